This design comes from an exercise in tuning for small area on the open sky130 flow, not from production work. RTL that was checked went through simulation tests only; none was proved equivalent to the original. Order is by start time. A run may have started before the one above it ended, and the first run may already hold edits. The series may have gaps, and a smaller design here may also do less where the tests do not look. The RTL of runs 1 to 4 and 10 was laid out without a check of its function. No activity file was given, so power comes from the tool's default toggle rates.

===== flow/run.sh =====
#!/bin/bash
# synth_recipe.tcl (not shown) runs the flow's synth.tcl, then flattens the netlist and writes it again
# the make line also repeats each setting of config.mk as NAME=value (left out here)
make -C /OpenROAD-flow-scripts/flow DESIGN_CONFIG=/design/flow/config.mk WORK_HOME=/design/flow/orfs CLKGATE_MAP_FILE= SYNTH_SCRIPT=/design/flow/synth_recipe.tcl finish

===== flow/config.mk =====
export PLATFORM = sky130hd
export DESIGN_NAME = spi_trx
export DESIGN_NICKNAME = spi_trx
export VERILOG_FILES = /design/flow/design.v
export SDC_FILE = /design/flow/constraint.sdc
export NUM_CORES = 4
export LEC_CHECK = 0
export CAP_MARGIN = 20
export CORE_MARGIN = 2
export CORE_UTILIZATION = 40
export SLEW_MARGIN = 20

===== flow/constraint.sdc =====
create_clock -name core_clock -period 5.0 [get_ports {clk}]
set_input_delay 1.0000 -clock core_clock [delete_from_list [all_inputs] [get_ports {clk}]]
set_output_delay 1.0000 -clock core_clock [all_outputs]
set_load 0.01 [all_outputs]

===== flow/design.v =====
module serial_crc_new (
    input wire clk,
    input wire rst_n,
    input wire data_in,     
    input wire data_valid,  
    input wire init,        
    input wire [1:0] crc_mode,  
    input wire [31:0] polynomial,  
    output reg [31:0] crc_out     
);
wire    crc_max;
assign crc_max = (crc_mode == 2'b00) ?  crc_out[7]  :
                 (crc_mode == 2'b01) ?  crc_out[15] :
                                        crc_out[31] ;
wire    [31:0] crc_mask;
assign  crc_mask = (crc_mode == 2'b00) ? 32'h0000_00ff :
                   (crc_mode == 2'b01) ? 32'h0000_ffff :
                                         32'hffff_ffff ;
wire    roll_back ;
assign  roll_back = crc_max ^ data_in;
wire    [31:0] crc_out_next;
assign crc_out_next[0] = polynomial[0] ? roll_back : data_in;
genvar i;
generate
    for (i = 1; i < 32; i = i + 1) begin : crc_out_next_gen
        assign crc_out_next[i] = polynomial[i] ? crc_out[i-1] ^ roll_back : crc_out[i-1];
    end
endgenerate
always @(posedge clk or negedge rst_n) begin
    if (!rst_n) begin
        crc_out <= 32'hffff_ffff;
    end
    else if (init) begin
        crc_out <= 32'hffff_ffff;
    end
    else if (data_valid) begin
        crc_out <= crc_out_next & crc_mask;
    end
end
endmodule
module spi_txc (
    input wire sclk_tx,
    input wire spi_tx_rstn,
    input wire [31:0] spi_tx_data,
    input wire [1:0] df,
    input wire [12:0] spi_tnum_max,
    input wire lsbf,
    input wire crc_en,
    input wire rxonly,
    input wire [31:0] crc_poly,
    output wire [31:0] tx_crc_data_out,
    output reg tx_start,
    output reg tx_num_max_en,
    output reg tx_crc_en,
    output wire shift_out
);
wire [31:0] shift_reg_pre;
reg [31:0]  shift_reg;
wire [4:0]  shift_num_cnt_pre;
reg [4:0]   shift_num_cnt;
wire [4:0]  shift_num_max;
reg [12:0]  tx_num_cnt;
assign shift_num_max = (df == 2'b00) ? 5'd7 :
                        (df == 2'b01) ? 5'd15 : 5'd31 ;
wire [31:0] tx_data;
wire [31:0] tx_data_sort;
assign tx_data = (crc_en & tx_num_max_en) ? tx_crc_data_out : spi_tx_data;
assign tx_data_sort = tx_msb_sort(tx_data, df, lsbf);
assign shift_reg_pre = rxonly                ? 32'h0 : 
                       shift_num_cnt == 5'd0 ? tx_data_sort : {1'b0, shift_reg[31:1]};
always @(posedge sclk_tx or negedge spi_tx_rstn) begin
    if (!spi_tx_rstn) begin
        shift_reg <= 32'h0;
    end
    else begin
        shift_reg <= shift_reg_pre;
    end
end
assign shift_num_cnt_pre = (shift_num_cnt >= shift_num_max) | rxonly ? 5'd0 : (shift_num_cnt + 1'b1);
always @(posedge sclk_tx or negedge spi_tx_rstn) begin
    if (!spi_tx_rstn) begin
        shift_num_cnt <= 5'd0;
    end
    else begin
        shift_num_cnt <= shift_num_cnt_pre;
    end
end
wire [12:0] tx_num_cnt_pre;
assign tx_num_cnt_pre = (rxonly | ~crc_en) ? 13'h0 : 
                        ((shift_num_cnt == 5'd0) & ~tx_num_max_en) ? (tx_num_cnt + 1'b1) : tx_num_cnt;
always @(posedge sclk_tx or negedge spi_tx_rstn) begin
    if (!spi_tx_rstn) begin
        tx_num_cnt <= 13'h0;
    end
    else begin
        tx_num_cnt <= tx_num_cnt_pre;
    end
end
wire tx_num_max_en_pre;
assign tx_num_max_en_pre = (tx_num_cnt_pre >= spi_tnum_max);
always @(posedge sclk_tx or negedge spi_tx_rstn) begin
    if (!spi_tx_rstn) begin
        tx_num_max_en <= 1'b0;
    end
    else begin
        tx_num_max_en <= tx_num_max_en_pre;
    end
end
wire tx_crc_en_pre;
assign tx_crc_en_pre =  ~crc_en ? 1'b0 : 
                        (tx_num_max_en & (shift_num_cnt == 5'd0) ? 1'b1 : tx_crc_en);
always @(posedge sclk_tx or negedge spi_tx_rstn) begin
    if (!spi_tx_rstn) begin
        tx_crc_en <= 1'b0;
    end
    else begin
        tx_crc_en <= tx_crc_en_pre;
    end
end 
always @(posedge sclk_tx or negedge spi_tx_rstn) begin
    if (!spi_tx_rstn) begin
        tx_start <= 1'b0;
    end
    else begin
        tx_start <= (shift_num_cnt == 5'd1);
    end
end
wire crc_calc_en;
assign crc_calc_en = crc_en & ~tx_crc_en_pre;
serial_crc_new u_tx_crc (
    .clk(sclk_tx),
    .rst_n(spi_tx_rstn),
    .data_in(shift_reg_pre[0]),
    .data_valid(crc_calc_en),
    .init(~crc_en),
    .crc_mode(df),
    .polynomial(crc_poly),
    .crc_out(tx_crc_data_out)
);
assign shift_out = shift_reg[0] ;
function [31:0] tx_msb_sort;
input [31:0] din    ;
input [1:0]  df     ;
input        lsbf   ;
begin
    if (lsbf) begin
        tx_msb_sort = din;
    end 
    else begin
        if (df == 2'b00) begin
            tx_msb_sort = { din[31], din[30], din[29], din[28], din[27], din[26], din[25], din[24], 
                            din[23], din[22], din[21], din[20], din[19], din[18], din[17], din[16], 
                            din[15], din[14], din[13], din[12], din[11], din[10], din[9] , din[8] , 
                            din[0] , din[1] , din[2] , din[3] , din[4] , din[5] , din[6] , din[7] }; 
        end
        else if (df == 2'b01) begin
            tx_msb_sort = { din[31], din[30], din[29], din[28], din[27], din[26], din[25], din[24], 
                            din[23], din[22], din[21], din[20], din[19], din[18], din[17], din[16], 
                            din[0] , din[1] , din[2] , din[3] , din[4] , din[5] , din[6] , din[7] , 
                            din[8] , din[9] , din[10], din[11], din[12], din[13], din[14], din[15] }; 
        end
        else begin
            tx_msb_sort = { din[0] , din[1] , din[2] , din[3] , din[4] , din[5] , din[6] , din[7] , 
                            din[8] , din[9] , din[10], din[11], din[12], din[13], din[14], din[15] ,
                            din[16], din[17], din[18], din[19], din[20], din[21], din[22], din[23] ,
                            din[24], din[25], din[26], din[27], din[28], din[29], din[30], din[31] };
        end
    end
end
endfunction
endmodule
module spi_rxc(
    input wire clk_rx,
    input wire spi_rx_rstn,
    input wire [1:0] df,
    input wire [12:0] spi_tnum_max,
    input wire lsbf,
    input wire crc_en,
    input wire rxonly,
    input wire shift_in,
    input wire [31:0] crc_poly,
    output wire [31:0] rx_crc_data_out,
    output reg [31:0] spi_rx_data,
    output reg rx_num_max_en,
    output reg rx_crc_en,
    output reg rx_busy
);
wire    [31:0]  shift_reg_pre;
reg     [31:0]  shift_reg;
wire    [4:0]   shift_num_cnt_pre;
reg     [4:0]   shift_num_cnt;
wire    [4:0]   shift_num_max;
wire    [12:0]  rx_num_cnt_pre;
reg     [12:0]  rx_num_cnt;
assign shift_num_max = (df == 2'b00) ? 5'd7 :
                        (df == 2'b01) ? 5'd15 : 5'd31 ;
assign shift_reg_pre =  {shift_in, shift_reg[31:1]};
always @(posedge clk_rx or negedge spi_rx_rstn) begin
    if (!spi_rx_rstn) begin
        shift_reg <= 32'h0;
    end
    else begin
        shift_reg <= shift_reg_pre;
    end
end
assign shift_num_cnt_pre = (shift_num_cnt >= shift_num_max) ? 5'd0 : (shift_num_cnt + 1'b1);
always @(posedge clk_rx or negedge spi_rx_rstn) begin
    if (!spi_rx_rstn) begin
        shift_num_cnt <= 5'd0;
    end
    else begin
        shift_num_cnt <= shift_num_cnt_pre;
    end
end
assign rx_num_cnt_pre = (~rxonly & ~crc_en) ? 13'h0 : 
                        ((shift_num_cnt == 5'd0) & ~rx_num_max_en) ? (rx_num_cnt + 1'b1) : rx_num_cnt;
always @(posedge clk_rx or negedge spi_rx_rstn) begin
    if (!spi_rx_rstn) begin
        rx_num_cnt <= 13'h0;
    end
    else begin
        rx_num_cnt <= rx_num_cnt_pre;
    end
end
wire rx_num_max_en_pre;
assign rx_num_max_en_pre = (rx_num_cnt_pre >= spi_tnum_max);
always @(posedge clk_rx or negedge spi_rx_rstn) begin
    if (!spi_rx_rstn) begin
        rx_num_max_en <= 1'b0;
    end
    else begin
        rx_num_max_en <= rx_num_max_en_pre;
    end
end
wire rx_crc_en_pre;
assign rx_crc_en_pre =  ~crc_en ? 1'b0 : 
                        (rx_num_max_en & (shift_num_cnt == 5'd0) ? 1'b1 : rx_crc_en);
always @(posedge clk_rx or negedge spi_rx_rstn) begin
    if (!spi_rx_rstn) begin
        rx_crc_en <= 1'b0;
    end
    else begin
        rx_crc_en <= rx_crc_en_pre;
    end
end
wire rx_busy_pre;
assign rx_busy_pre = (shift_num_cnt_pre != 5'd0);
always @(posedge clk_rx or negedge spi_rx_rstn) begin
    if (!spi_rx_rstn) begin
        rx_busy <= 1'b0;
    end
    else begin
        rx_busy <= rx_busy_pre;
    end
end
wire [31:0] rx_data;
assign rx_data = rx_msb_sort(shift_reg_pre, df, lsbf);
always @(posedge clk_rx or negedge spi_rx_rstn) begin
    if (!spi_rx_rstn) begin
        spi_rx_data <= 32'h0;
    end
    else if (shift_num_cnt_pre == 5'd0) begin
        spi_rx_data <= rx_data;
    end
end
wire crc_calc_en;
assign crc_calc_en = crc_en & ~rx_crc_en_pre;
serial_crc_new u_rx_crc (
    .clk(clk_rx),
    .rst_n(spi_rx_rstn),
    .data_in(shift_reg_pre[31]),
    .data_valid(crc_calc_en),
    .init(~crc_en),
    .crc_mode(df),
    .polynomial(crc_poly),
    .crc_out(rx_crc_data_out)
);
function [31:0] rx_msb_sort;
input [31:0] din;
input [1:0] df;
input lsbf;
begin   
    if (lsbf) begin
        if (df == 2'b00) begin
            rx_msb_sort = { 24'h0,
                            din[31], din[30], din[29], din[28], din[27], din[26], din[25], din[24]}; 
        end
        else if (df == 2'b01) begin
            rx_msb_sort = { 16'h0,
                            din[31], din[30], din[29], din[28], din[27], din[26], din[25], din[24], 
                            din[23], din[22], din[21], din[20], din[19], din[18], din[17], din[16]}; 
        end
        else begin
            rx_msb_sort = { din[31], din[30], din[29], din[28], din[27], din[26], din[25], din[24], 
                            din[23], din[22], din[21], din[20], din[19], din[18], din[17], din[16], 
                            din[15], din[14], din[13], din[12], din[11], din[10], din[9] , din[8] ,
                            din[7] , din[6] , din[5] , din[4] , din[3] , din[2] , din[1] , din[0] };
        end
    end 
    else begin
        if (df == 2'b00) begin
            rx_msb_sort = { 24'h0,
                            din[24], din[25], din[26], din[27], din[28], din[29], din[30], din[31]}; 
        end
        else if (df == 2'b01) begin
            rx_msb_sort = { 16'h0,
                            din[16], din[17], din[18], din[19], din[20], din[21], din[22], din[23], 
                            din[24], din[25], din[26], din[27], din[28], din[29], din[30], din[31]}; 
        end
        else begin
            rx_msb_sort = { din[0] , din[1] , din[2] , din[3] , din[4] , din[5] , din[6] , din[7] , 
                            din[8] , din[9] , din[10], din[11], din[12], din[13], din[14], din[15] ,
                            din[16], din[17], din[18], din[19], din[20], din[21], din[22], din[23] ,
                            din[24], din[25], din[26], din[27], din[28], din[29], din[30], din[31] };
        end
    end
end
endfunction
endmodule
module spi_trx (
    input  wire        clk,
    input  wire        rst_n,
    input  wire [1:0]  df,
    input  wire [12:0] spi_tnum_max,
    input  wire        lsbf,
    input  wire        crc_en,
    input  wire        rxonly,
    input  wire [31:0] crc_poly,
    input  wire [31:0] spi_tx_data,
    output wire [31:0] tx_crc_data_out,
    output wire        tx_start,
    output wire        tx_num_max_en,
    output wire        tx_crc_en,
    output wire        shift_out,
    input  wire        shift_in,
    output wire [31:0] rx_crc_data_out,
    output wire [31:0] spi_rx_data,
    output wire        rx_num_max_en,
    output wire        rx_crc_en,
    output wire        rx_busy
);
spi_txc u_txc (
    .sclk_tx        (clk),
    .spi_tx_rstn    (rst_n),
    .spi_tx_data    (spi_tx_data),
    .df             (df),
    .spi_tnum_max   (spi_tnum_max),
    .lsbf           (lsbf),
    .crc_en         (crc_en),
    .rxonly         (rxonly),
    .crc_poly       (crc_poly),
    .tx_crc_data_out(tx_crc_data_out),
    .tx_start       (tx_start),
    .tx_num_max_en  (tx_num_max_en),
    .tx_crc_en      (tx_crc_en),
    .shift_out      (shift_out)
);
spi_rxc u_rxc (
    .clk_rx         (clk),
    .spi_rx_rstn    (rst_n),
    .df             (df),
    .spi_tnum_max   (spi_tnum_max),
    .lsbf           (lsbf),
    .crc_en         (crc_en),
    .rxonly         (rxonly),
    .shift_in       (shift_in),
    .crc_poly       (crc_poly),
    .rx_crc_data_out(rx_crc_data_out),
    .spi_rx_data    (spi_rx_data),
    .rx_num_max_en  (rx_num_max_en),
    .rx_crc_en      (rx_crc_en),
    .rx_busy        (rx_busy)
);
endmodule

==> qor.txt, run 1 <==
Worst reg2reg startpoint -> u_rxc.shift_num_cnt[0]$_DFF_PN0_
Syn. warnings -> 3
Type of origin of the critical path -> register
Vias post-DR -> 9479
1st-pass router iterations -> 5
Total global-route track usage -> 22.19%
Buffer type at the clock tree root -> clkbuf_16
Max Freq -> 274.4 MHz
Final min period -> 3.644 ns
Commonest non-fill, non-tap cell in the layout -> clkdlybuf4s50_1
Placed Area -> 13390 sq um
LEAKAGE -> 6.004 nW
Die area -> 29460 sq um
Syn Nets -> 1314
Vias per cell -> 5.463
DRT iter0 DRCs -> 770
Hold buffer count at CTS -> 0
Finished Layout Cells -> 1735
CTS sink count -> 201
CP max FO -> 6
Register area share after synthesis -> 45.46%
RSZ-0062 raised after global routing -> no
TritonCTS Buffers -> 24
Post-Route WL -> 33260 um
Share of layout cells above drive strength 1 -> 10.70%
Worst-path clk slew -> 0.06 ns
Crit. End Element -> register
Post-route cell area -> 14190 sq um
Pre-CTS WS -> 1.170 ns
Power per Cell Area -> 392.8 nW/um^2
Placed Instances -> 1691
Antenna Violating Nets Remaining -> 0
Hold Vio Cnt, Final -> 0
Worst path cell trace -> inv_1 > ha_1 > nor4b_1 > nor2b_1 > and4_1 > nand3_1 > xor2_1 > nor2_1 > ha_1 > a21oi_1 > nor2b_1 > o21ai_0 > a21oi_1 > nor4_1 > a21oi_1
Mapped Area -> 11240 sq um
Global-route wire length before repair -> 51310 um
Hold Path Class -> reg -> reg
Vias in the first global route -> 9037
CTS tree -> done
Design Power -> 5.575 mW
Critical path type -> reg -> reg
WL/cell -> 19.17 um
Final setup fails -> 0
CP startpoint -> u_rxc.shift_num_cnt[0]$_DFF_PN0_
Fin Setup TNS -> 0 ns
Area growth syn-to-layout -> 26.26%
Status -> finished clean
DRC viols -> 0
Initial core utilization -> 40.57%
Crit path top cell by count -> a21oi_1
Row count -> 61
Slew Limit Fails -> 0
# fillers -> 2559
Synth cell types -> 55
Delay of the slowest critical-path stage -> 0.48 ns
Worst-Margin Slew -> 1.094 ns
IO Count -> 188
Register area -> 5110 sq um
Clk_skew -> 0.02090 ns
Postcts setup bufs -> 0
Synth async-reset ratio -> 100.0%
Largest net degree at the start of global routing -> 93
Max Cap Viol -> 0
Die width -> 171.6 um
Commonest cells after routing, fill and taps aside -> clkdlybuf4s50_1 (182), nand2_1 (173), dfrtp_1 (137)
Initial antenna violation count -> 1
Top_reg_cell synth -> dfrtp_1
Synthesis-stage register bit count -> 201
Placer Congestion -> 0.8724
Post-synth EDFFs -> 0
H-tree Lvls -> 1
Required @ worst endpoint -> 5.40 ns
Clock Latency Late Sink -> 0.53 ns
HPWL after DPL -> 23350 um
Clock Path Buffers -> 3
Global route overflow -> 0
Core Area -> 27710 sq um
Launch point of the worst hold path -> u_rxc.shift_reg[7]$_DFF_PN0_
Slew margin rel. -> 26.74%
Period utilisation layout -> 72.89%
Data arrival time of the worst path -> 4.04 ns
Die Y -> 171.6 um
Multi-input gate area -> 5699 sq um
Worst VDD drop -> 236.7 uV
Synth Area per Inst -> 9.430 sq um
Cts repair resizes -> 0
Synthesized instance count -> 1192
Final Worst Setup Slack -> 1.356 ns
Crit-path slowest cell -> nor2b_1
I/O Buffers -> 187
Net total in the final layout -> 1461
-- critical path: cells and delay by family (launching register included) --
kind | cells | cell delay, ns
flops | 1 | 0.46
buf+inv | 1 | 0.09
xor+xnor | 1 | 0.16
simple gates | 7 | 1.82
fa+ha+maj | 2 | 0.50
compound gates | 4 | 0.48
-- through the flow --
step / hold WS [ns] / util [%]
global route: 0.4086 / 51.22
finish: 0.3947 / 51.23
floorplan: 0.3735 / -
CTS: 0.3967 / 51.19
global placement: 0.3791 / 48.34
detailed placement: 0.3824 / 48.34
-- final timing paths --
path                                                     endpoint  slack [ns]  depth (start not counted)
setup / recovery                    u_rxc.rx_num_max_en$_DFF_PN0_        1.36                         15
hold / removal                       u_rxc.shift_reg[6]$_DFF_PN0_        0.39                          0
setup reg to reg                    u_rxc.rx_num_max_en$_DFF_PN0_        1.36                         15
hold reg to reg                      u_rxc.shift_reg[6]$_DFF_PN0_        0.39                          0
max in group asynchronous  u_txc.u_tx_crc.crc_out[31]$_DFFE_PN1P_        3.47                          2
min in group asynchronous           u_txc.shift_reg[20]$_DFF_PN0_        0.51                          1
-- where the power goes --
part	switching [mW]	total (mW)	leakage, nW	internal [mW]
registers	0.280	2.24	2.44	1.96
clock network	0.704	1.75	0.382	1.05
logic	0.823	1.58	3.18	0.760
-- synth_stat cells (11+ instances only) --
cell type	number	area [sq um]
o311ai_0	23	201.4
nand2_1	173	649.4
dfrtp_1	137	3428
and3_1	12	75.07
nor2_1	76	285.3
o211ai_1	40	300.3
nand2b_1	17	106.4
a21boi_0	17	127.6
buf_1	11	41.29
mux2i_1	57	570.6
ha_1	37	462.9
dfstp_2	64	1682
nand3_1	22	110.1
clkbuf_1	60	225.2
xnor2_1	16	140.1
o21ai_0	55	275.3
a21oi_1	113	565.5
o31ai_1	25	187.7
xor2_1	74	648.1
inv_1	27	101.4
-- metal layers --
metal | vias up | track usage (%) | wire (um)
met1 | 4611 | 32.75 | 15670
met2 | 276 | 33.23 | 14900
met4 | 0 | 6.153 | 722
li1 | 4547 | - | -
met3 | 45 | 4.050 | 1971
met5 | - | 0 | 0
-- area by class of cell --
| cell class | instances | area share (%) |
|---|---|---|
| Antenna cell | 2 | 0.03526 |
| Sequential cell | 201 | 36.00 |
| Multi-Input combinational cell | 878 | 40.16 |
| Tap cell | 378 | 3.332 |
| Clock inverter | 9 | 0.8111 |
| Inverter | 28 | 0.7405 |
| Timing Repair Buffer | 206 | 14.17 |
| Clock buffer | 33 | 4.752 |
-- cell families (layout without fill, tap and decap cells) --
| logic type | Yosys count | count (layout) | share of synthesized area, % |
|---|---|---|---|
| other cells | 0 | 2 | 0 |
| xor+xnor | 90 | 90 | 7.012 |
| buf+inv | 113 | 276 | 4.152 |
| mux | 64 | 64 | 5.877 |
| flops | 201 | 201 | 45.46 |
| simple gates | 354 | 354 | 14.27 |
| fa+ha+maj | 37 | 37 | 4.118 |
| compound gates | 333 | 333 | 19.11 |
==> inputs of run 2 (changes only) <==
==> flow/design.v (replaced) <==
module serial_crc_new (
    input  wire        clk,
    input  wire        rst_n,
    input  wire        din,
    input  wire        valid,
    input  wire        init,
    input  wire        w8,
    input  wire        w16,
    input  wire [31:0] poly,
    output reg  [31:0] crc
);
wire top = w8 ? crc[7] : w16 ? crc[15] : crc[31];
wire fb  = top ^ din;
wire [31:0] nx;
assign nx[0]    = din ^ (poly[0] & top);
assign nx[31:1] = crc[30:0] ^ (poly[31:1] & {31{fb}});
wire [31:0] mask = {{16{~w8 & ~w16}}, {8{~w8}}, 8'hff};
always @(posedge clk or negedge rst_n) begin
    if (!rst_n)
        crc <= 32'hffff_ffff;
    else if (init)
        crc <= 32'hffff_ffff;
    else if (valid)
        crc <= nx & mask;
end
endmodule
module spi_trx (
    input  wire        clk,
    input  wire        rst_n,
    input  wire [1:0]  df,
    input  wire [12:0] spi_tnum_max,
    input  wire        lsbf,
    input  wire        crc_en,
    input  wire        rxonly,
    input  wire [31:0] crc_poly,
    input  wire [31:0] spi_tx_data,
    output wire [31:0] tx_crc_data_out,
    output wire        tx_start,
    output reg         tx_num_max_en,
    output reg         tx_crc_en,
    output wire        shift_out,
    input  wire        shift_in,
    output wire [31:0] rx_crc_data_out,
    output reg  [31:0] spi_rx_data,
    output reg         rx_num_max_en,
    output reg         rx_crc_en,
    output wire        rx_busy
);
wire w8  = (df == 2'b00);
wire w16 = (df == 2'b01);
wire w32 = df[1];
reg  [4:0] cnt;
wire       cnt0 = (cnt == 5'd0);
wire       last = (&cnt[2:0]) & (w8 | (cnt[3] & (w16 | cnt[4])));
wire [4:0] cnt_inc = cnt + 1'b1;
wire [4:0] cnt_nx = {cnt_inc[4] & w32, cnt_inc[3] & ~w8, cnt_inc[2:0]};
always @(posedge clk or negedge rst_n) begin
    if (!rst_n)
        cnt <= 5'd0;
    else
        cnt <= cnt_nx;
end
assign rx_busy  = ~cnt0;
assign tx_start = ~rxonly & (cnt == 5'd2);
wire tcnt0 = cnt0 | rxonly;
reg  [12:0] ncnt;
wire        nclr = ~rxonly & ~crc_en;
wire [12:0] ncnt_pre = nclr ? 13'h0 :
                       (cnt0 & ~rx_num_max_en) ? (ncnt + 1'b1) : ncnt;
always @(posedge clk or negedge rst_n) begin
    if (!rst_n)
        ncnt <= 13'h0;
    else
        ncnt <= ncnt_pre;
end
wire max0 = (spi_tnum_max == 13'h0);
wire rx_max_pre = (ncnt_pre >= spi_tnum_max);
wire tx_max_pre = rxonly ? max0 : rx_max_pre;
wire rx_crc_pre = crc_en & ((rx_num_max_en & cnt0) | rx_crc_en);
wire tx_crc_pre = crc_en & ((tx_num_max_en & tcnt0) | tx_crc_en);
always @(posedge clk or negedge rst_n) begin
    if (!rst_n) begin
        rx_num_max_en <= 1'b0;
        tx_num_max_en <= 1'b0;
        rx_crc_en     <= 1'b0;
        tx_crc_en     <= 1'b0;
    end
    else begin
        rx_num_max_en <= rx_max_pre;
        tx_num_max_en <= tx_max_pre;
        rx_crc_en     <= rx_crc_pre;
        tx_crc_en     <= tx_crc_pre;
    end
end
wire [31:0] tsr;
wire [31:0] tsrc = (crc_en & tx_num_max_en) ? tx_crc_data_out : spi_tx_data;
wire [31:0] tsr_pre = rxonly ? 32'h0 :
                      cnt0   ? tsrc :
                      lsbf   ? {1'b0, tsr[31:1]} : {tsr[30:0], 1'b0};
reg        ts0, ts7, ts15, ts31;
reg [5:0]  ts1_6;
reg [6:0]  ts8_14;
reg [14:0] ts16_30;
assign tsr = {ts31, ts16_30, ts15, ts8_14, ts7, ts1_6, ts0};
always @(posedge clk or negedge rst_n) begin
    if (!rst_n) begin
        ts0  <= 1'b0;
        ts7  <= 1'b0;
        ts15 <= 1'b0;
        ts31 <= 1'b0;
    end
    else begin
        ts0  <= tsr_pre[0];
        ts7  <= tsr_pre[7];
        ts15 <= tsr_pre[15];
        ts31 <= tsr_pre[31];
    end
end
always @(posedge clk) begin
    ts1_6   <= tsr_pre[6:1];
    ts8_14  <= tsr_pre[14:8];
    ts16_30 <= tsr_pre[30:16];
end
assign shift_out = lsbf ? tsr[0] : w8 ? tsr[7] : w16 ? tsr[15] : tsr[31];
wire   tx_bit    = lsbf ? tsr_pre[0] : w8 ? tsr_pre[7] : w16 ? tsr_pre[15] : tsr_pre[31];
serial_crc_new u_tx_crc (
    .clk  (clk),
    .rst_n(rst_n),
    .din  (tx_bit),
    .valid(crc_en & ~tx_crc_pre),
    .init (~crc_en),
    .w8   (w8),
    .w16  (w16),
    .poly (crc_poly),
    .crc  (tx_crc_data_out)
);
reg  [31:1] rsr;
wire [31:0] din = {shift_in, rsr[31:1]};
always @(posedge clk)
    rsr <= din[31:1];
wire [31:0] rdata;
genvar g;
generate
    for (g = 0; g < 32; g = g + 1) begin : rsort
        if (g < 8)
            assign rdata[g] = lsbf ? (w8 ? din[g + 24] : w16 ? din[g + 16] : din[g]) : din[31 - g];
        else if (g < 16)
            assign rdata[g] = ~w8 & (lsbf ? (w16 ? din[g + 16] : din[g]) : din[31 - g]);
        else
            assign rdata[g] = w32 & (lsbf ? din[g] : din[31 - g]);
    end
endgenerate
always @(posedge clk or negedge rst_n) begin
    if (!rst_n)
        spi_rx_data <= 32'h0;
    else if (last)
        spi_rx_data <= rdata;
end
serial_crc_new u_rx_crc (
    .clk  (clk),
    .rst_n(rst_n),
    .din  (shift_in),
    .valid(crc_en & ~rx_crc_pre),
    .init (~crc_en),
    .w8   (w8),
    .w16  (w16),
    .poly (crc_poly),
    .crc  (rx_crc_data_out)
);
endmodule
==> qor.txt, run 2 <==
Net total in the final layout -> 1294 (-11%)
Status -> finished clean
Clock Latency Late Sink -> 0.43 ns (-0.10 ns)
Met3 usage -> 5.171% (+1.1 points)
Type of origin of the critical path -> primary input
Final min period -> 3.898 ns (+0.2538 ns)
Largest net degree at the start of global routing -> 78 (-16%)
Area growth syn-to-layout -> 28.65%
Synth cell types -> 56 (+1.8%)
Sw Pwr -> 1.205 mW (-33%)
Met1 Use GR -> 32.20% (-0.55 points)
Busiest grt layer -> met2
Global route overflow -> 0 (unchanged)
Synthesis-stage register bit count -> 181 (-10%)
Synthesized instance count -> 1043 (-13%)
Slew margin rel. -> 33.45% (+6.7 points)
Hold Crit Depth -> 0 (unchanged)
Row count -> 56 (-8.2%)
Hold Vio Cnt, Final -> 0 (unchanged)
Reg2Reg Setup Slack -> 1.27 ns (-0.09 ns)
Crit. End Element -> register
I/O Buffers -> 187 (unchanged)
Worst reg2reg path depth -> 16 (+1)
Total global-route track usage -> 22.71% (+0.52 points)
Commonest cells after routing, fill and taps aside -> clkdlybuf4s50_1 (185), nand2_1 (152), dfstp_2 (64)
Post-synth EDFFs -> 0 (unchanged)
Max Cap Viol -> 0 (unchanged)
Final setup fails -> 0 (unchanged)
Top-count cell post-synth -> nand2_1
CTS tree -> done
Combinational power share -> 21.4% (-7.0 points)
Worst-path clk slew -> 0.08 ns (+0.02 ns)
Vias per cell -> 5.479 (+0.28%)
Met2 Use GR -> 34.89% (+1.7 points)
Fin Setup TNS -> 0 ns (unchanged)
Hold Path Class -> reg -> reg
WL/cell -> 18.37 um (-4.2%)
Postcts setup bufs -> 0 (unchanged)
HPWL after DPL -> 19600 um (-16%)
Synth Area per Inst -> 9.148 sq um (-3.0%)
H-tree Lvls -> 4 (+3)
Period utilisation layout -> 77.96% (+5.1 points)
Die Y -> 158.4 um (-7.7%)
Top_reg_cell synth -> dfstp_2
Clk_skew -> 0.01535 ns (-0.005549 ns)
Clock Path Buffers -> 2 (-1)
Buffer type at the clock tree root -> clkbuf_16
Post-Route WL -> 28010 um (-16%)
Synth cell count leaders -> nand2_1 (153), dfstp_2 (64), clkbuf_1 (60)
Slew Limit Fails -> 0 (unchanged)
Cts repair resizes -> 0 (unchanged)
IO Count -> 188 (unchanged)
Largest registers -> spi_rx_data x32, u_rx_crc.crc x32, u_tx_crc.crc x32
Power share of the clock group -> 33.7% (+2.3 points)
Global-route wire length before repair -> 44480 um (-13%)
Core Area -> 23470 sq um (-15%)
DRC viols -> 0 (unchanged)
1st-pass router iterations -> 5 (unchanged)
Hold buffer count at CTS -> 0 (unchanged)
Die width -> 158.4 um (-7.7%)
Internal power -> 2.880 mW (-24%)
Vias post-DR -> 8355 (-12%)
Required @ worst endpoint -> 5.34 ns (-0.06 ns)
Mapped Area -> 9542 sq um (-15%)
Worst-Margin Slew -> 0.9959 ns (-0.09821 ns)
DRT iter0 DRCs -> 606 (-21%)
Data arrival time of the worst path -> 4.24 ns (+0.20 ns)
Power per Cell Area -> 332.8 nW/um^2 (-15%)
Register area share after synthesis -> 45.21% (-0.24 points)
Critical path type -> in -> reg
Antenna Violating Nets Remaining -> 0 (unchanged)
Design Power -> 4.085 mW (-27%)
Share of power burned in registers -> 44.9% (+4.7 points)
CTS sink count -> 181 (-10%)
Syn Nets -> 1146 (-13%)
Share of layout cells above drive strength 1 -> 11.46% (+0.76 points)
Area share of the largest cell type after synthesis -> 17.62% (-13 points)
Placer Congestion -> 0.8225 (-5.7%)
Synth top area cells -> dfstp_2 (18%), dfrtp_1 (15%), dfxtp_1 (12%)
RSZ-0062 raised after global routing -> no
Syn. warnings -> 2 (-1)
Worst VDD drop -> 208.6 uV (-12%)
Commonest non-fill, non-tap cell in the layout -> clkdlybuf4s50_1
Initial antenna violation count -> 3 (+2)
LEAKAGE -> 4.969 nW (-17%)
TritonCTS Buffers -> 17 (-29%)
CP max FO -> 16 (+10)
Vias in the first global route -> 8126 (-10%)
Synth async-reset ratio -> 67.40% (-33 points)
Initial core utilization -> 40.65% (+0.078 points)
Sw Ratio -> 29.50% (-2.9 points)
Yosys top cell by area -> dfstp_2
Die area -> 25100 sq um (-15%)
Max Freq -> 256.5 MHz (-6.5%)
[run 2: cell count changes in the layout (fill, tap and decap cells not counted), moves of 21 or more]
cell / before / now
a21oi_1: 113 / 23
dfrtp_1: 137 / 58
xor2_1: 74 / 14
dfxtp_1: 0 / 59
a311oi_1: 0 / 35
a211oi_1: 0 / 31
nor2b_1: 5 / 32
a221o_1: 0 / 24
nor2_1: 75 / 52
o21ai_1: 1 / 24
nand2_1: 173 / 152
[run 2: final timing paths]
kind / startpoint / endpoint
setup / recovery: crc_en / u_tx_crc.crc[3]$_DFFE_PN1P_
hold / removal: rsr[6]$_DFF_P_ / rsr[5]$_DFF_P_
min in group asynchronous: rst_n / spi_rx_data[23]$_DFFE_PN0P_
setup reg to reg: cnt[0]$_DFF_PN0_ / tx_num_max_en$_DFF_PN0_
max in group asynchronous: rst_n / u_tx_crc.crc[0]$_DFFE_PN1P_
hold reg to reg: rsr[6]$_DFF_P_ / rsr[5]$_DFF_P_
[run 2: power groups by stage]
stage	Clock, mW	Combinational (mW)	Sequential, mW
2_1_floorplan	0	0.406	1.85
3_3_place_gp	0	0.865	1.86
3_5_place_dp	0	0.874	1.86
4_1_cts	1.40	0.878	1.83
5_1_grt	1.47	0.963	1.86
6_report	1.38	0.873	1.83
[run 2: metal layers]
| metal | routed length [um] | part of all wire, % |
|---|---|---|
| met3 | 1623 | 5.8 |
| met1 | 13210 | 47 |
| met2 | 12750 | 46 |
| met5 | 16 | 0.057 |
| met4 | 402 | 1.4 |
[run 2: cells by family (layout without fill, tap and decap cells)]
kind of cell               Yosys count  after routing  synth area share, %
AOI/OAI and AO/OA                  298            298                22.07
xor gates and xnor gates            41             41                3.763
adders and majority gates           18             18                2.360
buffers and inverters              120            281                4.904
DFF                                181            181                45.21
muxes                               42             42                4.603
other                                0              2                    0
and+or+nand+nor                    343            343                17.09
[run 2: worst max-delay path, stage by stage]
cell and delay, ns:
clkdlybuf4s50_1 0.78, nand2_1 0.38, mux2_2 0.40, a41o_1 0.30, nor3b_2 0.36, mux2i_2 0.56
o221ai_1 0.18, a311oi_1 0.27
[run 2: area by class of cell]
class,count,area [sq um]
Clock buffer,21,493.0
Sequential cell,181,4314
Fill cell,2182,11200
Clock inverter,11,110.1
Inverter,43,161.4
Antenna cell,2,5.005
Multi-Input combinational cell,742,4783
Tap cell,319,399.1
Timing Repair Buffer,206,2009
[run 2: metrics by stage]
step	setup slack, ns	cells	cell area, sq um	util [%]	hold slack (ns)
after global routing	0.7200	1524	12270	52.29	0.3784
after detailed placement	0.7332	1491	11660	49.69	0.3601
final	1.102	1525	12280	52.30	0.3680
after floorplan	1.514	1043	9542	-	0.3503
after global placement	0.8007	1490	11650	49.65	0.3556
after CTS	1.145	1523	12270	52.25	0.3726
==> inputs of run 3 (changes only) <==
==> flow/flow/run.sh (new file) <==
#!/bin/bash
bash standard.sh > standard.log 2>&1
==> flow/standard.sh (new file) <==
#!/bin/bash
# synth_recipe.tcl (not shown) runs the flow's synth.tcl, then flattens the netlist and writes it again
# the make line also repeats each setting of config.mk as NAME=value (left out here)
make -C /OpenROAD-flow-scripts/flow DESIGN_CONFIG=/design/flow/config.mk WORK_HOME=/design/flow/orfs CLKGATE_MAP_FILE= SYNTH_SCRIPT=/design/flow/synth_recipe.tcl "${@:-finish}"
removed: flow/run.sh
==> qor.txt, run 3 <==
Clock Path Buffers -> 2 (unchanged)
Top-count cell post-synth -> nand2_1
Area share of the largest cell type after synthesis -> 17.62% (unchanged)
Data arrival time of the worst path -> 4.24 ns (about the same)
Max Cap Viol -> 0 (unchanged)
DRC viols -> 0 (unchanged)
Yosys top cell by area -> dfstp_2
Top_reg_cell synth -> dfstp_2
Placer Congestion -> 0.8225 (unchanged)
Critical path buffers and inverters -> 1 (unchanged)
Finished Layout Cells -> 1525 (unchanged)
Commonest cells after routing, fill and taps aside -> clkdlybuf4s50_1 (185), nand2_1 (152), dfstp_2 (64)
I/O Buffers -> 187 (unchanged)
Initial antenna violation count -> 3 (unchanged)
Initial core utilization -> 40.65% (unchanged)
LEAKAGE -> 4.969 nW (unchanged)
Synth cell types -> 56 (unchanged)
Worst-path clk slew -> 0.08 ns (about the same)
Final min period -> 3.898 ns (unchanged)
Antenna Violating Nets Remaining -> 0 (unchanged)
Vias in the first global route -> 8126 (unchanged)
TritonCTS Buffers -> 17 (unchanged)
Total global-route track usage -> 22.71% (unchanged)
Status -> finished clean
Fin Setup TNS -> 0 ns (unchanged)
Commonest non-fill, non-tap cell in the layout -> clkdlybuf4s50_1
Worst path cell trace -> clkdlybuf4s50_1 > nand2_1 > mux2_2 > a41o_1 > nor3b_2 > mux2i_2 > o221ai_1 > a311oi_1
Largest family of logic cells by synthesized area -> compound AO/OA/AOI/OAI gates
# fillers -> 2182 (unchanged)
DRT iter0 DRCs -> 606 (unchanged)
Syn. warnings -> 2 (unchanged)
Hold Path Class -> reg -> reg
Critical path type -> in -> reg
Syn Nets -> 1146 (unchanged)
Vias per cell -> 5.479 (unchanged)
Clock Latency Late Sink -> 0.43 ns (about the same)
CTS tree -> done
Mapped Area -> 9542 sq um (unchanged)
Type of origin of the critical path -> primary input
Post-Route WL -> 28010 um (unchanged)
CP max FO -> 16 (unchanged)
Synth Area in Compound Gates -> 22.07% (unchanged)
Global route overflow -> 0 (unchanged)
Synth top area cells -> dfstp_2 (18%), dfrtp_1 (15%), dfxtp_1 (12%)
Share of power burned in registers -> 44.9% (about the same)
Final setup fails -> 0 (unchanged)
Delay of the slowest critical-path stage -> 0.78 ns (about the same)
Post-Synth XOR/XNOR Area -> 3.763% (unchanged)
IO Count -> 188 (unchanged)
Required @ worst endpoint -> 5.34 ns (about the same)
Combinational power share -> 21.4% (about the same)
Global-route wire length before repair -> 44480 um (unchanged)
Crit-path slowest cell -> clkdlybuf4s50_1
1st-pass router iterations -> 5 (unchanged)
Placed Instances -> 1491 (unchanged)
Power per Cell Area -> 332.8 nW/um^2 (unchanged)
Register area share after synthesis -> 45.21% (unchanged)
Clk_skew -> 0.01535 ns (unchanged)
HPWL after DPL -> 19600 um (unchanged)
Internal power -> 2.880 mW (unchanged)
Post-synth EDFFs -> 0 (unchanged)
RSZ-0062 raised after global routing -> no
Synth async-reset ratio -> 67.40% (unchanged)
Synth cell count leaders -> nand2_1 (153), dfstp_2 (64), clkbuf_1 (60)
Slew margin rel. -> 33.45% (unchanged)
Synth Area per Inst -> 9.148 sq um (unchanged)
CP delay by family, top -> multiplexers
Synth Area in Adders -> 2.360% (unchanged)
Share of layout cells above drive strength 1 -> 11.46% (unchanged)
Period utilisation layout -> 77.96% (unchanged)
Core Area -> 23470 sq um (unchanged)
Slew Limit Fails -> 0 (unchanged)
Buffer type at the clock tree root -> clkbuf_16
Vias post-DR -> 8355 (unchanged)
Die width -> 158.4 um (unchanged)
Synthesized instance count -> 1043 (unchanged)
Max Freq -> 256.5 MHz (unchanged)
CTS sink count -> 181 (unchanged)
Die area -> 25100 sq um (unchanged)
Area growth syn-to-layout -> 28.65% (unchanged)
WL/cell -> 18.37 um (unchanged)
Sw Ratio -> 29.50% (unchanged)
Final Worst Setup Slack -> 1.102 ns (unchanged)
Worst-Margin Slew -> 0.9959 ns (unchanged)
Simple-gate share of the synthesized area -> 17.09% (unchanged)
Power share of the clock group -> 33.7% (about the same)
Hold buffer count at CTS -> 0 (unchanged)
Die Y -> 158.4 um (unchanged)
Postcts setup bufs -> 0 (unchanged)
Hold Vio Cnt, Final -> 0 (unchanged)
Largest net degree at the start of global routing -> 78 (unchanged)
Synthesis-stage register bit count -> 181 (unchanged)
Net total in the final layout -> 1294 (unchanged)
Largest registers -> spi_rx_data x32, u_rx_crc.crc x32, u_tx_crc.crc x32
Sw Pwr -> 1.205 mW (unchanged)
Pre-CTS WS -> 0.7332 ns (unchanged)
Cts repair resizes -> 0 (unchanged)
Crit. End Element -> register
H-tree Lvls -> 4 (unchanged)
Post-synthesis mux area share -> 4.603% (unchanged)
Worst VDD drop -> 208.6 uV (unchanged)
Row count -> 56 (unchanged)
## run 3: per-layer routing
metal | global-route usage [%] | part of all wire (%) | up-vias
li1 | - | - | 4103
met1 | 32.20 | 47 | 4007
met2 | 34.89 | 46 | 213
met3 | 5.171 | 5.8 | 30
met4 | 6.221 | 1.4 | 2
met5 | 0 | 0.057 | -
## run 3: cells by family (layout without fill, tap and decap cells)
family	after synthesis	count (layout)
AOI/OAI and AO/OA	298	298
xor gates and xnor gates	41	41
adders and majority gates	18	18
buffers and inverters	120	281
DFF	181	181
muxes	42	42
other	0	2
and+or+nand+nor	343	343
## run 3: power by group through the flow
stage	clock, mW	sequential (mW)	combinational, mW
floorplan	0	1.85	0.406
global placement	0	1.86	0.865
detailed placement	0	1.86	0.874
CTS	1.40	1.83	0.878
global route	1.47	1.86	0.963
finish	1.38	1.83	0.873
## run 3: through the flow
| stage | total power, mW | hold WS [ns] | cell area, sq um | util [%] |
|---|---|---|---|---|
| 4_1_cts | 4.116 | 0.3726 | 12270 | 52.25 |
| 2_1_floorplan | 2.259 | 0.3503 | 9542 | - |
| 3_5_place_dp | 2.732 | 0.3601 | 11660 | 49.69 |
| 5_1_grt | 4.287 | 0.3784 | 12270 | 52.29 |
| 6_report | 4.085 | 0.3680 | 12280 | 52.30 |
| 3_3_place_gp | 2.720 | 0.3556 | 11650 | 49.65 |
## run 3: path summary, 6_finish.rpt
path                            slack [ns]                          end  cells after the start             start
worst max register to register        1.27      tx_num_max_en$_DFF_PN0_                     16  cnt[0]$_DFF_PN0_
worst max-delay path                  1.10  u_tx_crc.crc[3]$_DFFE_PN1P_                      8            crc_en
min in group asynchronous             0.72  spi_rx_data[23]$_DFFE_PN0P_                      1             rst_n
worst min register to register        0.37               rsr[5]$_DFF_P_                      0    rsr[6]$_DFF_P_
max in group asynchronous             3.27  u_tx_crc.crc[0]$_DFFE_PN1P_                      2             rst_n
worst min-delay path                  0.37               rsr[5]$_DFF_P_                      0    rsr[6]$_DFF_P_
## run 3: final cells by class
type | instances | area [sq um] | area share [%]
clock inverter | 11 | 110.1 | 0.8970
sequential | 181 | 4314 | 35.14
clock buffer | 21 | 493.0 | 4.016
inverter | 43 | 161.4 | 1.315
antenna | 2 | 5.005 | 0.04077
multi-input combinational | 742 | 4783 | 38.97
tap | 319 | 399.1 | 3.251
timing repair buffer | 206 | 2009 | 16.37
==> inputs of run 4 (changes only) <==
==> flow/flow/run.sh (replaced) <==
#!/bin/bash
# Standard ORFS flow with three layout choices changed:
#  - ABC maps the logic with an area-oriented script (flow/abc_area.script);
#    flip-flops are mapped before ABC runs, so the registers are the standard
#    synthesis's;
#  - ports are buffered with the smallest buffer, sky130_fd_sc_hd__buf_1;
#  - the clock tree uses small clock buffers and no dummy loads.
set -euo pipefail
W=$PWD
rm -rf "$W/scripts_area"
cp -r "$FLOW_HOME/scripts" "$W/scripts_area"
cp "$W/flow/abc_area.script" "$W/scripts_area/abc_area.script"
ARGS=(
  "SCRIPTS_DIR=$W/scripts_area"
  "ABC_AREA=1"
  "BUFFER_PORTS_ARGS=-buffer_cell sky130_fd_sc_hd__buf_1"
  "CTS_ARGS=-sink_clustering_enable -repair_clock_nets -buf_list {sky130_fd_sc_hd__clkbuf_4 sky130_fd_sc_hd__clkbuf_8} -dont_use_dummy_load"
)
bash standard.sh "${ARGS[@]}" synth > "$W/synth.log" 2>&1
bash standard.sh "${ARGS[@]}" finish > "$W/layout.log" 2>&1
==> flow/flow/abc_area.script (new file) <==
strash
dch
amap
strash
dch
amap
==> qor.txt, run 4 <==
I/O Buffers -> 187 (unchanged)
Status -> finished clean
Clock Latency Late Sink -> 0.46 ns (+0.03 ns)
Commonest cells after routing, fill and taps aside -> buf_1 (183), clkinv_1 (108), nor2_1 (105)
Busiest grt layer -> met2
Vias in the first global route -> 7630 (-6.1%)
Worst reg2reg path depth -> 13 (-3)
Clk_skew -> 0.03121 ns (+0.01586 ns)
Synthesized instance count -> 863 (-17%)
Yosys top cell by area -> dfstp_2
Top-count cell post-synth -> clkinv_1
Hold Crit Depth -> 0 (unchanged)
Die area -> 21790 sq um (-13%)
CTS tree -> done
Clock Path Buffers -> 2 (unchanged)
CP max FO -> 29 (+13)
IO Count -> 188 (unchanged)
Post-synth EDFFs -> 0 (unchanged)
Synth async-reset ratio -> 67.40% (unchanged)
Global-route wire length before repair -> 41470 um (-6.8%)
HPWL after DPL -> 18960 um (-3.3%)
Share of layout cells above drive strength 1 -> 10.53% (-0.93 points)
TritonCTS Buffers -> 17 (unchanged)
Vias post-DR -> 7807 (-6.6%)
Power per Cell Area -> 309.7 nW/um^2 (-6.9%)
Launch point of the worst hold path -> rsr[7]$_DFF_P_
Initial antenna violation count -> 1 (-2)
Reg2reg end -> u_tx_crc.crc[27]$_DFFE_PN1P_
Met1 Use GR -> 32.88% (+0.68 points)
Commonest non-fill, non-tap cell in the layout -> buf_1
Slew margin rel. -> 39.11% (+5.7 points)
Required @ worst endpoint -> 5.34 ns (about the same)
Register area share after synthesis -> 52.29% (+7.1 points)
Worst-Margin Slew -> 0.9077 ns (-0.08819 ns)
DRT iter0 DRCs -> 477 (-21%)
Die width -> 147.6 um (-6.8%)
Cts repair resizes -> 0 (unchanged)
Fin Setup TNS -> 0 ns (unchanged)
Vias per cell -> 5.728 (+4.5%)
Area share of the largest cell type after synthesis -> 20.38% (+2.8 points)
Syn. warnings -> 2 (unchanged)
Crit. End Element -> register
Synth cell count leaders -> clkinv_1 (109), nor2_1 (105), dfstp_2 (64)
Max Freq -> 235.4 MHz (-8.2%)
Core Area -> 20230 sq um (-14%)
Final min period -> 4.247 ns (+0.3494 ns)
Placer Congestion -> 0.8386 (+2.0%)
Antenna Violating Nets Remaining -> 0 (unchanged)
Period utilisation layout -> 84.95% (+7.0 points)
Worst reg2reg startpoint -> cnt[0]$_DFF_PN0_
WL/cell -> 19.22 um (+4.6%)
Max Cap Viol -> 0 (unchanged)
Synth top area cells -> dfstp_2 (20%), dfrtp_1 (18%), dfxtp_1 (14%)
Hold path endpoint -> rsr[6]$_DFF_P_
RSZ-0062 raised after global routing -> no
Largest registers -> spi_rx_data x32, u_rx_crc.crc x32, u_tx_crc.crc x32
1st-pass router iterations -> 5 (unchanged)
Final setup fails -> 0 (unchanged)
Synth cell types -> 38 (-32%)
Die Y -> 147.6 um (-6.8%)
Net total in the final layout -> 1197 (-7.5%)
Worst-path clk slew -> 0.10 ns (+0.02 ns)
Synth Area per Inst -> 9.560 sq um (+4.5%)
Type of origin of the critical path -> register
Critical path type -> reg -> reg
Reg2Reg Setup Slack -> 0.75 ns (-0.52 ns)
Postcts setup bufs -> 0 (unchanged)
Area growth syn-to-layout -> 18.30%
Mapped Area -> 8250 sq um (-14%)
Hold Vio Cnt, Final -> 0 (unchanged)
Slew Limit Fails -> 0 (unchanged)
H-tree Lvls -> 4 (unchanged)
Row count -> 52 (-7.1%)
LEAKAGE -> 3.595 nW (-28%)
Top_reg_cell synth -> dfstp_2
Post-Route WL -> 26190 um (-6.5%)
CTS sink count -> 181 (unchanged)
Largest net degree at the start of global routing -> 69 (-12%)
Initial core utilization -> 40.77% (+0.12 points)
Worst VDD drop -> 174.7 uV (-16%)
Hold buffer count at CTS -> 0 (unchanged)
Data arrival time of the worst path -> 4.59 ns (+0.35 ns)
DRC viols -> 0 (unchanged)
Buffer type at the clock tree root -> clkbuf_8
Global route overflow -> 0 (unchanged)
Hold Path Class -> reg -> reg
Design Power -> 3.023 mW (-26%)
Met3 usage -> 5.123% (-0.048 points)
Total global-route track usage -> 24.17% (+1.5 points)
Syn Nets -> 966 (-16%)
Met2 Use GR -> 38.14% (+3.3 points)
Synthesis-stage register bit count -> 181 (unchanged)
run 4: changes by cell type after synthesis, moves of 26 or more:
cell      before  now
nor2_1        52  105
nand3_1       37    6
clkinv_1       1  109
nor2b_1       32    1
clkbuf_1      60    0
mux2i_1       38    0
inv_1         41    0
a21oi_1       23   60
a22oi_1        0   26
o22ai_1        8   54
nand2_1      153   50
a311oi_1      35    0
run 4: worst max-delay path: stages (launching register included):
cell	delay, ns
dfrtp_1	0.40
clkinv_1	0.10
ha_1	0.15
nand4_1	0.32
clkinv_1	0.30
or2_0	0.72
o22ai_1	0.25
a22o_1	0.25
o32ai_1	0.54
nand2_1	0.19
o21ai_4	0.14
buf_4	0.33
o311ai_0	0.17
a32oi_1	0.26
run 4: how the worst max path moves through the flow:
stage,startpoint,cells past startpoint,end,slack [ns]
after floorplan,crc_en,12,u_tx_crc.crc[13]$_DFFE_PN1P_,0.47
after global placement,rxonly,16,tx_num_max_en$_DFF_PN0_,0.69
after detailed placement,rxonly,10,u_tx_crc.crc[27]$_DFFE_PN1P_,0.67
after CTS,cnt[0]$_DFF_PN0_,13,u_tx_crc.crc[27]$_DFFE_PN1P_,0.77
after global routing,cnt[0]$_DFF_PN0_,14,u_tx_crc.crc[2]$_DFFE_PN1P_,0.38
final,cnt[0]$_DFF_PN0_,13,u_tx_crc.crc[27]$_DFFE_PN1P_,0.75
run 4: logic make-up after synthesis:
logic type / Yosys count / synth area share, %
buf+inv: 109 / 4.959
xor+xnor: 1 / 0.1062
flops: 181 / 52.29
simple gates: 199 / 10.01
compound gates: 355 / 29.91
fa+ha+maj: 18 / 2.730
run 4: cell type report:
cell class / count / area [sq um]
Sequential cell: 181 / 4314
Antenna cell: 1 / 2.502
Fill cell: 2025 / 10470
Tap cell: 270 / 337.8
Inverter: 109 / 409.1
Timing Repair Buffer: 212 / 909.6
Clock buffer: 17 / 234.0
Multi-Input combinational cell: 573 / 3553
run 4: per-layer routing:
metal  vias to the layer above  wire [um]
li1                       3770          -
met1                      3722      11680
met2                       274      12110
met3                        41       1706
met4                         0        697
met5                         -          0
run 4: stage by stage:
stage	hold WS (ns)	util, %	cells	setup slack [ns]	instance area (sq um)
final	0.3599	48.24	1363	0.7526	9761
after global routing	0.3663	48.24	1363	0.3832	9761
after CTS	0.3587	48.23	1362	0.7725	9758
after detailed placement	0.3625	47.07	1345	0.6728	9524
after global placement	0.3649	47.07	1345	0.6944	9524
after floorplan	0.3503	-	863	0.4690	8259
run 4: power breakdown:
| part | internal [mW] | switching, mW |
|---|---|---|
| Combinational | 0.196 | 0.346 |
| Sequential | 1.61 | 0.0996 |
| Clock | 0.302 | 0.466 |
==> inputs of run 5 (changes only) <==
==> flow/design.v (replaced) <==
module spi_crc_bit (
    input  wire init,
    input  wire ld,
    input  wire hold,
    input  wire prev,
    input  wire self,
    input  wire poly,
    input  wire fb,
    output wire d
);
assign d = init | (ld & (prev ^ (poly & fb))) | (hold & self);
endmodule
module spi_ao3 (
    input  wire a, sa,
    input  wire b, sb,
    input  wire c, sc,
    output wire y
);
assign y = (a & sa) | (b & sb) | (c & sc);
endmodule
module spi_ao4 (
    input  wire a, sa,
    input  wire b, sb,
    input  wire c, sc,
    input  wire d, sd,
    output wire y
);
assign y = (a & sa) | (b & sb) | (c & sc) | (d & sd);
endmodule
module spi_ao5 (
    input  wire a, sa,
    input  wire b, sb,
    input  wire c, sc,
    input  wire d, sd,
    input  wire e, se,
    output wire y
);
assign y = (a & sa) | (b & sb) | (c & sc) | (d & sd) | (e & se);
endmodule
module spi_trx (
    input  wire        clk,
    input  wire        rst_n,
    input  wire [1:0]  df,
    input  wire [12:0] spi_tnum_max,
    input  wire        lsbf,
    input  wire        crc_en,
    input  wire        rxonly,
    input  wire [31:0] crc_poly,
    input  wire [31:0] spi_tx_data,
    output reg  [31:0] tx_crc_data_out,
    output wire        tx_start,
    output reg         tx_num_max_en,
    output reg         tx_crc_en,
    output wire        shift_out,
    input  wire        shift_in,
    output reg  [31:0] rx_crc_data_out,
    output reg  [31:0] spi_rx_data,
    output reg         rx_num_max_en,
    output reg         rx_crc_en,
    output wire        rx_busy
);
genvar g;
wire w8  = (df == 2'b00);
wire w16 = (df == 2'b01);
wire w32 = df[1];
reg  [4:0] cnt;
wire       cnt0 = (cnt == 5'd0);
wire       last = (&cnt[2:0]) & (w8 | (cnt[3] & (w16 | cnt[4])));
wire [4:0] cnt_c = {&cnt[3:0], &cnt[2:0], &cnt[1:0], cnt[0], 1'b1};
wire [4:0] cnt_inc = cnt ^ cnt_c;
wire [4:0] cnt_nx = {cnt_inc[4] & w32, cnt_inc[3] & ~w8, cnt_inc[2:0]};
always @(posedge clk or negedge rst_n) begin
    if (!rst_n)
        cnt <= 5'd0;
    else
        cnt <= cnt_nx;
end
assign rx_busy  = ~cnt0;
assign tx_start = ~rxonly & (cnt == 5'd2);
wire tcnt0 = cnt0 | rxonly;
reg  [12:0] ncnt;
wire        nclr = ~rxonly & ~crc_en;
wire        ninc = cnt0 & ~rx_num_max_en;
wire [13:0] ncy;
wire [12:0] ncnt_pre;
wire [13:0] gcy;
assign ncy[0] = ninc;
assign gcy[0] = 1'b0;
generate
    for (g = 0; g < 13; g = g + 1) begin : ncnt_bit
        assign ncy[g + 1]  = ncy[g] & ncnt[g];
        assign ncnt_pre[g] = ~nclr & (ncnt[g] ^ ncy[g]);
        assign gcy[g + 1]  = (~ncnt_pre[g] & spi_tnum_max[g]) |
                             ((~ncnt_pre[g] | spi_tnum_max[g]) & gcy[g]);
    end
endgenerate
always @(posedge clk or negedge rst_n) begin
    if (!rst_n)
        ncnt <= 13'h0;
    else
        ncnt <= ncnt_pre;
end
wire max0 = (spi_tnum_max == 13'h0);
wire rx_max_pre = ~gcy[13];
wire tx_max_pre = rxonly ? max0 : rx_max_pre;
wire rx_crc_pre = crc_en & ((rx_num_max_en & cnt0) | rx_crc_en);
wire tx_crc_pre = crc_en & ((tx_num_max_en & tcnt0) | tx_crc_en);
always @(posedge clk or negedge rst_n) begin
    if (!rst_n) begin
        rx_num_max_en <= 1'b0;
        tx_num_max_en <= 1'b0;
        rx_crc_en     <= 1'b0;
        tx_crc_en     <= 1'b0;
    end
    else begin
        rx_num_max_en <= rx_max_pre;
        tx_num_max_en <= tx_max_pre;
        rx_crc_en     <= rx_crc_pre;
        tx_crc_en     <= tx_crc_pre;
    end
end
wire [31:0] tsr;
wire        tx_on = ~rxonly;
wire        ld_c  = tx_on & cnt0 & crc_en & tx_num_max_en;
wire        ld_d  = tx_on & cnt0 & ~(crc_en & tx_num_max_en);
wire        sh_r  = tx_on & ~cnt0 & lsbf;
wire        sh_l  = tx_on & ~cnt0 & ~lsbf;
wire [31:0] tsr_pre;
generate
    for (g = 0; g < 32; g = g + 1) begin : tx_next
        if (g == 0)
            spi_ao3 u_sel (.a(tx_crc_data_out[g]), .sa(ld_c), .b(spi_tx_data[g]), .sb(ld_d),
                           .c(tsr[g + 1]), .sc(sh_r), .y(tsr_pre[g]));
        else if (g == 31)
            spi_ao3 u_sel (.a(tx_crc_data_out[g]), .sa(ld_c), .b(spi_tx_data[g]), .sb(ld_d),
                           .c(tsr[g - 1]), .sc(sh_l), .y(tsr_pre[g]));
        else
            spi_ao4 u_sel (.a(tx_crc_data_out[g]), .sa(ld_c), .b(spi_tx_data[g]), .sb(ld_d),
                           .c(tsr[g + 1]), .sc(sh_r), .d(tsr[g - 1]), .sd(sh_l), .y(tsr_pre[g]));
    end
endgenerate
reg        ts0, ts7, ts15, ts31;
reg [5:0]  ts1_6;
reg [6:0]  ts8_14;
reg [14:0] ts16_30;
assign tsr = {ts31, ts16_30, ts15, ts8_14, ts7, ts1_6, ts0};
always @(posedge clk or negedge rst_n) begin
    if (!rst_n) begin
        ts0  <= 1'b0;
        ts7  <= 1'b0;
        ts15 <= 1'b0;
        ts31 <= 1'b0;
    end
    else begin
        ts0  <= tsr_pre[0];
        ts7  <= tsr_pre[7];
        ts15 <= tsr_pre[15];
        ts31 <= tsr_pre[31];
    end
end
always @(posedge clk) begin
    ts1_6   <= tsr_pre[6:1];
    ts8_14  <= tsr_pre[14:8];
    ts16_30 <= tsr_pre[30:16];
end
assign shift_out = lsbf ? tsr[0] : w8 ? tsr[7] : w16 ? tsr[15] : tsr[31];
wire   tx_bit    = lsbf ? tsr_pre[0] : w8 ? tsr_pre[7] : w16 ? tsr_pre[15] : tsr_pre[31];
reg  [31:1] rsr;
wire [31:0] din = {shift_in, rsr[31:1]};
always @(posedge clk)
    rsr <= din[31:1];
wire [31:0] rdata;
wire r_l8  = last & lsbf & w8;
wire r_l16 = last & lsbf & w16;
wire r_l32 = last & lsbf & w32;
wire r_m8  = last & ~lsbf;
wire r_m16 = last & ~lsbf & ~w8;
wire r_m32 = last & ~lsbf & w32;
wire r_h   = ~last;
generate
    for (g = 0; g < 32; g = g + 1) begin : rx_next
        if (g < 8)
            spi_ao5 u_sel (.a(din[g + 24]), .sa(r_l8), .b(din[g + 16]), .sb(r_l16),
                           .c(din[g]), .sc(r_l32), .d(din[31 - g]), .sd(r_m8),
                           .e(spi_rx_data[g]), .se(r_h), .y(rdata[g]));
        else if (g < 16)
            spi_ao4 u_sel (.a(din[g + 16]), .sa(r_l16), .b(din[g]), .sb(r_l32),
                           .c(din[31 - g]), .sc(r_m16), .d(spi_rx_data[g]), .sd(r_h),
                           .y(rdata[g]));
        else
            spi_ao3 u_sel (.a(din[g]), .sa(r_l32), .b(din[31 - g]), .sb(r_m32),
                           .c(spi_rx_data[g]), .sc(r_h), .y(rdata[g]));
    end
endgenerate
always @(posedge clk or negedge rst_n) begin
    if (!rst_n)
        spi_rx_data <= 32'h0;
    else
        spi_rx_data <= rdata;
end
wire init    = ~crc_en;
wire tx_v    = crc_en & ~tx_crc_pre;
wire rx_v    = crc_en & ~rx_crc_pre;
wire [31:0] tx_ld = {{16{tx_v & w32}}, {8{tx_v & ~w8}}, {8{tx_v}}};
wire [31:0] rx_ld = {{16{rx_v & w32}}, {8{rx_v & ~w8}}, {8{rx_v}}};
wire tx_top = w8 ? tx_crc_data_out[7] : w16 ? tx_crc_data_out[15] : tx_crc_data_out[31];
wire rx_top = w8 ? rx_crc_data_out[7] : w16 ? rx_crc_data_out[15] : rx_crc_data_out[31];
wire tx_fb  = tx_top ^ tx_bit;
wire rx_fb  = rx_top ^ shift_in;
wire [31:0] tx_crc_nx, rx_crc_nx;
wire [31:0] tx_prev = {tx_crc_data_out[30:0], tx_bit};
wire [31:0] rx_prev = {rx_crc_data_out[30:0], shift_in};
generate
    for (g = 0; g < 32; g = g + 1) begin : crc_next
        spi_crc_bit u_tx (.init(init), .ld(tx_ld[g]), .hold(~tx_v), .prev(tx_prev[g]),
                          .self(tx_crc_data_out[g]), .poly(crc_poly[g]),
                          .fb(g == 0 ? tx_top : tx_fb), .d(tx_crc_nx[g]));
        spi_crc_bit u_rx (.init(init), .ld(rx_ld[g]), .hold(~rx_v), .prev(rx_prev[g]),
                          .self(rx_crc_data_out[g]), .poly(crc_poly[g]),
                          .fb(g == 0 ? rx_top : rx_fb), .d(rx_crc_nx[g]));
    end
endgenerate
always @(posedge clk or negedge rst_n) begin
    if (!rst_n) begin
        tx_crc_data_out <= 32'hffff_ffff;
        rx_crc_data_out <= 32'hffff_ffff;
    end
    else begin
        tx_crc_data_out <= tx_crc_nx;
        rx_crc_data_out <= rx_crc_nx;
    end
end
endmodule
--- a/flow/flow/run.sh
+++ b/flow/flow/run.sh
@@ -1,8 +1,10 @@
 #!/bin/bash
-# Standard ORFS flow with three layout choices changed:
-#  - ABC maps the logic with an area-oriented script (flow/abc_area.script);
+# Standard ORFS flow with these layout choices changed:
+#  - synthesis keeps the (combinational) submodules apart while ABC maps
+#    them, then flattens as usual; all registers are in the top module, and
 #    flip-flops are mapped before ABC runs, so the registers are the standard
 #    synthesis's;
+#  - ABC maps with an area-oriented script (flow/abc_area.script);
 #  - ports are buffered with the smallest buffer, sky130_fd_sc_hd__buf_1;
 #  - the clock tree uses small clock buffers and no dummy loads.
 set -euo pipefail
@@ -13,6 +15,8 @@
 ARGS=(
   "SCRIPTS_DIR=$W/scripts_area"
   "ABC_AREA=1"
+  "SYNTH_HIERARCHICAL=1"
+  "SYNTH_MINIMUM_KEEP_SIZE=0"
   "BUFFER_PORTS_ARGS=-buffer_cell sky130_fd_sc_hd__buf_1"
   "CTS_ARGS=-sink_clustering_enable -repair_clock_nets -buf_list {sky130_fd_sc_hd__clkbuf_4 sky130_fd_sc_hd__clkbuf_8} -dont_use_dummy_load"
 )
==> flow/flow/abc_area.script (replaced) <==
strash
dch
amap
strash
dch
amap
strash
dch
amap
==> qor.txt, run 5 <==
Status -> finished clean
Largest family of logic cells by synthesized area -> compound AO/OA/AOI/OAI gates
Postcts setup bufs -> 0 (unchanged)
Synth Area in Adders -> 2.650% (-0.080 points)
Design Power -> 2.896 mW (-4.2%)
Clock Latency Late Sink -> 0.47 ns (about the same)
Row count -> 50 (-3.8%)
Synth top area cells -> dfstp_2 (22%), dfrtp_1 (19%), dfxtp_1 (16%)
Hold buffer count at CTS -> 0 (unchanged)
Mapped Area -> 7555 sq um (-8.4%)
Syn. warnings -> 7 (+5)
Top_reg_cell synth -> dfstp_2
Net total in the final layout -> 1017 (-15%)
Global-route wire length before repair -> 35510 um (-14%)
Data arrival time of the worst path -> 4.68 ns (+0.09 ns)
Final setup fails -> 0 (unchanged)
CP max FO -> 5 (-83%)
I/O Buffers -> 187 (unchanged)
Area share of the largest cell type after synthesis -> 22.26% (+1.9 points)
Final min period -> 4.294 ns (+0.04609 ns)
Die area -> 20000 sq um (-8.2%)
Worst reg2reg startpoint -> cnt[0]$_DFF_PN0_
HPWL after DPL -> 15400 um (-19%)
DR top layer -> met5
LEAKAGE -> 3.676 nW (+2.3%)
Die Y -> 141.4 um (-4.2%)
Worst-path clk slew -> 0.11 ns (about the same)
Reg2reg end -> tx_num_max_en$_DFF_PN0_
Vias post-DR -> 6869 (-12%)
Worst reg2reg path depth -> 25 (+12)
Share of layout cells above drive strength 1 -> 12.25% (+1.7 points)
Antenna Violating Nets Remaining -> 0 (unchanged)
Synth cell types -> 25 (-34%)
Type of origin of the critical path -> register
Post-synthesis mux area share -> 0% (unchanged)
Launch point of the worst hold path -> rsr[6]$_DFF_P_
Crit path top cell by count -> ha_1
Area growth syn-to-layout -> 19.66%
Synthesis-stage register bit count -> 181 (unchanged)
Met3 wire len -> 1659 um (-2.8%)
Commonest non-fill, non-tap cell in the layout -> buf_1
Syn Nets -> 788 (-18%)
Max Freq -> 232.9 MHz (-1.1%)
TritonCTS Buffers -> 17 (unchanged)
Finished Layout Cells -> 1148 (-16%)
CTS sink count -> 181 (unchanged)
Period utilisation layout -> 85.87% (+0.92 points)
Post-Route WL -> 22640 um (-14%)
Crit-path slowest cell -> a222oi_1
Synth cell count leaders -> nand2_1 (92), a21oi_1 (74), a222oi_1 (70)
Met2 WL -> 10470 um (-14%)
Largest registers -> rx_crc_data_out x32, spi_rx_data x32, tx_crc_data_out x32
Yosys top cell by area -> dfstp_2
Power per Cell Area -> 320.4 nW/um^2 (+3.4%)
Post-synth EDFFs -> 0 (unchanged)
IO Count -> 188 (unchanged)
Worst VDD drop -> 224.0 uV (+28%)
Delay of the slowest critical-path stage -> 0.40 ns (-0.32 ns)
Commonest cells after routing, fill and taps aside -> buf_1 (186), nand2_1 (92), a21oi_1 (74)
Die width -> 141.4 um (-4.2%)
Simple-gate share of the synthesized area -> 7.304% (-2.7 points)
Initial antenna violation count -> 1 (unchanged)
Synth Area in Compound Gates -> 30.61% (+0.70 points)
Placer Congestion -> 0.7911 (-5.7%)
Vias in the first global route -> 6296 (-17%)
Total global-route track usage -> 22.58% (-1.6 points)
Clk_skew -> 0.04003 ns (+0.008819 ns)
Required @ worst endpoint -> 5.38 ns (+0.04 ns)
Met1 wire length -> 10240 um (-12%)
Hold Vio Cnt, Final -> 0 (unchanged)
Hold path endpoint -> rsr[5]$_DFF_P_
Ant. Diodes -> 0 (-1)
Top-count cell post-synth -> nand2_1
DRT iter0 DRCs -> 754 (+58%)
RSZ-0062 raised after global routing -> no
Largest net degree at the start of global routing -> 66 (-4.3%)
Slew Limit Fails -> 0 (unchanged)
Placed Instances -> 1130 (-16%)
Synth Area per Inst -> 11.00 sq um (+15%)
Reg2Reg Setup Slack -> 0.71 ns (-0.05 ns)
Slew margin rel. -> 28.90% (-10 points)
Vias per cell -> 5.983 (+4.5%)
H-tree Lvls -> 4 (unchanged)
Synthesized instance count -> 687 (-20%)
WL/cell -> 19.72 um (+2.6%)
CTS tree -> done
Max Cap Viol -> 0 (unchanged)
Register area share after synthesis -> 57.11% (+4.8 points)
Global route overflow -> 0 (unchanged)
Clock Path Buffers -> 2 (unchanged)
Buffer type at the clock tree root -> clkbuf_8
Core Area -> 18640 sq um (-7.9%)
1st-pass router iterations -> 9 (+4)
Synth async-reset ratio -> 67.40% (unchanged)
DRC viols -> 0 (unchanged)
Worst-Margin Slew -> 1.062 ns (+0.1547 ns)
Fin Setup TNS -> 0 ns (unchanged)
Cts repair resizes -> 0 (unchanged)
Post-Synth XOR/XNOR Area -> 0% (-0.11 points)
Hold Crit Depth -> 0 (unchanged)
Critical path type -> reg -> reg
Hold Path Class -> reg -> reg
Initial core utilization -> 40.52% (-0.25 points)
Crit. End Element -> register
## run 5: critical path: cells and delay by family, from the launching register on
| family | cells | cell delay, ns |
|---|---|---|
| AOI/OAI and AO/OA | 8 | 1.28 |
| adders and majority gates | 10 | 1.91 |
| buffers and inverters | 1 | 0.10 |
| DFF | 1 | 0.36 |
| and+or+nand+nor | 6 | 0.56 |
## run 5: metrics by stage
stage	area [sq um]	hold WS, ns	utilization [%]	worst slack [ns]
after floorplan	7564	0.3501	-	0.6890
after global placement	8778	0.3611	47.09	0.6792
after detailed placement	8778	0.3628	47.09	0.5533
after CTS	9012	0.3628	48.34	0.6828
after global routing	9040	0.3631	48.49	0.3498
final	9040	0.3669	48.49	0.7065
## run 5: final cells by class
type / count / area, sq um
well taps: 234 / 292.8
inverters: 47 / 176.4
flip-flops and latches: 181 / 4314
repair buffers: 210 / 910.9
fillers: 1785 / 9603
multi-input cells: 459 / 3112
clock buffers: 17 / 234.0
## run 5: per-module statistics from Yosys, one instance, submodules excluded
module,cell area (sq um),flip-flops and latches,copies in the design
spi_crc_bit,21.27,0,64
spi_ao4,17.52,0,38
spi_ao3,13.76,0,18
spi_ao5,21.27,0,8
spi_trx,5110,181,1
## run 5: worst max path at each step
| stage | startpoint | endpoint | slack (ns) | depth (start not counted) |
|---|---|---|---|---|
| floorplan | rxonly | tx_crc_data_out[10]$_DFF_PN1_ | 0.69 | 9 |
| global placement | rxonly | tx_crc_data_out[10]$_DFF_PN1_ | 0.68 | 11 |
| detailed placement | rxonly | tx_crc_data_out[9]$_DFF_PN1_ | 0.55 | 11 |
| CTS | cnt[0]$_DFF_PN0_ | tx_num_max_en$_DFF_PN0_ | 0.68 | 25 |
| global route | cnt[0]$_DFF_PN0_ | tx_num_max_en$_DFF_PN0_ | 0.35 | 25 |
| finish | cnt[0]$_DFF_PN0_ | tx_num_max_en$_DFF_PN0_ | 0.71 | 25 |
## run 5: power by group
group / total (mW) / switching, mW / leakage (nW) / internal, mW
combinational: 0.436 / 0.273 / 1.61 / 0.163
sequential: 1.69 / 0.101 / 1.94 / 1.59
clock: 0.768 / 0.466 / 0.122 / 0.302
## run 5: cells by family after synthesis
group / Yosys count
AND/OR/NAND/NOR: 140
adder cells (fa/ha/maj): 16
buffers and inverters: 47
AO/OA/AOI/OAI: 303
flip-flops: 181
## run 5: layer usage
| layer | GRT usage [%] | vias to the layer above |
|---|---|---|
| li1 | - | 3255 |
| met5 | 0 | - |
| met1 | 32.60 | 3322 |
| met3 | 4.624 | 20 |
| met2 | 35.13 | 270 |
| met4 | 5.263 | 2 |
==> inputs of run 6 (changes only) <==
--- a/flow/design.v
+++ b/flow/design.v
@@ -49,7 +49,7 @@
     input  wire [31:0] spi_tx_data,
     output reg  [31:0] tx_crc_data_out,
     output wire        tx_start,
-    output reg         tx_num_max_en,
+    output wire        tx_num_max_en,
     output reg         tx_crc_en,
     output wire        shift_out,
     input  wire        shift_in,
@@ -102,19 +102,17 @@
 end
 wire max0 = (spi_tnum_max == 13'h0);
 wire rx_max_pre = ~gcy[13];
-wire tx_max_pre = rxonly ? max0 : rx_max_pre;
+assign tx_num_max_en = rx_num_max_en & (~rxonly | max0);
 wire rx_crc_pre = crc_en & ((rx_num_max_en & cnt0) | rx_crc_en);
 wire tx_crc_pre = crc_en & ((tx_num_max_en & tcnt0) | tx_crc_en);
 always @(posedge clk or negedge rst_n) begin
     if (!rst_n) begin
         rx_num_max_en <= 1'b0;
-        tx_num_max_en <= 1'b0;
         rx_crc_en     <= 1'b0;
         tx_crc_en     <= 1'b0;
     end
     else begin
         rx_num_max_en <= rx_max_pre;
-        tx_num_max_en <= tx_max_pre;
         rx_crc_en     <= rx_crc_pre;
         tx_crc_en     <= tx_crc_pre;
     end
==> flow/config.mk (replaced) <==
export PLATFORM = sky130hd
export DESIGN_NAME = spi_trx
export DESIGN_NICKNAME = spi_trx
export VERILOG_FILES = /design/flow/design.v
export SDC_FILE = /design/flow/constraint.sdc
export NUM_CORES = 4
export LEC_CHECK = 0
export CAP_MARGIN = 5
export CORE_MARGIN = 2
export CORE_UTILIZATION = 60
export SLEW_MARGIN = 5
==> qor.txt, run 6 <==
Internal power -> 2.043 mW (-0.64%)
Placed Instances -> 1062 (-6.0%)
Synth top area cells -> dfstp_2 (22%), dfrtp_1 (19%), dfxtp_1 (16%)
CP delay by family, top -> compound AO/OA/AOI/OAI gates
Max Freq -> 231.4 MHz (-0.63%)
Data arrival time of the worst path -> 4.70 ns (+0.02 ns)
Worst-path clk slew -> 0.09 ns (-0.02 ns)
CTS tree -> done
Yosys top cell by area -> dfstp_2
Hold Vio Cnt, Final -> 0 (unchanged)
Worst-Margin Slew -> 1.305 ns (+0.2422 ns)
Required @ worst endpoint -> 5.38 ns (about the same)
Global route overflow -> 0 (unchanged)
Total global-route track usage -> 32.20% (+9.6 points)
Ant. Diodes -> 0 (unchanged)
Final min period -> 4.321 ns (+0.02720 ns)
Largest net degree at the start of global routing -> 75 (+14%)
Die Y -> 116.0 um (-18%)
Share of power burned in registers -> 58.8% (+0.4 points)
Buffer type at the clock tree root -> clkbuf_8
Worst path cell trace -> buf_1 > or4_1 > nor4_1 > o21ai_0 > clkinv_1 > a21oi_2 > a222oi_1 > clkinv_1 > a222oi_1 > a21oi_1 > nand2_1 > o21ai_4 > buf_4 > a21oi_1 > a31oi_1 > a221o_1
Synth cell count leaders -> nand2_1 (93), a21oi_1 (75), a222oi_1 (70)
Commonest non-fill, non-tap cell in the layout -> buf_1
Finished Layout Cells -> 1079 (-6.0%)
Clk_skew -> 0.02076 ns (-0.01927 ns)
Row count -> 40 (-20%)
Synthesis-stage register bit count -> 180 (-0.55%)
Slew Limit Fails -> 0 (unchanged)
Synthesized instance count -> 686 (-0.15%)
IO Count -> 188 (unchanged)
Syn Nets -> 787 (-0.13%)
Design Power -> 2.861 mW (-1.2%)
Worst reg2reg startpoint -> cnt[0]$_DFF_PN0_
Sw Pwr -> 817.7 uW (-2.6%)
Commonest cells after routing, fill and taps aside -> buf_1 (186), nand2_1 (93), a21oi_1 (74)
Period utilisation layout -> 86.41% (+0.54 points)
Register area share after synthesis -> 56.98% (-0.12 points)
Hold Path Class -> reg -> reg
Slew margin rel. -> 12.71% (-16 points)
H-tree Lvls -> 4 (unchanged)
Top-count cell post-synth -> nand2_1
Die area -> 13460 sq um (-33%)
RSZ-0062 raised after global routing -> no
Crit-path slowest cell -> or4_1
Final setup fails -> 0 (unchanged)
Area share of the largest cell type after synthesis -> 22.34% (+0.081 points)
I/O Buffers -> 187 (unchanged)
Die width -> 116.0 um (-18%)
Syn. warnings -> 7 (unchanged)
Net total in the final layout -> 1014 (-0.29%)
Combinational power share -> 15.1% (about the same)
Largest registers -> rx_crc_data_out x32, spi_rx_data x32, tx_crc_data_out x32
Initial core utilization -> 62.15% (+22 points)
Critical path type -> in -> reg
CP max FO -> 38 (+33)
Launch point of the worst hold path -> rsr[2]$_DFF_P_
Antenna Violating Nets Remaining -> 0 (unchanged)
Global-route wire length before repair -> 33620 um (-5.3%)
Power per Cell Area -> 322.1 nW/um^2 (+0.53%)
Mapped Area -> 7527 sq um (-0.36%)
CP startpoint -> spi_tnum_max[2]
Area growth syn-to-layout -> 18.02%
Critical path buffers and inverters -> 4 (+3)
Initial antenna violation count -> 0 (-1)
Vias in the first global route -> 6572 (+4.4%)
Power share of the clock group -> 26.0% (-0.5 points)
Placer Congestion -> 0.8316 (+5.1%)
LEAKAGE -> 3.637 nW (-1.1%)
Synth async-reset ratio -> 67.22% (-0.18 points)
Core Area -> 12110 sq um (-35%)
Vias per cell -> 6.589 (+10%)
Worst VDD drop -> 251.3 uV (+12%)
Fin Setup TNS -> 0 ns (unchanged)
Vias post-DR -> 7110 (+3.5%)
Post-synth EDFFs -> 0 (unchanged)
CTS sink count -> 180 (-0.55%)
Max Cap Viol -> 0 (unchanged)
Hold buffer count at CTS -> 0 (unchanged)
1st-pass router iterations -> 9 (unchanged)
Clock Latency Late Sink -> 0.47 ns (about the same)
Synth Area per Inst -> 10.97 sq um (-0.22%)
Cts repair resizes -> 0 (unchanged)
WL/cell -> 20.03 um (+1.6%)
TritonCTS Buffers -> 17 (unchanged)
Clock Path Buffers -> 2 (unchanged)
Top_reg_cell synth -> dfstp_2
Delay of the slowest critical-path stage -> 0.52 ns (+0.12 ns)
DRC viols -> 0 (unchanged)
Status -> finished clean
Crit. End Element -> register
Postcts setup bufs -> 0 (unchanged)
Synth cell types -> 24 (-4.0%)
DRT iter0 DRCs -> 954 (+27%)
Share of layout cells above drive strength 1 -> 12.18% (-0.069 points)
HPWL after DPL -> 14650 um (-4.9%)
Post-Route WL -> 21620 um (-4.5%)
Type of origin of the critical path -> primary input
Sw Ratio -> 28.58% (-0.41 points)
-- run 6: changes by cell type after synthesis, sizes merged --
| cell | before | now |
|---|---|---|
| a32o | 1 | 0 |
| nor4 | 1 | 2 |
| nor3 | 6 | 5 |
| nand3 | 3 | 2 |
| nor2 | 33 | 31 |
| nand2 | 92 | 93 |
| or4 | 0 | 1 |
| and3 | 1 | 0 |
| dfrtp | 58 | 57 |
| o21ai | 16 | 17 |
| clkinv | 47 | 48 |
| a21oi | 74 | 75 |
-- run 6: path summary, 6_finish.rpt --
check / cells past startpoint / to / slack, ns
worst max-delay path: 16 / tx_crc_data_out[20]$_DFF_PN1_ / 0.68
worst min-delay path: 0 / rsr[1]$_DFF_P_ / 0.38
worst max register to register: 24 / rx_num_max_en$_DFF_PN0_ / 0.84
worst min register to register: 0 / rsr[1]$_DFF_P_ / 0.38
max in group asynchronous: 2 / rx_crc_data_out[31]$_DFF_PN1_ / 3.23
min in group asynchronous: 1 / spi_rx_data[0]$_DFF_PN0_ / 0.76
-- run 6: power by group through the flow --
stage          registers [mW]  clock network, mW  logic, mW
2_1_floorplan            1.72                  0      0.207
3_3_place_gp             1.70                  0      0.414
3_5_place_dp             1.71                  0      0.430
4_1_cts                  1.68              0.758      0.431
5_1_grt                  1.70              0.810      0.480
6_report                 1.68              0.745      0.433
-- run 6: metrics by stage --
stage / worst slack [ns] / cell area (sq um) / hold slack, ns / utilization (%)
final: 0.6793 / 8884 / 0.3772 / 73.35
after global routing: 0.4768 / 8884 / 0.3830 / 73.35
after CTS: 0.8205 / 8884 / 0.3769 / 73.35
after detailed placement: 0.3416 / 8650 / 0.3611 / 71.42
after global placement: 0.4902 / 8650 / 0.3595 / 71.42
after floorplan: 0.1084 / 7550 / 0.3501 / -
-- run 6: logic make-up after synthesis --
kind of cell / synth area share, %
simple gates: 7.247
compound gates: 30.72
flops: 56.98
fa+ha+maj: 2.660
buf+inv: 2.394
-- run 6: worst register-to-register path, cell delays in order (launching register included) --
cell and delay, ns:
dfrtp_1 0.36, clkinv_1 0.11, ha_1 0.22, nand4_1 0.19, nor2_1 0.07, ha_1 0.20
ha_1 0.20, ha_1 0.19, ha_1 0.18, ha_1 0.18, ha_1 0.18, ha_1 0.19
ha_1 0.18, ha_1 0.26, o21ai_0 0.15, a222oi_1 0.41, nor2_1 0.08, a21oi_1 0.12
nor2_1 0.06, o21a_1 0.09, a21oi_1 0.12, nor2_1 0.06, a21oi_1 0.11, nor2_1 0.05
a21oi_1 0.12
-- run 6: final cells by class --
type	instances	area, sq um
clock buffers	17	234.0
fillers	961	3228
inverters	48	180.2
multi-input cells	458	3107
flip-flops and latches	180	4289
well taps	168	210.2
repair buffers	208	863.3
-- run 6: per-module statistics from Yosys (local to each module, per instance) --
module | cells | flops+latches | area (sq um)
spi_crc_bit | 3 | 0 | 21.27
spi_trx | 320 | 180 | 5082
spi_ao3 | 2 | 0 | 13.76
spi_ao4 | 3 | 0 | 17.52
spi_ao5 | 3 | 0 | 21.27
-- run 6: per-layer routing --
metal  part of all wire, %  vias to the layer above  global-route usage [%]  wire [um]
li1                      -                     3243                       -          -
met1                    40                     3521                   41.97       8727
met2                    50                      322                   54.39      10910
met3                   7.7                       24                   6.172       1664
met4                   1.5                        0                   10.95        315
met5                     0                        -                       0          0
==> inputs of run 7 (changes only) <==
--- a/flow/config.mk
+++ b/flow/config.mk
@@ -7,5 +7,5 @@
 export LEC_CHECK = 0
 export CAP_MARGIN = 5
 export CORE_MARGIN = 2
-export CORE_UTILIZATION = 60
+export CORE_UTILIZATION = 40
 export SLEW_MARGIN = 5
==> qor.txt, run 7 <==
Status -> finished clean
Largest registers -> rx_crc_data_out x32, spi_rx_data x32, tx_crc_data_out x32
Post-synth EDFFs -> 0 (unchanged)
Crit. End Element -> register
TritonCTS Buffers -> 17 (unchanged)
Top_reg_cell synth -> dfstp_2
Clk_skew -> 0.04851 ns (+0.02775 ns)
Commonest non-fill, non-tap cell in the layout -> buf_1
Die area -> 19930 sq um (+48%)
I/O Buffers -> 187 (unchanged)
Reg2Reg Setup Slack -> 0.91 ns (+0.07 ns)
RSZ-0062 raised after global routing -> no
Max Freq -> 236.7 MHz (+2.3%)
Sw Pwr -> 821.4 uW (+0.45%)
Vias per cell -> 5.991 (-9.1%)
Area growth syn-to-layout -> 19.58%
Synth cell types -> 24 (unchanged)
Synth top area cells -> dfstp_2 (22%), dfrtp_1 (19%), dfxtp_1 (16%)
DRT iter0 DRCs -> 698 (-27%)
Commonest cells after routing, fill and taps aside -> buf_1 (186), nand2_1 (93), a21oi_1 (74)
Register area -> 4289 sq um (unchanged)
Clock Latency Late Sink -> 0.46 ns (about the same)
Vias in the first global route -> 6360 (-3.2%)
Vias post-DR -> 6884 (-3.2%)
Combinational power share -> 15.0% (about the same)
Register area share after synthesis -> 56.98% (unchanged)
Worst-Margin Slew -> 1.120 ns (-0.1850 ns)
Total global-route track usage -> 22.07% (-10 points)
HPWL after DPL -> 15490 um (+5.8%)
Buffer type at the clock tree root -> clkbuf_8
Antenna Violating Nets Remaining -> 0 (unchanged)
Share of layout cells above drive strength 1 -> 12.49% (+0.30 points)
Type of origin of the critical path -> primary input
Worst-path clk slew -> 0.10 ns (about the same)
Hold buffer count at CTS -> 0 (unchanged)
Fin Setup TNS -> 0 ns (unchanged)
CTS sink count -> 180 (unchanged)
CTS tree -> done
Required @ worst endpoint -> 5.34 ns (-0.04 ns)
Period utilisation layout -> 84.49% (-1.9 points)
Die Y -> 141.2 um (+22%)
Hold Path Class -> reg -> reg
Hold Crit Depth -> 0 (unchanged)
CP max FO -> 62 (+63%)
Row count -> 50 (+25%)
WL/cell -> 19.37 um (-3.3%)
Critical path type -> in -> reg
Synth Area per Inst -> 10.97 sq um (unchanged)
Finished Layout Cells -> 1149 (+6.5%)
Initial antenna violation count -> 2 (+2)
Clock Path Buffers -> 2 (unchanged)
Synthesis-stage register bit count -> 180 (unchanged)
Data arrival time of the worst path -> 4.56 ns (-0.14 ns)
Pre-CTS WS -> 0.3612 ns (+0.01960 ns)
Internal power -> 2.046 mW (+0.15%)
Cts repair resizes -> 0 (unchanged)
Core Area -> 18580 sq um (+53%)
Area share of the largest cell type after synthesis -> 22.34% (unchanged)
Postcts setup bufs -> 0 (unchanged)
Worst VDD drop -> 252.0 uV (+0.28%)
Net total in the final layout -> 1016 (+0.20%)
Power share of the clock group -> 26.2% (+0.2 points)
Post-Route WL -> 22250 um (+3.0%)
DRC viols -> 0 (unchanged)
Slew margin rel. -> 25.08% (+12 points)
IO Count -> 188 (unchanged)
Max Cap Viol -> 0 (unchanged)
Power per Cell Area -> 318.6 nW/um^2 (-1.1%)
Worst reg2reg startpoint -> cnt[0]$_DFF_PN0_
Reg2reg end -> rx_num_max_en$_DFF_PN0_
# fillers -> 1762 (+83%)
Synth async-reset ratio -> 67.22% (unchanged)
Global-route wire length before repair -> 34910 um (+3.8%)
Final min period -> 4.224 ns (-0.09625 ns)
Sw Ratio -> 28.64% (+0.062 points)
Share of power burned in registers -> 58.9% (about the same)
Placer Congestion -> 0.7892 (-5.1%)
Final Worst Setup Slack -> 0.7755 ns (+0.09625 ns)
Initial core utilization -> 40.51% (-22 points)
Syn Nets -> 787 (unchanged)
Die width -> 141.2 um (+22%)
Synthesized instance count -> 686 (unchanged)
Hold Vio Cnt, Final -> 0 (unchanged)
Syn. warnings -> 7 (unchanged)
Largest net degree at the start of global routing -> 67 (-11%)
Synth cell count leaders -> nand2_1 (93), a21oi_1 (75), a222oi_1 (70)
1st-pass router iterations -> 9 (unchanged)
Top-count cell post-synth -> nand2_1
Slew Limit Fails -> 0 (unchanged)
Yosys top cell by area -> dfstp_2
Launch point of the worst hold path -> rsr[15]$_DFF_P_
H-tree Lvls -> 4 (unchanged)
Mapped Area -> 7527 sq um (unchanged)
Hold path endpoint -> rsr[14]$_DFF_P_
Placed Instances -> 1130 (+6.4%)
Multi-input gate area -> 3109 sq um (about the same)
Worst reg2reg path depth -> 24 (unchanged)
LEAKAGE -> 3.652 nW (+0.42%)
Final setup fails -> 0 (unchanged)
Global route overflow -> 0 (unchanged)
[run 7: cell counts after synthesis]
Identical to the previous run, type by type.
[run 7: critical path, cell delays in order]
cell and delay, ns:
buf_1 0.13, nor4_1 0.07, nand2_1 0.07, nor4_1 0.05
o21ai_0 0.37, clkinv_1 0.21, a21oi_2 0.71, a222oi_1 0.25
nand2_1 0.14, a222oi_1 0.09, a21oi_1 0.41, nand2_1 0.16
o21ai_4 0.11, buf_12 0.27, a31oi_1 0.12, a221o_1 0.36
[run 7: modules after synthesis, one instance, submodules excluded]
module       cell area (sq um)  cells inside
spi_trx                   5082           320
spi_ao5                  21.27             3
spi_crc_bit              21.27             3
spi_ao4                  17.52             3
spi_ao3                  13.76             2
[run 7: cell families after synthesis]
kind of cell             Yosys count  synth area share [%]
AO/OA/AOI/OAI                    304                 30.72
AND/OR/NAND/NOR                  138                 7.247
buffers and inverters             48                 2.394
adder cells (fa/ha/maj)           16                 2.660
flip-flops                       180                 56.98
[run 7: worst max path at each step]
stage / startpoint / endpoint / slack, ns / cells past startpoint
5_1_grt: cnt[0]$_DFF_PN0_ / rx_num_max_en$_DFF_PN0_ / 0.49 / 24
3_5_place_dp: spi_tnum_max[7] / tx_crc_data_out[13]$_DFF_PN1_ / 0.36 / 16
3_3_place_gp: spi_tnum_max[7] / tx_crc_data_out[11]$_DFF_PN1_ / 0.44 / 16
2_1_floorplan: spi_tnum_max[12] / tx_crc_data_out[10]$_DFF_PN1_ / 0.11 / 14
6_report: spi_tnum_max[7] / tx_crc_data_out[9]$_DFF_PN1_ / 0.78 / 16
4_1_cts: spi_tnum_max[7] / tx_crc_data_out[9]$_DFF_PN1_ / 0.81 / 16
[run 7: metal layers]
| metal | routed length [um] | track usage [%] | share of wire, % |
|---|---|---|---|
| met5 | 0 | 0 | 0 |
| met4 | 235 | 4.947 | 1.1 |
| met3 | 1707 | 5.469 | 7.7 |
| met2 | 10440 | 35.26 | 47 |
| met1 | 9875 | 30.50 | 44 |
[run 7: through the flow]
stage	total power [mW]	utilization [%]	hold slack, ns	cell area, sq um
6_report	2.868	48.44	0.3562	9001
5_1_grt	3.015	48.42	0.3712	8996
4_1_cts	2.896	48.42	0.3595	8996
3_5_place_dp	2.145	47.16	0.3607	8762
3_3_place_gp	2.139	47.16	0.3618	8762
2_1_floorplan	1.926	-	0.3501	7550
[run 7: cell type report]
class,count,area share [%]
inverters,48,2.002
multi-input cells,458,34.54
clock buffers,17,2.599
diodes,2,0.05560
flip-flops and latches,180,47.65
well taps,234,3.253
repair buffers,210,9.897
[run 7: power groups by stage]
| stage | Sequential (mW) | Combinational [mW] | Clock [mW] |
|---|---|---|---|
| 2_1_floorplan | 1.72 | 0.207 | 0 |
| 5_1_grt | 1.70 | 0.478 | 0.834 |
| 3_5_place_dp | 1.71 | 0.432 | 0 |
| 6_report | 1.69 | 0.430 | 0.750 |
| 4_1_cts | 1.69 | 0.433 | 0.775 |
| 3_3_place_gp | 1.71 | 0.426 | 0 |
==> inputs of run 8 (changes only) <==
==> flow/config.mk (replaced) <==
export PLATFORM = sky130hd
export DESIGN_NAME = spi_trx
export DESIGN_NICKNAME = spi_trx
export VERILOG_FILES = /design/flow/design.v
export SDC_FILE = /design/flow/constraint.sdc
export NUM_CORES = 4
export LEC_CHECK = 0
export CAP_MARGIN = 0
export CORE_MARGIN = 2
export CORE_UTILIZATION = 60
export SLEW_MARGIN = 0
==> qor.txt, run 8 <==
Top_reg_cell synth -> dfstp_2
Slew Limit Fails -> 0 (unchanged)
Clock Latency Late Sink -> 0.47 ns (about the same)
Data arrival time of the worst path -> 4.70 ns (+0.14 ns)
Hold Path Class -> reg -> reg
CTS sink count -> 180 (unchanged)
DRT iter0 DRCs -> 954 (+37%)
Share of layout cells above drive strength 1 -> 12.18% (-0.30 points)
Worst VDD drop -> 251.3 uV (-0.28%)
Type of origin of the critical path -> primary input
Worst-path clk slew -> 0.09 ns (about the same)
Largest net degree at the start of global routing -> 75 (+12%)
Core Area -> 12110 sq um (-35%)
Register area share after synthesis -> 56.98% (unchanged)
Period utilisation layout -> 86.41% (+1.9 points)
Buffer type at the clock tree root -> clkbuf_8
Delay of the slowest critical-path stage -> 0.52 ns (-0.19 ns)
Commonest non-fill, non-tap cell in the layout -> buf_1
Slew margin rel. -> 12.71% (-12 points)
Post-Route WL -> 21620 um (-2.9%)
CP max FO -> 38 (-39%)
Mapped Area -> 7527 sq um (unchanged)
1st-pass router iterations -> 9 (unchanged)
LEAKAGE -> 3.637 nW (-0.42%)
Max Cap Viol -> 0 (unchanged)
Fin Setup TNS -> 0 ns (unchanged)
Synth async-reset ratio -> 67.22% (unchanged)
Synth cell count leaders -> nand2_1 (93), a21oi_1 (75), a222oi_1 (70)
Hold Vio Cnt, Final -> 0 (unchanged)
Post-synth EDFFs -> 0 (unchanged)
Synth cell types -> 24 (unchanged)
Cts repair resizes -> 0 (unchanged)
Initial core utilization -> 62.15% (+22 points)
Required @ worst endpoint -> 5.38 ns (+0.04 ns)
Die width -> 116.0 um (-18%)
Pre-CTS WS -> 0.3416 ns (-0.01960 ns)
Worst path cell trace -> buf_1 > or4_1 > nor4_1 > o21ai_0 > clkinv_1 > a21oi_2 > a222oi_1 > clkinv_1 > a222oi_1 > a21oi_1 > nand2_1 > o21ai_4 > buf_4 > a21oi_1 > a31oi_1 > a221o_1
IO Count -> 188 (unchanged)
Global route overflow -> 0 (unchanged)
CP delay by family, top -> compound AO/OA/AOI/OAI gates
Vias in the first global route -> 6572 (+3.3%)
Power per Cell Area -> 322.1 nW/um^2 (+1.1%)
Commonest cells after routing, fill and taps aside -> buf_1 (186), nand2_1 (93), a21oi_1 (74)
Total global-route track usage -> 32.20% (+10 points)
RSZ-0062 raised after global routing -> no
Synth Area per Inst -> 10.97 sq um (unchanged)
Syn Nets -> 787 (unchanged)
Critical path type -> in -> reg
Yosys top cell by area -> dfstp_2
Placer Congestion -> 0.8316 (+5.4%)
I/O Buffers -> 187 (unchanged)
Top-count cell post-synth -> nand2_1
Status -> finished clean
Crit-path slowest cell -> or4_1
Ant. Diodes -> 0 (-2)
Global-route wire length before repair -> 33620 um (-3.7%)
Vias post-DR -> 7110 (+3.3%)
Final Worst Setup Slack -> 0.6793 ns (-0.09625 ns)
Crit. End Element -> register
Max Freq -> 231.4 MHz (-2.2%)
Final min period -> 4.321 ns (+0.09625 ns)
Die Y -> 116.0 um (-18%)
HPWL after DPL -> 14650 um (-5.5%)
WL/cell -> 20.03 um (+3.4%)
Largest registers -> rx_crc_data_out x32, spi_rx_data x32, tx_crc_data_out x32
Final setup fails -> 0 (unchanged)
Clk_skew -> 0.02076 ns (-0.02775 ns)
Synthesized instance count -> 686 (unchanged)
Critical path buffers and inverters -> 4 (+1)
Die area -> 13460 sq um (-32%)
Initial antenna violation count -> 0 (-2)
Net total in the final layout -> 1014 (-0.20%)
Area share of the largest cell type after synthesis -> 22.34% (unchanged)
Worst-Margin Slew -> 1.305 ns (+0.1850 ns)
H-tree Lvls -> 4 (unchanged)
Postcts setup bufs -> 0 (unchanged)
CTS tree -> done
DRC viols -> 0 (unchanged)
Synthesis-stage register bit count -> 180 (unchanged)
Area growth syn-to-layout -> 18.02%
Hold buffer count at CTS -> 0 (unchanged)
Vias per cell -> 6.589 (+10%)
Antenna Violating Nets Remaining -> 0 (unchanged)
Syn. warnings -> 7 (unchanged)
TritonCTS Buffers -> 17 (unchanged)
Synth top area cells -> dfstp_2 (22%), dfrtp_1 (19%), dfxtp_1 (16%)
Clock Path Buffers -> 2 (unchanged)
Row count -> 40 (-20%)
## run 8: worst paths after layout
| check | from | end | slack, ns | cells past startpoint |
|---|---|---|---|---|
| setup / recovery | spi_tnum_max[2] | tx_crc_data_out[20]$_DFF_PN1_ | 0.68 | 16 |
| hold / removal | rsr[2]$_DFF_P_ | rsr[1]$_DFF_P_ | 0.38 | 0 |
| setup reg to reg | cnt[0]$_DFF_PN0_ | rx_num_max_en$_DFF_PN0_ | 0.84 | 24 |
| hold reg to reg | rsr[2]$_DFF_P_ | rsr[1]$_DFF_P_ | 0.38 | 0 |
| max in group asynchronous | rst_n | rx_crc_data_out[31]$_DFF_PN1_ | 3.23 | 2 |
| min in group asynchronous | rst_n | spi_rx_data[0]$_DFF_PN0_ | 0.76 | 1 |
## run 8: final cells by class
class	instances	area, sq um
Timing Repair Buffer	208	863.3
Sequential cell	180	4289
Multi-Input combinational cell	458	3107
Tap cell	168	210.2
Fill cell	961	3228
Inverter	48	180.2
Clock buffer	17	234.0
## run 8: worst reg2reg max path, stage by stage, from the launching register on
cell,delay (ns)
dfrtp_1,0.36
clkinv_1,0.11
ha_1,0.22
nand4_1,0.19
nor2_1,0.07
ha_1,0.20
ha_1,0.20
ha_1,0.19
ha_1,0.18
ha_1,0.18
ha_1,0.18
ha_1,0.19
ha_1,0.18
ha_1,0.26
o21ai_0,0.15
a222oi_1,0.41
nor2_1,0.08
a21oi_1,0.12
nor2_1,0.06
o21a_1,0.09
a21oi_1,0.12
nor2_1,0.06
a21oi_1,0.11
nor2_1,0.05
a21oi_1,0.12
## run 8: routing by layer
metal / track usage, % / share of wire (%) / vias to the layer above / wire length (um)
met5: 0 / 0 / - / 0
met4: 10.95 / 1.5 / 0 / 315
met3: 6.172 / 7.7 / 24 / 1664
met2: 54.39 / 50 / 322 / 10910
met1: 41.97 / 40 / 3521 / 8727
li1: - / - / 3243 / -
## run 8: report_power, final
group | internal, mW | switching [mW]
clock network | 0.300 | 0.445
registers | 1.58 | 0.0994
logic | 0.159 | 0.274
## run 8: per-module statistics from Yosys, one instance, submodules excluded
module | cells | copies in the design
spi_ao4 | 3 | 38
spi_crc_bit | 3 | 64
spi_ao3 | 2 | 18
spi_ao5 | 3 | 8
spi_trx | 320 | 1
## run 8: per-stage QoR
| stage | std cells | hold slack [ns] | area (sq um) | power (mW) | utilization, % |
|---|---|---|---|---|---|
| after detailed placement | 1062 | 0.3611 | 8650 | 2.136 | 71.42 |
| final | 1079 | 0.3772 | 8884 | 2.861 | 73.35 |
| after floorplan | 686 | 0.3501 | 7550 | 1.926 | - |
| after CTS | 1079 | 0.3769 | 8884 | 2.869 | 73.35 |
| after global placement | 1062 | 0.3595 | 8650 | 2.116 | 71.42 |
| after global routing | 1079 | 0.3830 | 8884 | 2.987 | 73.35 |
## run 8: cells by family after synthesis
| group | after synthesis | share of synthesized area (%) |
|---|---|---|
| buf+inv | 48 | 2.394 |
| simple gates | 138 | 7.247 |
| flops | 180 | 56.98 |
| fa+ha+maj | 16 | 2.660 |
| compound gates | 304 | 30.72 |
==> inputs of run 9 (changes only) <==
--- a/flow/design.v
+++ b/flow/design.v
@@ -137,39 +137,32 @@
                            .c(tsr[g + 1]), .sc(sh_r), .d(tsr[g - 1]), .sd(sh_l), .y(tsr_pre[g]));
     end
 endgenerate
-reg        ts0, ts7, ts15, ts31;
-reg [5:0]  ts1_6;
-reg [6:0]  ts8_14;
-reg [14:0] ts16_30;
-assign tsr = {ts31, ts16_30, ts15, ts8_14, ts7, ts1_6, ts0};
-always @(posedge clk or negedge rst_n) begin
-    if (!rst_n) begin
-        ts0  <= 1'b0;
-        ts7  <= 1'b0;
-        ts15 <= 1'b0;
-        ts31 <= 1'b0;
-    end
-    else begin
-        ts0  <= tsr_pre[0];
-        ts7  <= tsr_pre[7];
-        ts15 <= tsr_pre[15];
-        ts31 <= tsr_pre[31];
-    end
-end
-always @(posedge clk) begin
-    ts1_6   <= tsr_pre[6:1];
-    ts8_14  <= tsr_pre[14:8];
-    ts16_30 <= tsr_pre[30:16];
-end
-assign shift_out = lsbf ? tsr[0] : w8 ? tsr[7] : w16 ? tsr[15] : tsr[31];
-wire   tx_bit    = lsbf ? tsr_pre[0] : w8 ? tsr_pre[7] : w16 ? tsr_pre[15] : tsr_pre[31];
+reg [31:0] tsr_q;
+assign tsr = tsr_q;
+always @(posedge clk)
+    tsr_q <= tsr_pre;
+wire tx_bit = lsbf ? tsr_pre[0] : w8 ? tsr_pre[7] : w16 ? tsr_pre[15] : tsr_pre[31];
+reg so;
+always @(posedge clk or negedge rst_n) begin
+    if (!rst_n)
+        so <= 1'b0;
+    else
+        so <= tx_bit;
+end
+assign shift_out = so;
 reg  [31:1] rsr;
-wire [31:0] din = {shift_in, rsr[31:1]};
+wire [31:0] din;
+assign din[31]    = shift_in;
+assign din[30:16] = rsr[31:17];
+assign din[15]    = (lsbf & w16) ? shift_in : rsr[16];
+assign din[14:8]  = rsr[15:9];
+assign din[7]     = (lsbf & w8) ? shift_in : rsr[8];
+assign din[6:0]   = rsr[7:1];
 always @(posedge clk)
     rsr <= din[31:1];
 wire [31:0] rdata;
-wire r_l8  = last & lsbf & w8;
-wire r_l16 = last & lsbf & w16;
+wire r_l   = last & lsbf;
+wire r_l16 = last & lsbf & ~w8;
 wire r_l32 = last & lsbf & w32;
 wire r_m8  = last & ~lsbf;
 wire r_m16 = last & ~lsbf & ~w8;
@@ -178,13 +171,11 @@
 generate
     for (g = 0; g < 32; g = g + 1) begin : rx_next
         if (g < 8)
-            spi_ao5 u_sel (.a(din[g + 24]), .sa(r_l8), .b(din[g + 16]), .sb(r_l16),
-                           .c(din[g]), .sc(r_l32), .d(din[31 - g]), .sd(r_m8),
-                           .e(spi_rx_data[g]), .se(r_h), .y(rdata[g]));
+            spi_ao3 u_sel (.a(din[g]), .sa(r_l), .b(din[31 - g]), .sb(r_m8),
+                           .c(spi_rx_data[g]), .sc(r_h), .y(rdata[g]));
         else if (g < 16)
-            spi_ao4 u_sel (.a(din[g + 16]), .sa(r_l16), .b(din[g]), .sb(r_l32),
-                           .c(din[31 - g]), .sc(r_m16), .d(spi_rx_data[g]), .sd(r_h),
-                           .y(rdata[g]));
+            spi_ao3 u_sel (.a(din[g]), .sa(r_l16), .b(din[31 - g]), .sb(r_m16),
+                           .c(spi_rx_data[g]), .sc(r_h), .y(rdata[g]));
         else
             spi_ao3 u_sel (.a(din[g]), .sa(r_l32), .b(din[31 - g]), .sb(r_m32),
                            .c(spi_rx_data[g]), .sc(r_h), .y(rdata[g]));
--- a/flow/config.mk
+++ b/flow/config.mk
@@ -5,7 +5,7 @@
 export SDC_FILE = /design/flow/constraint.sdc
 export NUM_CORES = 4
 export LEC_CHECK = 0
-export CAP_MARGIN = 0
+export CAP_MARGIN = 5
 export CORE_MARGIN = 2
 export CORE_UTILIZATION = 60
-export SLEW_MARGIN = 0
+export SLEW_MARGIN = 5
==> qor.txt, run 9 <==
Slew Limit Fails -> 0 (unchanged)
Reg2reg end -> rx_num_max_en$_DFF_PN0_
Die Y -> 115.4 um (-0.53%)
Ant. Diodes -> 0 (unchanged)
Commonest cells after routing, fill and taps aside -> buf_1 (186), a21oi_1 (76), a222oi_1 (69)
Synth top area cells -> dfstp_2 (23%), dfrtp_1 (18%), dfxtp_1 (17%)
Max Freq -> 241.3 MHz (+4.2%)
DRC viols -> 0 (unchanged)
Die area -> 13310 sq um (-1.1%)
Hold Path Class -> reg -> reg
CP startpoint -> spi_tnum_max[1]
Worst VDD drop -> 256.7 uV (+2.1%)
Synth Area per Inst -> 11.05 sq um (+0.66%)
Placed Instances -> 1044 (-1.7%)
Synth async-reset ratio -> 65.19% (-2.0 points)
Die width -> 115.4 um (-0.53%)
CP max FO -> 62 (+63%)
DRT iter0 DRCs -> 826 (-13%)
Initial antenna violation count -> 0 (unchanged)
IO Count -> 188 (unchanged)
Top_reg_cell synth -> dfstp_2
Total global-route track usage -> 30.89% (-1.3 points)
Crit-path slowest cell -> a21oi_1
Synthesized instance count -> 674 (-1.7%)
Register area share after synthesis -> 57.68% (+0.70 points)
Multi-input gate area -> 2957 sq um (-4.8%)
Crit. End Element -> register
Placed Area -> 8537 sq um (-1.3%)
I/O Buffers -> 187 (unchanged)
Vias in the first global route -> 6313 (-3.9%)
LEAKAGE -> 3.556 nW (-2.2%)
Clk_skew -> 0.02510 ns (+0.004347 ns)
Postcts setup bufs -> 0 (unchanged)
Clock Path Buffers -> 2 (unchanged)
Worst reg2reg startpoint -> cnt[0]$_DFF_PN0_
H-tree Lvls -> 4 (unchanged)
Antenna Violating Nets Remaining -> 0 (unchanged)
Worst path cell trace -> buf_1 > nor4_1 > nand3_1 > nor3_1 > o21ai_0 > nor3_4 > buf_4 > a222oi_1 > nand2_1 > a222oi_1 > a21oi_1 > nand2_1 > o21ai_4 > buf_12 > a31oi_1 > a221o_1
Slew margin rel. -> 13.55% (+0.85 points)
Share of layout cells above drive strength 1 -> 11.87% (-0.31 points)
Fin Setup TNS -> 0 ns (unchanged)
Max Cap Viol -> 0 (unchanged)
CTS tree -> done
Mapped Area -> 7445 sq um (-1.1%)
Global route overflow -> 0 (unchanged)
Design Power -> 2.871 mW (+0.36%)
Area growth syn-to-layout -> 17.85%
Synth cell count leaders -> a21oi_1 (77), a222oi_1 (69), clkinv_1 (66), nand2_1 (66), a221o_1 (65)
Initial core utilization -> 61.72% (-0.43 points)
Hold Vio Cnt, Final -> 0 (unchanged)
Commonest non-fill, non-tap cell in the layout -> buf_1
Post-route cell area -> 8773 sq um (-1.2%)
Vias per cell -> 6.456 (-2.0%)
Worst-Margin Slew -> 1.292 ns (-0.01269 ns)
Vias post-DR -> 6850 (-3.7%)
Final setup fails -> 0 (unchanged)
TritonCTS Buffers -> 17 (unchanged)
Yosys top cell by area -> dfstp_2
Net total in the final layout -> 996 (-1.8%)
Top-count cell post-synth -> a21oi_1
Post-Route WL -> 20310 um (-6.1%)
Required @ worst endpoint -> 5.36 ns (-0.02 ns)
Syn Nets -> 775 (-1.5%)
Worst-path clk slew -> 0.10 ns (about the same)
Status -> finished clean
1st-pass router iterations -> 13 (+4)
RSZ-0062 raised after global routing -> no
Synthesis-stage register bit count -> 181 (+0.56%)
Core Area -> 12060 sq um (-0.41%)
Register area -> 4294 sq um (+0.12%)
Largest net degree at the start of global routing -> 74 (-1.3%)
Reg2Reg Setup Slack -> 0.88 ns (+0.04 ns)
# fillers -> 941 (-2.1%)
Final min period -> 4.145 ns (-0.1760 ns)
Finished Layout Cells -> 1061 (-1.7%)
Syn. warnings -> 7 (unchanged)
Period utilisation layout -> 82.89% (-3.5 points)
Row count -> 40 (unchanged)
CTS sink count -> 181 (+0.56%)
Delay of the slowest critical-path stage -> 0.45 ns (-0.07 ns)
Power per Cell Area -> 327.3 nW/um^2 (+1.6%)
Hold buffer count at CTS -> 0 (unchanged)
Global-route wire length before repair -> 32220 um (-4.1%)
Clock Latency Late Sink -> 0.45 ns (-0.02 ns)
Critical path type -> in -> reg
Type of origin of the critical path -> primary input
Cts repair resizes -> 0 (unchanged)
Synth cell types -> 21 (-13%)
Hold WS -> 0.3602 ns (-0.01708 ns)
Buffer type at the clock tree root -> clkbuf_8
Worst reg2reg path depth -> 24 (unchanged)
Placer Congestion -> 0.8823 (+6.1%)
WL/cell -> 19.14 um (-4.5%)
Data arrival time of the worst path -> 4.51 ns (-0.19 ns)
Worst setup endpoint -> tx_crc_data_out[24]$_DFF_PN1_
HPWL after DPL -> 13730 um (-6.3%)
Post-synth EDFFs -> 0 (unchanged)
Area share of the largest cell type after synthesis -> 22.59% (+0.25 points)
[run 9: changes by cell type in the layout (fill, tap and decap cells not counted), moves of 2 or more]
cell / previous run / this run
clkinv_1: 47 / 65
buf_4: 21 / 14
nand2_1: 93 / 66
a21oi_1: 74 / 76
dfxtp_1: 59 / 63
dfrtp_1: 57 / 54
nor2_1: 29 / 32
o21ai_0: 15 / 13
a22oi_1: 8 / 0
[run 9: worst min path at each step]
stage	from	end	cells past startpoint
global placement	rsr[20]$_DFF_P_	rsr[19]$_DFF_P_	0
CTS	rsr[24]$_DFF_P_	rsr[23]$_DFF_P_	0
detailed placement	rsr[30]$_DFF_P_	rsr[29]$_DFF_P_	0
global route	rsr[24]$_DFF_P_	rsr[23]$_DFF_P_	0
finish	rsr[24]$_DFF_P_	rsr[23]$_DFF_P_	0
floorplan	rsr[11]$_DFF_P_	rsr[10]$_DFF_P_	0
[run 9: final cells by class]
| class | count | share of cell area, % |
|---|---|---|
| Clock buffer | 17 | 2.667 |
| Sequential cell | 181 | 48.94 |
| Multi-Input combinational cell | 427 | 33.70 |
| Tap cell | 168 | 2.396 |
| Inverter | 66 | 2.824 |
| Timing Repair Buffer | 202 | 9.469 |
[run 9: cells by family after synthesis]
| family | Yosys count | synth area share (%) |
|---|---|---|
| buffers and inverters | 66 | 3.328 |
| flip-flops | 181 | 57.68 |
| AO/OA/AOI/OAI | 295 | 30.10 |
| adder cells (fa/ha/maj) | 16 | 2.689 |
| AND/OR/NAND/NOR | 116 | 6.202 |
[run 9: metrics by stage]
stage          worst slack [ns]  util [%]
2_1_floorplan           0.06563         -
3_3_place_gp             0.6083     70.78
3_5_place_dp             0.4705     70.78
4_1_cts                  0.8946     72.72
5_1_grt                  0.4457     72.74
6_report                 0.8553     72.74
[run 9: modules after synthesis (local to each module, per instance)]
module / cell area [sq um] / flops+latches / cells inside
spi_crc_bit: 21.27 / 0 / 3
spi_trx: 5090 / 181 / 324
spi_ao3: 13.76 / 0 / 2
spi_ao4: 17.52 / 0 / 3
[run 9: where the power goes]
part           leakage (nW)  switching [mW]  internal (mW)
clock network         0.122           0.439          0.301
logic                  1.52           0.275          0.159
registers              1.92          0.0996           1.60
[run 9: worst max-delay path: cells and delay by family]
kind	cells	cell delay (ns)
and+or+nand+nor	6	1.27
AOI/OAI and AO/OA	7	1.47
buffers and inverters	3	0.74
[run 9: metal layers]
metal / global-route usage, % / routed length (um) / share of wire, %
met1: 41.50 / 8307 / 41
met2: 50.45 / 9991 / 49
met3: 6.537 / 1722 / 8.5
met4: 9.880 / 286 / 1.4
met5: 0 / 0 / 0
==> inputs of run 10 (changes only) <==
--- a/flow/design.v
+++ b/flow/design.v
@@ -78,30 +78,32 @@
 assign rx_busy  = ~cnt0;
 assign tx_start = ~rxonly & (cnt == 5'd2);
 wire tcnt0 = cnt0 | rxonly;
-reg  [12:0] ncnt;
+reg         started;
+reg  [12:0] rem;
 wire        nclr = ~rxonly & ~crc_en;
 wire        ninc = cnt0 & ~rx_num_max_en;
-wire [13:0] ncy;
-wire [12:0] ncnt_pre;
-wire [13:0] gcy;
-assign ncy[0] = ninc;
-assign gcy[0] = 1'b0;
-generate
-    for (g = 0; g < 13; g = g + 1) begin : ncnt_bit
-        assign ncy[g + 1]  = ncy[g] & ncnt[g];
-        assign ncnt_pre[g] = ~nclr & (ncnt[g] ^ ncy[g]);
-        assign gcy[g + 1]  = (~ncnt_pre[g] & spi_tnum_max[g]) |
-                             ((~ncnt_pre[g] | spi_tnum_max[g]) & gcy[g]);
-    end
-endgenerate
-always @(posedge clk or negedge rst_n) begin
-    if (!rst_n)
-        ncnt <= 13'h0;
-    else
-        ncnt <= ncnt_pre;
-end
+wire        rload = nclr | ~started;
+wire        rdec = ninc & ~nclr;
+wire [12:0] rsrc = rload ? spi_tnum_max : rem;
+wire [13:0] rby;
+wire [12:0] rem_pre;
+assign rby[0] = rdec;
+generate
+    for (g = 0; g < 13; g = g + 1) begin : rem_bit
+        assign rby[g + 1] = rby[g] & ~rsrc[g];
+        assign rem_pre[g] = rsrc[g] ^ rby[g];
+    end
+endgenerate
+always @(posedge clk or negedge rst_n) begin
+    if (!rst_n)
+        started <= 1'b0;
+    else
+        started <= 1'b1;
+end
+always @(posedge clk)
+    rem <= rem_pre;
 wire max0 = (spi_tnum_max == 13'h0);
-wire rx_max_pre = ~gcy[13];
+wire rx_max_pre = max0 | (rem_pre == 13'h0);
 assign tx_num_max_en = rx_num_max_en & (~rxonly | max0);
 wire rx_crc_pre = crc_en & ((rx_num_max_en & cnt0) | rx_crc_en);
 wire tx_crc_pre = crc_en & ((tx_num_max_en & tcnt0) | tx_crc_en);
==> qor.txt, run 10 <==
Synth cell count leaders -> dfxtp_1 (76), a21oi_1 (71), a222oi_1 (67), clkinv_1 (67), nand2_1 (67)
Data arrival time of the worst path -> 4.84 ns (+0.33 ns)
Area share of the largest cell type after synthesis -> 22.94% (+0.35 points)
Slew margin rel. -> 18.95% (+5.4 points)
Register area -> 4254 sq um (-0.93%)
Reg2Reg Setup Slack -> 0.83 ns (-0.05 ns)
Post-Route WL -> 20150 um (-0.79%)
Total global-route track usage -> 30.71% (-0.18 points)
Fin Setup TNS -> 0 ns (unchanged)
Final Worst Setup Slack -> 0.5104 ns (-0.3449 ns)
Max Freq -> 222.7 MHz (-7.7%)
Yosys top cell by area -> dfstp_2
Postcts setup bufs -> 0 (unchanged)
RSZ-0062 raised after global routing -> no
Syn Nets -> 758 (-2.2%)
Synth cell types -> 22 (+4.8%)
HPWL after DPL -> 13520 um (-1.5%)
Delay of the slowest critical-path stage -> 0.54 ns (+0.09 ns)
Row count -> 40 (unchanged)
# fillers -> 957 (+1.7%)
Worst path cell trace -> buf_1 > or4_1 > nor4_1 > o21ai_0 > clkinv_1 > a21oi_2 > a222oi_1 > clkinv_1 > a222oi_1 > a21oi_1 > nand2_1 > o21ai_4 > buf_12 > a21oi_1 > a31oi_1 > a221o_1
Top-count cell post-synth -> dfxtp_1
Crit. End Element -> register
Slew Limit Fails -> 0 (unchanged)
Synth top area cells -> dfstp_2 (23%), dfxtp_1 (21%), dfrtp_1 (14%)
Max Cap Viol -> 0 (unchanged)
Critical path buffers and inverters -> 4 (+1)
Clk_skew -> 0.03079 ns (+0.005683 ns)
Global-route wire length before repair -> 31600 um (-1.9%)
Core Area -> 11960 sq um (-0.83%)
Status -> finished clean
Syn. warnings -> 7 (unchanged)
Buffer type at the clock tree root -> clkbuf_8
Hold buffer count at CTS -> 0 (unchanged)
Largest net degree at the start of global routing -> 71 (-4.1%)
Die area -> 13120 sq um (-1.5%)
Pre-CTS WS -> 0.1320 ns (-0.3385 ns)
CTS tree -> done
Design Power -> 2.909 mW (+1.3%)
Multi-input gate area -> 2878 sq um (-2.7%)
Crit-path slowest cell -> or4_1
Commonest cells after routing, fill and taps aside -> buf_1 (186), dfxtp_1 (76), a21oi_1 (70)
Type of origin of the critical path -> primary input
Final min period -> 4.490 ns (+0.3449 ns)
Worst-path clk slew -> 0.10 ns (about the same)
Initial core utilization -> 61.30% (-0.42 points)
DRC viols -> 0 (unchanged)
Commonest non-fill, non-tap cell in the layout -> buf_1
Vias in the first global route -> 6332 (+0.30%)
Power per Cell Area -> 336.4 nW/um^2 (+2.8%)
Area growth syn-to-layout -> 17.94% (about the same)
Hold Path Class -> reg -> reg
Share of layout cells above drive strength 1 -> 12.19% (+0.32 points)
IO Count -> 188 (unchanged)
CP delay by family, top -> compound AO/OA/AOI/OAI gates
Worst-Margin Slew -> 1.211 ns (-0.08057 ns)
I/O Buffers -> 187 (unchanged)
CTS sink count -> 182 (+0.55%)
LEAKAGE -> 3.448 nW (-3.0%)
DRT iter0 DRCs -> 859 (+4.0%)
Ant. Diodes -> 0 (unchanged)
Final setup fails -> 0 (unchanged)
CP max FO -> 62 (unchanged)
Register area share after synthesis -> 58.02% (+0.34 points)
Die width -> 114.5 um (-0.73%)
H-tree Lvls -> 4 (unchanged)
WL/cell -> 19.66 um (+2.7%)
Mapped Area -> 7332 sq um (-1.5%)
Synthesized instance count -> 657 (-2.5%)
Post-synth EDFFs -> 0 (unchanged)
Synthesis-stage register bit count -> 182 (+0.55%)
Critical path type -> in -> reg
Synth Area per Inst -> 11.16 sq um (+1.0%)
Clock Path Buffers -> 2 (unchanged)
Vias per cell -> 6.600 (+2.2%)
Antenna Violating Nets Remaining -> 0 (unchanged)
1st-pass router iterations -> 10 (-3)
Clock Latency Late Sink -> 0.46 ns (about the same)
Period utilisation layout -> 89.79% (+6.9 points)
Hold Vio Cnt, Final -> 0 (unchanged)
Worst VDD drop -> 255.0 uV (-0.65%)
TritonCTS Buffers -> 17 (unchanged)
Placer Congestion -> 0.8355 (-5.3%)
Global route overflow -> 0 (unchanged)
Net total in the final layout -> 981 (-1.5%)
Top_reg_cell synth -> dfxtp_1
Vias post-DR -> 6765 (-1.2%)
Die Y -> 114.5 um (-0.73%)
Required @ worst endpoint -> 5.35 ns (about the same)
Initial antenna violation count -> 0 (unchanged)
Synth async-reset ratio -> 58.24% (-7.0 points)
Cts repair resizes -> 0 (unchanged)
==> run 10: final cells by class <==
type / instances / area share [%]
Clock buffer: 17 / 2.706
Timing Repair Buffer: 204 / 9.782
Multi-Input combinational cell: 408 / 33.28
Inverter: 67 / 2.908
Sequential cell: 182 / 49.20
Tap cell: 147 / 2.127
==> run 10: power breakdown <==
| group | internal [mW] | leakage, nW | switching, mW |
|---|---|---|---|
| logic | 0.170 | 1.47 | 0.286 |
| clock network | 0.301 | 0.122 | 0.435 |
| registers | 1.62 | 1.86 | 0.101 |
| total | 2.09 | 3.45 | 0.822 |
==> run 10: cell families (layout without fill, tap and decap cells) <==
kind of cell | Yosys count | in the layout | share of synthesized area [%]
AO/OA/AOI/OAI | 288 | 288 | 30.15
adder cells (fa/ha/maj) | 16 | 16 | 2.730
buffers and inverters | 67 | 288 | 3.430
flip-flops | 182 | 182 | 58.02
other | 1 | 1 | 0.05115
AND/OR/NAND/NOR | 103 | 103 | 5.614
==> run 10: metal layers <==
metal | share of wire (%) | vias to the layer above | GRT usage [%]
li1 | - | 3121 | -
met1 | 42 | 3322 | 40.60
met2 | 49 | 297 | 50.69
met3 | 7.1 | 25 | 6.247
met4 | 1.4 | 0 | 10.49
met5 | 0 | - | 0
==> run 10: per-stage QoR <==
step	hold WS, ns	util [%]	cells	cell area [sq um]
2_1_floorplan	0.3501	-	657	7355
3_3_place_gp	0.3528	70.33	1008	8413
3_5_place_dp	0.3597	70.33	1008	8413
4_1_cts	0.3528	72.29	1025	8647
5_1_grt	0.3545	72.29	1025	8647
6_report	0.3434	72.29	1025	8647
==> run 10: worst paths after layout <==
| kind | from | to | depth (start not counted) |
|---|---|---|---|
| setup / recovery | spi_tnum_max[2] | tx_crc_data_out[14]$_DFF_PN1_ | 16 |
| hold / removal | rsr[3]$_DFF_P_ | rsr[2]$_DFF_P_ | 0 |
| setup reg to reg | cnt[0]$_DFF_PN0_ | rx_num_max_en$_DFF_PN0_ | 19 |
| hold reg to reg | rsr[3]$_DFF_P_ | rsr[2]$_DFF_P_ | 0 |
| max in group asynchronous | rst_n | cnt[3]$_DFF_PN0_ | 2 |
| min in group asynchronous | rst_n | tx_crc_en$_DFF_PN0_ | 1 |
==> run 10: per-module statistics from Yosys, one instance, submodules excluded <==
module,cells,flip-flops and latches
spi_crc_bit,3,0
spi_ao3,2,0
spi_ao4,3,0
spi_trx,307,182
==> inputs of run 11 (changes only) <==
--- a/flow/design.v
+++ b/flow/design.v
@@ -36,6 +36,14 @@
     output wire y
 );
 assign y = (a & sa) | (b & sb) | (c & sc) | (d & sd) | (e & se);
+endmodule
+module spi_rx_sel (
+    input  wire na, nsa,
+    input  wire nb, nsb,
+    input  wire c, sc,
+    output wire y
+);
+assign y = (~na & ~nsa) | (~nb & ~nsb) | (c & sc);
 endmodule
 module spi_trx (
     input  wire        clk,
@@ -79,7 +87,8 @@
 assign tx_start = ~rxonly & (cnt == 5'd2);
 wire tcnt0 = cnt0 | rxonly;
 reg         started;
-reg  [12:0] rem;
+reg  [12:0] nrem;    
+wire [12:0] rem = ~nrem;
 wire        nclr = ~rxonly & ~crc_en;
 wire        ninc = cnt0 & ~rx_num_max_en;
 wire        rload = nclr | ~started;
@@ -101,7 +110,7 @@
         started <= 1'b1;
 end
 always @(posedge clk)
-    rem <= rem_pre;
+    nrem <= ~rem_pre;
 wire max0 = (spi_tnum_max == 13'h0);
 wire rx_max_pre = max0 | (rem_pre == 13'h0);
 assign tx_num_max_en = rx_num_max_en & (~rxonly | max0);
@@ -152,35 +161,36 @@
         so <= tx_bit;
 end
 assign shift_out = so;
-reg  [31:1] rsr;
-wire [31:0] din;
-assign din[31]    = shift_in;
-assign din[30:16] = rsr[31:17];
-assign din[15]    = (lsbf & w16) ? shift_in : rsr[16];
-assign din[14:8]  = rsr[15:9];
-assign din[7]     = (lsbf & w8) ? shift_in : rsr[8];
-assign din[6:0]   = rsr[7:1];
+reg  [31:1] nrsr;
+wire [31:0] ndin;
+wire        nshift_in = ~shift_in;
+assign ndin[31]    = nshift_in;
+assign ndin[30:16] = nrsr[31:17];
+assign ndin[15]    = (lsbf & w16) ? nshift_in : nrsr[16];
+assign ndin[14:8]  = nrsr[15:9];
+assign ndin[7]     = (lsbf & w8) ? nshift_in : nrsr[8];
+assign ndin[6:0]   = nrsr[7:1];
 always @(posedge clk)
-    rsr <= din[31:1];
+    nrsr <= ndin[31:1];
 wire [31:0] rdata;
-wire r_l   = last & lsbf;
-wire r_l16 = last & lsbf & ~w8;
-wire r_l32 = last & lsbf & w32;
-wire r_m8  = last & ~lsbf;
-wire r_m16 = last & ~lsbf & ~w8;
-wire r_m32 = last & ~lsbf & w32;
+wire n_l   = ~(last & lsbf);
+wire n_l16 = ~(last & lsbf & ~w8);
+wire n_l32 = ~(last & lsbf & w32);
+wire n_m8  = ~(last & ~lsbf);
+wire n_m16 = ~(last & ~lsbf & ~w8);
+wire n_m32 = ~(last & ~lsbf & w32);
 wire r_h   = ~last;
 generate
     for (g = 0; g < 32; g = g + 1) begin : rx_next
         if (g < 8)
-            spi_ao3 u_sel (.a(din[g]), .sa(r_l), .b(din[31 - g]), .sb(r_m8),
-                           .c(spi_rx_data[g]), .sc(r_h), .y(rdata[g]));
+            spi_rx_sel u_sel (.na(ndin[g]), .nsa(n_l), .nb(ndin[31 - g]), .nsb(n_m8),
+                              .c(spi_rx_data[g]), .sc(r_h), .y(rdata[g]));
         else if (g < 16)
-            spi_ao3 u_sel (.a(din[g]), .sa(r_l16), .b(din[31 - g]), .sb(r_m16),
-                           .c(spi_rx_data[g]), .sc(r_h), .y(rdata[g]));
+            spi_rx_sel u_sel (.na(ndin[g]), .nsa(n_l16), .nb(ndin[31 - g]), .nsb(n_m16),
+                              .c(spi_rx_data[g]), .sc(r_h), .y(rdata[g]));
         else
-            spi_ao3 u_sel (.a(din[g]), .sa(r_l32), .b(din[31 - g]), .sb(r_m32),
-                           .c(spi_rx_data[g]), .sc(r_h), .y(rdata[g]));
+            spi_rx_sel u_sel (.na(ndin[g]), .nsa(n_l32), .nb(ndin[31 - g]), .nsb(n_m32),
+                              .c(spi_rx_data[g]), .sc(r_h), .y(rdata[g]));
     end
 endgenerate
 always @(posedge clk or negedge rst_n) begin
==> qor.txt, run 11 <==
LEAKAGE -> 3.387 nW (-1.8%)
Net total in the final layout -> 976 (-0.51%)
CP max FO -> 62 (unchanged)
Hold buffer count at CTS -> 0 (unchanged)
Max Freq -> 232.6 MHz (+4.4%)
Synth cell count leaders -> nand2_1 (99), a21oi_1 (84), dfxtp_1 (76)
Worst VDD drop -> 272.6 uV (+6.9%)
Hold Path Class -> reg -> reg
Ant. Diodes -> 0 (unchanged)
Register area share after synthesis -> 58.41% (+0.39 points)
H-tree Lvls -> 4 (unchanged)
Slew Limit Fails -> 0 (unchanged)
Row count -> 40 (unchanged)
1st-pass router iterations -> 8 (-2)
Post-route cell area -> 8598 sq um (-0.56%)
Worst-path clk slew -> 0.09 ns (about the same)
Worst-Margin Slew -> 1.210 ns (-0.001688 ns)
Critical path type -> in -> reg
Post-synth EDFFs -> 0 (unchanged)
Top_reg_cell synth -> dfxtp_1
Initial antenna violation count -> 0 (unchanged)
Synth Area per Inst -> 11.14 sq um (-0.21%)
Global route overflow -> 0 (unchanged)
Worst path cell trace -> buf_1 > nor4_1 > nand2_1 > nor4b_1 > o21ai_0 > clkinv_1 > a21oi_2 > a222oi_1 > nand2_1 > a222oi_1 > a21oi_1 > nand2_1 > o21ai_4 > buf_12 > a21oi_1 > a31oi_1 > a221o_1
RSZ-0062 raised after global routing -> no
Required @ worst endpoint -> 5.37 ns (+0.02 ns)
Max Cap Viol -> 0 (unchanged)
Synthesized instance count -> 654 (-0.46%)
Final min period -> 4.299 ns (-0.1908 ns)
Area growth syn-to-layout -> 18.06%
Hold Vio Cnt, Final -> 0 (unchanged)
Crit-path slowest cell -> nor4b_1
Type of origin of the critical path -> primary input
Synth cell types -> 25 (+14%)
Commonest non-fill, non-tap cell in the layout -> buf_1
Vias per cell -> 6.575 (-0.39%)
Placer Congestion -> 0.8520 (+2.0%)
TritonCTS Buffers -> 17 (unchanged)
Post-Route WL -> 20280 um (+0.67%)
Total global-route track usage -> 31.13% (+0.42 points)
Postcts setup bufs -> 0 (unchanged)
I/O Buffers -> 187 (unchanged)
DRT iter0 DRCs -> 874 (+1.7%)
DRC viols -> 0 (unchanged)
Data arrival time of the worst path -> 4.67 ns (-0.17 ns)
Clk_skew -> 0.02387 ns (-0.006922 ns)
IO Count -> 188 (unchanged)
Commonest cells after routing, fill and taps aside -> buf_1 (186), nand2_1 (99), a21oi_1 (83)
CTS sink count -> 182 (unchanged)
Final setup fails -> 0 (unchanged)
Initial core utilization -> 61.14% (-0.15 points)
Vias post-DR -> 6706 (-0.87%)
Hold WS -> 0.3721 ns (+0.02869 ns)
Fin Setup TNS -> 0 ns (unchanged)
Top-count cell post-synth -> nand2_1
Global-route wire length before repair -> 31860 um (+0.81%)
Reg2Reg Setup Slack -> 1.09 ns (+0.26 ns)
Delay of the slowest critical-path stage -> 0.39 ns (-0.15 ns)
Antenna Violating Nets Remaining -> 0 (unchanged)
Crit. End Element -> register
Vias in the first global route -> 6174 (-2.5%)
Synth async-reset ratio -> 58.24% (unchanged)
Die area -> 13040 sq um (-0.65%)
Yosys top cell by area -> dfstp_2
HPWL after DPL -> 13670 um (+1.2%)
Placed Area -> 8362 sq um (-0.61%)
Critical path buffers and inverters -> 3 (-1)
Cts repair resizes -> 0 (unchanged)
Synthesis-stage register bit count -> 182 (unchanged)
Clock Latency Late Sink -> 0.46 ns (about the same)
CP delay by family, top -> compound AO/OA/AOI/OAI gates
Crit path top cell by count -> nand2_1
Status -> finished clean
Mapped Area -> 7283 sq um (-0.67%)
Area share of the largest cell type after synthesis -> 23.09% (+0.15 points)
Period utilisation layout -> 85.98% (-3.8 points)
Die Y -> 114.2 um (-0.32%)
Buffer type at the clock tree root -> clkbuf_8
Slew margin rel. -> 19.06% (+0.11 points)
Core Area -> 11910 sq um (-0.42%)
WL/cell -> 19.89 um (+1.2%)
Largest net degree at the start of global routing -> 71 (unchanged)
Clock Path Buffers -> 2 (unchanged)
Power per Cell Area -> 342.5 nW/um^2 (+1.8%)
Synth top area cells -> dfstp_2 (23%), dfxtp_1 (21%), dfrtp_1 (14%)
Syn Nets -> 755 (-0.40%)
CTS tree -> done
Share of layout cells above drive strength 1 -> 12.14% (-0.045 points)
Syn. warnings -> 7 (unchanged)
Die width -> 114.2 um (-0.32%)
[run 11: cell types whose count changed after synthesis, moves of 4 or more]
cell      before  now
a21oi_1       71   84
clkinv_1      67   19
or3_1          0    4
nand2_1       67   99
o22ai_1       14    1
o221ai_1       1   33
a222oi_1      67   35
nor2_1        22   30
[run 11: per-layer routing]
| metal | vias up | wire [um] | track usage, % |
|---|---|---|---|
| li1 | 3102 | - | - |
| met1 | 3277 | 8435 | 42.21 |
| met2 | 299 | 9959 | 50.44 |
| met3 | 28 | 1549 | 6.458 |
| met4 | 0 | 340 | 10.33 |
| met5 | - | 0 | 0 |
[run 11: logic make-up (layout without fill, tap and decap cells)]
logic type | count (synthesis) | count (layout) | share of synthesized area, %
compound gates | 288 | 288 | 29.57
fa+ha+maj | 16 | 16 | 2.749
buf+inv | 19 | 238 | 0.9792
flops | 182 | 182 | 58.41
other cells | 1 | 1 | 0.05149
simple gates | 148 | 148 | 8.246
[run 11: power breakdown]
group / switching, mW / internal (mW) / total, mW / leakage, nW
clock: 0.444 / 0.301 / 0.745 / 0.122
sequential: 0.106 / 1.62 / 1.73 / 1.85
combinational: 0.294 / 0.178 / 0.472 / 1.41
total: 0.844 / 2.10 / 2.95 / 3.39
[run 11: per-stage QoR]
stage                     total power, mW  instances  worst slack (ns)  util [%]
after floorplan                     1.997        654           0.03566         -
after global placement              2.198       1003            0.4141     70.20
after detailed placement            2.220       1003            0.3437     70.20
after CTS                           2.958       1020            0.7980     72.16
after global routing                3.078       1020            0.2766     72.18
final                               2.945       1020            0.7012     72.18
[run 11: Yosys stat by module (local to each module, per instance)]
module | cells | area (sq um) | flops+latches
spi_crc_bit | 3 | 21.27 | 0
spi_ao4 | 3 | 17.52 | 0
spi_rx_sel | 2 | 12.51 | 0
spi_ao3 | 2 | 13.76 | 0
spi_trx | 304 | 4969 | 182
[run 11: final timing paths]
kind                       depth (start not counted)              from                      endpoint
min in group asynchronous                          1             rst_n                  so$_DFF_PN0_
hold reg to reg                                    0  nrsr[13]$_DFF_P_              nrsr[12]$_DFF_P_
hold / removal                                     0  nrsr[13]$_DFF_P_              nrsr[12]$_DFF_P_
setup reg to reg                                  19  cnt[0]$_DFF_PN0_       rx_num_max_en$_DFF_PN0_
setup / recovery                                  17   spi_tnum_max[1]  tx_crc_data_out[1]$_DFF_PN1_
max in group asynchronous                          2             rst_n  tx_crc_data_out[7]$_DFF_PN1_
[run 11: worst register-to-register path, cell delays in order, from the launching register on]
cell	delay, ns
dfrtp_1	0.36
clkinv_1	0.11
ha_1	0.21
nand4_1	0.19
a211oi_1	0.10
ha_1	0.22
ha_1	0.20
ha_1	0.20
ha_1	0.20
ha_1	0.21
ha_1	0.21
ha_1	0.21
ha_1	0.20
ha_1	0.18
ha_1	0.20
ha_1	0.20
ha_1	0.30
nand4_1	0.07
nor2_1	0.04
a31o_1	0.19
[run 11: final cells by class]
type                    instances  area [sq um]
flip-flops and latches        182          4254
fillers                       938          3313
multi-input cells             453          3012
repair buffers                202         843.3
clock buffers                  17         234.0
well taps                     147         183.9
inverters                      19         71.32
==> inputs of run 12 (changes only) <==
--- a/flow/config.mk
+++ b/flow/config.mk
@@ -7,5 +7,5 @@
 export LEC_CHECK = 0
 export CAP_MARGIN = 5
 export CORE_MARGIN = 2
-export CORE_UTILIZATION = 60
+export CORE_UTILIZATION = 65
 export SLEW_MARGIN = 5
==> qor.txt, run 12 <==
Worst reg2reg startpoint -> cnt[0]$_DFF_PN0_
CTS tree -> done
Clock Latency Late Sink -> 0.46 ns (about the same)
CTS sink count -> 182 (unchanged)
Area growth syn-to-layout -> 17.52%
Commonest non-fill, non-tap cell in the layout -> buf_1
Net total in the final layout -> 974 (-0.20%)
Yosys top cell by area -> dfstp_2
Post-route cell area -> 8559 sq um (-0.45%)
Commonest cells after routing, fill and taps aside -> buf_1 (186), nand2_1 (99), a21oi_1 (83)
Fin Setup TNS -> 0 ns (unchanged)
Finished Layout Cells -> 1011 (-0.88%)
Crit-path slowest cell -> nor4b_1
Buffer type at the clock tree root -> clkbuf_8
Vias per cell -> 6.753 (+2.7%)
Delay of the slowest critical-path stage -> 0.55 ns (+0.16 ns)
DRT iter0 DRCs -> 912 (+4.3%)
Die width -> 109.9 um (-3.8%)
Global-route wire length before repair -> 31620 um (-0.74%)
Synth cell types -> 25 (unchanged)
Die area -> 12070 sq um (-7.4%)
1st-pass router iterations -> 12 (+4)
Clock Path Buffers -> 2 (unchanged)
Critical path type -> in -> reg
Core Area -> 10890 sq um (-8.6%)
Synthesis-stage register bit count -> 182 (unchanged)
Area share of the largest cell type after synthesis -> 23.09% (unchanged)
Reg2Reg Setup Slack -> 1.08 ns (about the same)
Post-layout util -> 78.61% (+6.4 points)
Synth cell count leaders -> nand2_1 (99), a21oi_1 (84), dfxtp_1 (76)
DRC viols -> 0 (unchanged)
Largest net degree at the start of global routing -> 68 (-4.2%)
H-tree Lvls -> 4 (unchanged)
Row count -> 38 (-5.0%)
Hold Crit Depth -> 0 (unchanged)
Period utilisation layout -> 89.04% (+3.1 points)
Final min period -> 4.452 ns (+0.1532 ns)
Vias post-DR -> 6827 (+1.8%)
Placer Congestion -> 0.8569 (+0.58%)
Placed Area -> 8325 sq um (-0.43%)
Max Cap Viol -> 0 (unchanged)
IO Count -> 188 (unchanged)
RSZ-0062 raised after global routing -> no
Clk_skew -> 0.01978 ns (-0.004081 ns)
Synth async-reset ratio -> 58.24% (unchanged)
Register area share after synthesis -> 58.41% (unchanged)
Slew margin rel. -> 11.42% (-7.6 points)
Crit. End Element -> register
Synth top area cells -> dfstp_2 (23%), dfxtp_1 (21%), dfrtp_1 (14%)
Design Power -> 2.937 mW (-0.27%)
Type of origin of the critical path -> primary input
Top-count cell post-synth -> nand2_1
LEAKAGE -> 3.372 nW (-0.44%)
Post-synth EDFFs -> 0 (unchanged)
Status -> finished clean
Final setup fails -> 0 (unchanged)
HPWL after DPL -> 13760 um (+0.63%)
Share of layout cells above drive strength 1 -> 11.83% (-0.32 points)
Hold Vio Cnt, Final -> 0 (unchanged)
Synth Area per Inst -> 11.14 sq um (unchanged)
Vias in the first global route -> 6385 (+3.4%)
Initial antenna violation count -> 0 (unchanged)
Max Freq -> 224.6 MHz (-3.4%)
Post-Route WL -> 20500 um (+1.1%)
Hold Path Class -> reg -> reg
Power per Cell Area -> 343.2 nW/um^2 (+0.18%)
Reg2reg end -> rx_num_max_en$_DFF_PN0_
Hold buffer count at CTS -> 0 (unchanged)
Data arrival time of the worst path -> 4.83 ns (+0.16 ns)
Top_reg_cell synth -> dfxtp_1
Ant. Diodes -> 0 (unchanged)
Die Y -> 109.9 um (-3.8%)
Required @ worst endpoint -> 5.38 ns (about the same)
Cts repair resizes -> 0 (unchanged)
Worst-path clk slew -> 0.08 ns (about the same)
Worst VDD drop -> 290.5 uV (+6.6%)
Slew Limit Fails -> 0 (unchanged)
Launch point of the worst hold path -> nrsr[18]$_DFF_P_
Postcts setup bufs -> 0 (unchanged)
Antenna Violating Nets Remaining -> 0 (unchanged)
Worst reg2reg path depth -> 19 (unchanged)
Initial core utilization -> 66.89% (+5.7 points)
CP max FO -> 62 (unchanged)
I/O Buffers -> 187 (unchanged)
Worst-Margin Slew -> 1.324 ns (+0.1142 ns)
TritonCTS Buffers -> 17 (unchanged)
Placed Instances -> 994 (-0.90%)
Syn. warnings -> 7 (unchanged)
Synthesized instance count -> 654 (unchanged)
WL/cell -> 20.27 um (+2.0%)
Syn Nets -> 755 (unchanged)
Global route overflow -> 0 (unchanged)
Mapped Area -> 7283 sq um (unchanged)
Total global-route track usage -> 34.05% (+2.9 points)
Worst path cell trace -> buf_1 > nor4_1 > nor4b_1 > o21ai_0 > nor3_4 > a222oi_1 > nand2_1 > a222oi_1 > a21oi_1 > nand2_1 > o21ai_4 > buf_12 > a31oi_1 > a221o_1
Hold path endpoint -> nrsr[17]$_DFF_P_
-- run 12: cell counts after synthesis --
Identical to the previous run, type by type.
-- run 12: report_power, final --
group	switching (mW)	internal, mW	total (mW)
logic	0.292	0.175	0.467
registers	0.107	1.62	1.73
clock network	0.440	0.301	0.741
-- run 12: layout make-up --
class | count | area (sq um)
repair buffers | 200 | 815.8
multi-input cells | 453 | 3009
clock buffers | 17 | 234.0
flip-flops and latches | 182 | 4254
inverters | 19 | 71.32
well taps | 140 | 175.2
fillers | 763 | 2328
-- run 12: modules after synthesis, one instance, submodules excluded --
module | cell area (sq um) | cells inside
spi_trx | 4969 | 304
spi_crc_bit | 21.27 | 3
spi_ao4 | 17.52 | 3
spi_ao3 | 13.76 | 2
spi_rx_sel | 12.51 | 2
-- run 12: critical path: cells and delay by family --
| kind | cells | cell delay (ns) |
|---|---|---|
| AO/OA/AOI/OAI | 7 | 1.69 |
| buffers and inverters | 2 | 0.36 |
| AND/OR/NAND/NOR | 5 | 1.73 |
-- run 12: how the worst max path moves through the flow --
| stage | from | to | slack [ns] |
|---|---|---|---|
| 2_1_floorplan | spi_tnum_max[0] | tx_crc_data_out[10]$_DFF_PN1_ | 0.04 |
| 3_3_place_gp | spi_tnum_max[1] | tx_crc_data_out[20]$_DFF_PN1_ | 0.48 |
| 3_5_place_dp | spi_tnum_max[9] | tx_crc_data_out[2]$_DFF_PN1_ | 0.24 |
| 4_1_cts | spi_tnum_max[9] | tx_crc_data_out[29]$_DFF_PN1_ | 0.71 |
| 5_1_grt | spi_tnum_max[1] | tx_crc_data_out[19]$_DFF_PN1_ | 0.29 |
| 6_report | spi_tnum_max[9] | tx_crc_data_out[12]$_DFF_PN1_ | 0.55 |
-- run 12: metal layers --
layer	part of all wire (%)	global-route usage (%)
met5	0	0
met4	2.2	12.75
met3	9.2	8.239
met2	50	57.06
met1	39	42.76
-- run 12: kinds of logic (layout without fill, tap and decap cells) --
kind of cell | Yosys count | count (layout) | share of synthesized area, %
AOI/OAI and AO/OA | 288 | 288 | 29.57
DFF | 182 | 182 | 58.41
and+or+nand+nor | 148 | 148 | 8.246
buffers and inverters | 19 | 236 | 0.9792
adders and majority gates | 16 | 16 | 2.749
other | 1 | 1 | 0.05149
-- run 12: stage by stage --
stage | hold WS [ns] | worst slack (ns)
4_1_cts | 0.3673 | 0.7052
2_1_floorplan | 0.3506 | 0.03566
3_3_place_gp | 0.3530 | 0.4773
3_5_place_dp | 0.3631 | 0.2443
5_1_grt | 0.3782 | 0.2871
6_report | 0.3671 | 0.5480

-- afterwards: timing with drivers on the ports --
Ports are ideal in the flow. The routed layouts listed here were re-timed in OpenROAD. Step 1 assumes that a clkbuf_16 drives the clock port and a buf_2 every other input. Step 2 also shifts input and output timing later by t, the mid clock arrival at the registers, as if the neighbouring blocks saw the same clock. a / b / c = ideal / step 1 / step 2; a / b = the first two.
run | t, ns | setup slack, ns | worst setup path at the end
run 1 | 0.568 | 1.356 / 1.356 / 1.114 | input to register
run 2 | 0.473 | 1.102 / 1.097 / 0.650 | input to register
run 3 | 0.473 | 1.102 / 1.097 / 0.650 | input to register
run 4 | 0.486 | 0.753 / 0.753 / 0.633 | input to register
run 5 | 0.484 | 0.706 / 0.706 / 0.477 | input to register
run 6 | 0.493 | 0.679 / 0.695 / 0.202 | input to register
run 7 | 0.476 | 0.776 / 0.791 / 0.316 | input to register
run 8 | 0.493 | 0.679 / 0.695 / 0.202 | input to register
run 9 | 0.475 | 0.855 / 0.871 / 0.397 | input to register
run 10 | 0.483 | 0.510 / 0.529 / 0.046 | input to register
run 11 | 0.490 | 0.701 / 0.720 / 0.230 | input to register
run 12 | 0.487 | 0.548 / 0.566 / 0.079 | input to register
After both steps setup and hold are still met in every run listed.
